From an optimization exercise on the open Yosys and OpenROAD flow, aimed at small area and few clock cycles per item; shortcuts taken in it are not production practice. Where RTL was checked, it was by simulation tests only, not by an equivalence proof against the original. Runs are listed by start time; runs that overlapped did not see each other's results, and the first one shown may already differ from the original design. Not every run is shown, and edits may drop behaviour that the tests do not exercise. No functional check of the RTL was part of runs 2 and 3. No activity file was given, so power comes from the tool's default toggle rates.

### flow/run.sh
#!/bin/bash
# synth_recipe.tcl (not shown) runs the flow's synth.tcl, then flattens the netlist and writes it again
# the make line also repeats each setting of config.mk as NAME=value (left out here)
make -C /OpenROAD-flow-scripts/flow DESIGN_CONFIG=/design/flow/config.mk WORK_HOME=/design/flow/orfs CLKGATE_MAP_FILE= SYNTH_SCRIPT=/design/flow/synth_recipe.tcl finish
### flow/config.mk
export PLATFORM = sky130hd
export DESIGN_NAME = axi_ram
export DESIGN_NICKNAME = axi_ram
export VERILOG_FILES = /design/flow/design.v
export SDC_FILE = /design/flow/constraint.sdc
export NUM_CORES = 4
export LEC_CHECK = 0
export CAP_MARGIN = 20
export CORE_MARGIN = 2
export CORE_UTILIZATION = 40
export SLEW_MARGIN = 20
### flow/constraint.sdc
create_clock -name core_clock -period 5.0 [get_ports {clk}]
set_input_delay 1.0000 -clock core_clock [delete_from_list [all_inputs] [get_ports {clk}]]
set_output_delay 1.0000 -clock core_clock [all_outputs]
set_load 0.01 [all_outputs]
### flow/design.v
module axi_ram
(
    input  wire                   clk,
    input  wire                   rst,
    input  wire [8-1:0]    s_axi_awid,
    input  wire [8-1:0]  s_axi_awaddr,
    input  wire [7:0]             s_axi_awlen,
    input  wire [2:0]             s_axi_awsize,
    input  wire [1:0]             s_axi_awburst,
    input  wire                   s_axi_awlock,
    input  wire [3:0]             s_axi_awcache,
    input  wire [2:0]             s_axi_awprot,
    input  wire                   s_axi_awvalid,
    output wire                   s_axi_awready,
    input  wire [32-1:0]  s_axi_wdata,
    input  wire [4-1:0]  s_axi_wstrb,
    input  wire                   s_axi_wlast,
    input  wire                   s_axi_wvalid,
    output wire                   s_axi_wready,
    output wire [8-1:0]    s_axi_bid,
    output wire [1:0]             s_axi_bresp,
    output wire                   s_axi_bvalid,
    input  wire                   s_axi_bready,
    input  wire [8-1:0]    s_axi_arid,
    input  wire [8-1:0]  s_axi_araddr,
    input  wire [7:0]             s_axi_arlen,
    input  wire [2:0]             s_axi_arsize,
    input  wire [1:0]             s_axi_arburst,
    input  wire                   s_axi_arlock,
    input  wire [3:0]             s_axi_arcache,
    input  wire [2:0]             s_axi_arprot,
    input  wire                   s_axi_arvalid,
    output wire                   s_axi_arready,
    output wire [8-1:0]    s_axi_rid,
    output wire [32-1:0]  s_axi_rdata,
    output wire [1:0]             s_axi_rresp,
    output wire                   s_axi_rlast,
    output wire                   s_axi_rvalid,
    input  wire                   s_axi_rready
);
parameter VALID_ADDR_WIDTH = 8 - $clog2(4);
parameter WORD_WIDTH = 4;
parameter WORD_SIZE = 32/WORD_WIDTH;
localparam [0:0]
    READ_STATE_IDLE = 1'd0,
    READ_STATE_BURST = 1'd1;
reg [0:0] read_state_reg, read_state_next;
localparam [1:0]
    WRITE_STATE_IDLE = 2'd0,
    WRITE_STATE_BURST = 2'd1,
    WRITE_STATE_RESP = 2'd2;
reg [1:0] write_state_reg, write_state_next;
reg mem_wr_en;
reg mem_rd_en;
reg [8-1:0] read_id_reg, read_id_next;
reg [8-1:0] read_addr_reg, read_addr_next;
reg [7:0] read_count_reg, read_count_next;
reg [2:0] read_size_reg, read_size_next;
reg [1:0] read_burst_reg, read_burst_next;
reg [8-1:0] write_id_reg, write_id_next;
reg [8-1:0] write_addr_reg, write_addr_next;
reg [7:0] write_count_reg, write_count_next;
reg [2:0] write_size_reg, write_size_next;
reg [1:0] write_burst_reg, write_burst_next;
reg s_axi_awready_reg, s_axi_awready_next;
reg s_axi_wready_reg, s_axi_wready_next;
reg [8-1:0] s_axi_bid_reg, s_axi_bid_next;
reg s_axi_bvalid_reg, s_axi_bvalid_next;
reg s_axi_arready_reg, s_axi_arready_next;
reg [8-1:0] s_axi_rid_reg, s_axi_rid_next;
reg [32-1:0] s_axi_rdata_reg, s_axi_rdata_next;
reg s_axi_rlast_reg, s_axi_rlast_next;
reg s_axi_rvalid_reg, s_axi_rvalid_next;
reg [8-1:0] s_axi_rid_pipe_reg;
reg [32-1:0] s_axi_rdata_pipe_reg;
reg s_axi_rlast_pipe_reg;
reg s_axi_rvalid_pipe_reg;
reg [32-1:0] mem[(2**VALID_ADDR_WIDTH)-1:0];
wire [VALID_ADDR_WIDTH-1:0] s_axi_awaddr_valid = s_axi_awaddr >> (8 - VALID_ADDR_WIDTH);
wire [VALID_ADDR_WIDTH-1:0] s_axi_araddr_valid = s_axi_araddr >> (8 - VALID_ADDR_WIDTH);
wire [VALID_ADDR_WIDTH-1:0] read_addr_valid = read_addr_reg >> (8 - VALID_ADDR_WIDTH);
wire [VALID_ADDR_WIDTH-1:0] write_addr_valid = write_addr_reg >> (8 - VALID_ADDR_WIDTH);
assign s_axi_awready = s_axi_awready_reg;
assign s_axi_wready = s_axi_wready_reg;
assign s_axi_bid = s_axi_bid_reg;
assign s_axi_bresp = 2'b00;
assign s_axi_bvalid = s_axi_bvalid_reg;
assign s_axi_arready = s_axi_arready_reg;
assign s_axi_rid = 0 ? s_axi_rid_pipe_reg : s_axi_rid_reg;
assign s_axi_rdata = 0 ? s_axi_rdata_pipe_reg : s_axi_rdata_reg;
assign s_axi_rresp = 2'b00;
assign s_axi_rlast = 0 ? s_axi_rlast_pipe_reg : s_axi_rlast_reg;
assign s_axi_rvalid = 0 ? s_axi_rvalid_pipe_reg : s_axi_rvalid_reg;
integer i, j;
always @* begin
    write_state_next = WRITE_STATE_IDLE;
    mem_wr_en = 1'b0;
    write_id_next = write_id_reg;
    write_addr_next = write_addr_reg;
    write_count_next = write_count_reg;
    write_size_next = write_size_reg;
    write_burst_next = write_burst_reg;
    s_axi_awready_next = 1'b0;
    s_axi_wready_next = 1'b0;
    s_axi_bid_next = s_axi_bid_reg;
    s_axi_bvalid_next = s_axi_bvalid_reg && !s_axi_bready;
    case (write_state_reg)
        WRITE_STATE_IDLE: begin
            s_axi_awready_next = 1'b1;
            if (s_axi_awready && s_axi_awvalid) begin
                write_id_next = s_axi_awid;
                write_addr_next = s_axi_awaddr;
                write_count_next = s_axi_awlen;
                write_size_next = s_axi_awsize < $clog2(4) ? s_axi_awsize : $clog2(4);
                write_burst_next = s_axi_awburst;
                s_axi_awready_next = 1'b0;
                s_axi_wready_next = 1'b1;
                write_state_next = WRITE_STATE_BURST;
            end else begin
                write_state_next = WRITE_STATE_IDLE;
            end
        end
        WRITE_STATE_BURST: begin
            s_axi_wready_next = 1'b1;
            if (s_axi_wready && s_axi_wvalid) begin
                mem_wr_en = 1'b1;
                if (write_burst_reg != 2'b00) begin
                    write_addr_next = write_addr_reg + (1 << write_size_reg);
                end
                write_count_next = write_count_reg - 1;
                if (write_count_reg > 0) begin
                    write_state_next = WRITE_STATE_BURST;
                end else begin
                    s_axi_wready_next = 1'b0;
                    if (s_axi_bready || !s_axi_bvalid) begin
                        s_axi_bid_next = write_id_reg;
                        s_axi_bvalid_next = 1'b1;
                        s_axi_awready_next = 1'b1;
                        write_state_next = WRITE_STATE_IDLE;
                    end else begin
                        write_state_next = WRITE_STATE_RESP;
                    end
                end
            end else begin
                write_state_next = WRITE_STATE_BURST;
            end
        end
        WRITE_STATE_RESP: begin
            if (s_axi_bready || !s_axi_bvalid) begin
                s_axi_bid_next = write_id_reg;
                s_axi_bvalid_next = 1'b1;
                s_axi_awready_next = 1'b1;
                write_state_next = WRITE_STATE_IDLE;
            end else begin
                write_state_next = WRITE_STATE_RESP;
            end
        end
    endcase
end
always @(posedge clk) begin
    write_state_reg <= write_state_next;
    write_id_reg <= write_id_next;
    write_addr_reg <= write_addr_next;
    write_count_reg <= write_count_next;
    write_size_reg <= write_size_next;
    write_burst_reg <= write_burst_next;
    s_axi_awready_reg <= s_axi_awready_next;
    s_axi_wready_reg <= s_axi_wready_next;
    s_axi_bid_reg <= s_axi_bid_next;
    s_axi_bvalid_reg <= s_axi_bvalid_next;
    for (i = 0; i < WORD_WIDTH; i = i + 1) begin
        if (mem_wr_en & s_axi_wstrb[i]) begin
            mem[write_addr_valid][WORD_SIZE*i +: WORD_SIZE] <= s_axi_wdata[WORD_SIZE*i +: WORD_SIZE];
        end
    end
    if (rst) begin
        write_state_reg <= WRITE_STATE_IDLE;
        s_axi_awready_reg <= 1'b0;
        s_axi_wready_reg <= 1'b0;
        s_axi_bvalid_reg <= 1'b0;
    end
end
always @* begin
    read_state_next = READ_STATE_IDLE;
    mem_rd_en = 1'b0;
    s_axi_rid_next = s_axi_rid_reg;
    s_axi_rlast_next = s_axi_rlast_reg;
    s_axi_rvalid_next = s_axi_rvalid_reg && !(s_axi_rready || (0 && !s_axi_rvalid_pipe_reg));
    read_id_next = read_id_reg;
    read_addr_next = read_addr_reg;
    read_count_next = read_count_reg;
    read_size_next = read_size_reg;
    read_burst_next = read_burst_reg;
    s_axi_arready_next = 1'b0;
    case (read_state_reg)
        READ_STATE_IDLE: begin
            s_axi_arready_next = 1'b1;
            if (s_axi_arready && s_axi_arvalid) begin
                read_id_next = s_axi_arid;
                read_addr_next = s_axi_araddr;
                read_count_next = s_axi_arlen;
                read_size_next = s_axi_arsize < $clog2(4) ? s_axi_arsize : $clog2(4);
                read_burst_next = s_axi_arburst;
                s_axi_arready_next = 1'b0;
                read_state_next = READ_STATE_BURST;
            end else begin
                read_state_next = READ_STATE_IDLE;
            end
        end
        READ_STATE_BURST: begin
            if (s_axi_rready || (0 && !s_axi_rvalid_pipe_reg) || !s_axi_rvalid_reg) begin
                mem_rd_en = 1'b1;
                s_axi_rvalid_next = 1'b1;
                s_axi_rid_next = read_id_reg;
                s_axi_rlast_next = read_count_reg == 0;
                if (read_burst_reg != 2'b00) begin
                    read_addr_next = read_addr_reg + (1 << read_size_reg);
                end
                read_count_next = read_count_reg - 1;
                if (read_count_reg > 0) begin
                    read_state_next = READ_STATE_BURST;
                end else begin
                    s_axi_arready_next = 1'b1;
                    read_state_next = READ_STATE_IDLE;
                end
            end else begin
                read_state_next = READ_STATE_BURST;
            end
        end
    endcase
end
always @(posedge clk) begin
    read_state_reg <= read_state_next;
    read_id_reg <= read_id_next;
    read_addr_reg <= read_addr_next;
    read_count_reg <= read_count_next;
    read_size_reg <= read_size_next;
    read_burst_reg <= read_burst_next;
    s_axi_arready_reg <= s_axi_arready_next;
    s_axi_rid_reg <= s_axi_rid_next;
    s_axi_rlast_reg <= s_axi_rlast_next;
    s_axi_rvalid_reg <= s_axi_rvalid_next;
    if (mem_rd_en) begin
        s_axi_rdata_reg <= mem[read_addr_valid];
    end
    if (!s_axi_rvalid_pipe_reg || s_axi_rready) begin
        s_axi_rid_pipe_reg <= s_axi_rid_reg;
        s_axi_rdata_pipe_reg <= s_axi_rdata_reg;
        s_axi_rlast_pipe_reg <= s_axi_rlast_reg;
        s_axi_rvalid_pipe_reg <= s_axi_rvalid_reg;
    end
    if (rst) begin
        read_state_reg <= READ_STATE_IDLE;
        s_axi_arready_reg <= 1'b0;
        s_axi_rvalid_reg <= 1'b0;
        s_axi_rvalid_pipe_reg <= 1'b0;
    end
end
endmodule
==> results.ini, run 1 <==
[global_route]
grt_pass1_wl_mm = 303
antenna_found_initial = 17
grt_usage = 0.202
grt_max_degree = 111
overflow = 0
grt_pass1_vias = 40900

[pwr]
pwr-share-comb = 0.074
power_per_cell_area_nw_per_um2 = 403
pwr-share-clk = 0.403
vdd_drop_max_uv = 364
power_frac_seq = 0.523
swShare = 0.225
p_sw_uw = 8630
intPower_uw = 29800
p_leak_uw = 0.0293

[synth]
synthAdderAreaFrac = 0.00377
synth_top_area_frac = 0.774
synth-xor-area-share = 0.00220
synth_mux_area_frac = 0.147
yosys.area_share.simple = 0.0276
ys.flop_type = edfxtp_1
synth_compound_area_frac = 0.0288
synthCells = 3921
synth-edff-count = 2155
yosysWarnings = 1
synth_top_family_by_area = multiplexers
synth_area_um2 = 83600
async_flop_share = 0
synth_seq_area_share = 0.776
synth_area_per_cell_um2 = 21.3
synth-seq-cells = 2163
synth_area_leaders = edfxtp_1 77%, mux4_2 14%, nor2_1 1.5%
ys_types = 51
yosysTopAreaCell = edfxtp_1

[cts]
clk_pin_slew_ns = 0.06
cts_resized = 0
clockBufferDepth = 3
cts_buffers = 212
cts.htree.levels = 4
root_buffer = clkbuf_16
clk-insertion-delay-late_ns = 0.86
ctsHoldBuffers = 0
cts_sinks = 2163
postCtsSetupBuffers = 0
cts_tree = done

[final_layout]
syn2layout_area_growth_pct = 14.0
final_common_cell = edfxtp_1
register_area_um2 = 64900
largest_reg_flops = 2048
multiInputGateArea_um2 = 17600
layout_common_cells = 2155 x edfxtp_1, 514 x mux4_2, 326 x nor2_1
fillCellCount = 17200
fin_nets = 4332
drive_gt1_frac = 0.227

[setup_path]
end_kind = flop
startpoint_type = flop
cp_max_fo = 9
arrival_ns = 4.12
worstPathRequired_ns = 5.44
crit_type = reg -> reg
r2r_slack_ns = 1.32

[sta]
hold_slack_ns = 0.417
setup_viol = 0
tightest_slew_ns = 1.21
tns_ns = 0
fmax_mhz = 271
slew_headroom = 0.195
clock_skew_ns = 0.0378
period_share = 0.737
rsz0062_at_grt = false
finalHoldViolCount = 0
period_needed_ns = 3.68
maxSlewViolCount = 0

[floorplanning]
fp.dieW_um = 461
io-pin-count = 176
die_area_um2 = 213000
die_y_um = 461
rows = 167
fp.coreArea_um2 = 207000
start_util = 0.403

[routing]
via_per_inst = 5.70
finalWirelength_mm = 216
wl_met3_mm = 19.2
dr_wl_met2_mm = 102
wire_per_inst_um = 30.1
top_layer = met5
ant_nets = 0
drt_iter0_drc = 5091
dr.pass1.iters = 8
wl_met1_mm = 86.1
drc_errors = 0
vias = 40800

[run]
maxCapViolCount = 0

[placed_design]
port_buffers = 154
place_congestion = 0.833
dp_hpwl_mm = 135

[hold_path]
hold_path.class = reg -> reg

[status]
status = timing/DRC/antenna clean

==> final timing paths <==
kind	start	endpoint	depth (start not counted)
hold reg to reg	write_id_reg[0]	s_axi_bid_reg[0]	0
setup / recovery	write_addr_reg[2]	mem[44][26]	3
hold / removal	write_id_reg[0]	s_axi_bid_reg[0]	0
setup reg to reg	write_addr_reg[2]	mem[44][26]	3
==> metrics by stage <==
| step | instances | setup WS [ns] | total power, uW | cell area, um^2 | util |
|---|---|---|---|---|---|
| after CTS | 7149 | 1.31 | 38700 | 95300 | 0.459 |
| after global routing | 7151 | 0.979 | 39500 | 95300 | 0.459 |
| final | 7160 | 1.32 | 38400 | 95300 | 0.459 |
| after global placement | 6764 | 1.29 | 23300 | 88600 | 0.427 |
| after detailed placement | 6764 | 1.29 | 23400 | 88600 | 0.427 |
| after floorplan | 3926 | 2.55 | 22100 | 83700 | - |
==> logic make-up after synthesis <==
logic type      Yosys count
xor+xnor                 21
buf+inv                 255
fa+ha+maj                24
compound gates          322
mux                     586
simple gates            549
other cells               1
flops                  2163
==> layout make-up <==
type	instances	area share
clock inverter	125	0.0119
timing repair buffer	275	0.0265
inverter	30	0.00118
antenna	11	0.000289
clock buffer	260	0.0582
tap	2788	0.0366
multi-input combinational	1508	0.185
sequential	2163	0.681
==> power groups by stage <==
stage,sequential (uW),clock [uW],combinational [uW]
2_1_floorplan,20500,0,1610
3_3_place_gp,20500,0,2840
3_5_place_dp,20500,0,2870
4_1_cts,20100,15700,2880
5_1_grt,20100,16400,3000
6_report,20100,15500,2850
==> worst max-delay path: stages, from the launching register on <==
cell	delay, ns
edfxtp_1	0.54
nor3b_1	0.79
nand2_1	0.92
nor2_1	1.02
==> routing by layer <==
layer  GRT usage  vias up
met5           0        -
met4      0.0752       34
met3      0.0470      382
met2       0.314     1731
met1       0.278    21800
li1            -    16900
==> cell usage after synthesis, drive strengths merged (10+ instances only) <==
cell / number
a21oi: 47
a221oi: 90
a22o: 60
a32oi: 26
buf: 110
clkbuf: 115
edfxtp: 2155
ha: 22
inv: 30
mux2: 10
mux2i: 62
mux4: 514
nand2: 144
nand2b: 10
nor2: 329
nor2b: 10
nor3: 12
nor3b: 10
o21ai: 18
o22ai: 64
xnor2: 17
Testbench counts, summed over its fixed seeds: cycles 5,852, beats 6,951.
==> inputs of run 2 (changes only) <==
==> flow/design.v (replaced) <==
module axi_ram
(
    input  wire                   clk,
    input  wire                   rst,
    input  wire [8-1:0]    s_axi_awid,
    input  wire [8-1:0]  s_axi_awaddr,
    input  wire [7:0]             s_axi_awlen,
    input  wire [2:0]             s_axi_awsize,
    input  wire [1:0]             s_axi_awburst,
    input  wire                   s_axi_awlock,
    input  wire [3:0]             s_axi_awcache,
    input  wire [2:0]             s_axi_awprot,
    input  wire                   s_axi_awvalid,
    output wire                   s_axi_awready,
    input  wire [32-1:0]  s_axi_wdata,
    input  wire [4-1:0]  s_axi_wstrb,
    input  wire                   s_axi_wlast,
    input  wire                   s_axi_wvalid,
    output wire                   s_axi_wready,
    output wire [8-1:0]    s_axi_bid,
    output wire [1:0]             s_axi_bresp,
    output wire                   s_axi_bvalid,
    input  wire                   s_axi_bready,
    input  wire [8-1:0]    s_axi_arid,
    input  wire [8-1:0]  s_axi_araddr,
    input  wire [7:0]             s_axi_arlen,
    input  wire [2:0]             s_axi_arsize,
    input  wire [1:0]             s_axi_arburst,
    input  wire                   s_axi_arlock,
    input  wire [3:0]             s_axi_arcache,
    input  wire [2:0]             s_axi_arprot,
    input  wire                   s_axi_arvalid,
    output wire                   s_axi_arready,
    output wire [8-1:0]    s_axi_rid,
    output wire [32-1:0]  s_axi_rdata,
    output wire [1:0]             s_axi_rresp,
    output wire                   s_axi_rlast,
    output wire                   s_axi_rvalid,
    input  wire                   s_axi_rready
);
reg [31:0] mem [0:63];
reg       w_act;
reg [7:0] w_addr;
reg [7:0] w_cnt;
reg       w_last;
reg       b_valid;
reg [7:0] b_id;
reg       r_act;
reg [7:0] r_addr;
reg [7:0] r_cnt;
reg       r_lastq;
reg [7:0] r_id;
reg [2:0] r_inc;
function [2:0] inc_of;
    input [2:0] size;
    input [1:0] burst;
    begin
        if (burst == 2'b00)
            inc_of = 3'd0;
        else if (size == 3'd0)
            inc_of = 3'd1;
        else if (size == 3'd1)
            inc_of = 3'd2;
        else
            inc_of = 3'd4;
    end
endfunction
wire [7:0] ws_addr = w_act ? w_addr : s_axi_awaddr;
wire [7:0] ws_cnt  = w_act ? w_cnt  : s_axi_awlen;
wire [2:0] ws_inc  = inc_of(s_axi_awsize, s_axi_awburst);
wire       ws_last = w_act ? w_last : (s_axi_awlen == 8'd0);
wire       b_free  = !b_valid || s_axi_bready;
assign s_axi_wready  = s_axi_awvalid && (!ws_last || b_free);
assign s_axi_awready = s_axi_wvalid && ws_last && b_free;
assign s_axi_bvalid  = b_valid;
assign s_axi_bid     = b_id;
assign s_axi_bresp   = 2'b00;
wire w_hs = s_axi_wvalid && s_axi_wready;
always @(posedge clk) begin
    if (w_hs) begin
        w_addr <= ws_addr + {5'd0, ws_inc};
        w_cnt  <= ws_cnt - 8'd1;
        w_last <= (ws_cnt == 8'd1);
        w_act  <= !ws_last;
    end
    if (w_hs && ws_last) begin
        b_valid <= 1'b1;
        b_id    <= s_axi_awid;
    end else if (s_axi_bready) begin
        b_valid <= 1'b0;
    end
    if (rst) begin
        w_act   <= 1'b0;
        b_valid <= 1'b0;
    end
end
integer i;
always @(posedge clk) begin
    for (i = 0; i < 4; i = i + 1) begin
        if (w_hs && s_axi_wstrb[i])
            mem[ws_addr[7:2]][8*i +: 8] <= s_axi_wdata[8*i +: 8];
    end
end
wire r_last = r_lastq;
wire r_hs   = r_act && s_axi_rready;
assign s_axi_arready = !r_act || (s_axi_rready && r_last);
assign s_axi_rvalid  = r_act;
assign s_axi_rid     = r_id;
assign s_axi_rlast   = r_last;
assign s_axi_rresp   = 2'b00;
wire ar_hs = s_axi_arvalid && s_axi_arready;
reg [7:0] r_addr_n;
always @* begin
    if (r_hs && !r_last)
        r_addr_n = r_addr + {5'd0, r_inc};
    else if (ar_hs)
        r_addr_n = s_axi_araddr;
    else
        r_addr_n = r_addr;
end
wire [63:0] r_sel = 64'd1 << r_addr_n[7:2];
reg  [31:0] r_word;
reg  [31:0] r_data;
integer j;
always @* begin
    r_word = 32'd0;
    for (j = 0; j < 64; j = j + 1)
        r_word = r_word | (mem[j] & {32{r_sel[j]}});
end
assign s_axi_rdata = r_data;
always @(posedge clk) begin
    r_data <= r_word;
    r_addr <= r_addr_n;
    if (r_hs && !r_last) begin
        r_cnt   <= r_cnt - 8'd1;
        r_lastq <= (r_cnt == 8'd1);
    end else if (ar_hs) begin
        r_cnt   <= s_axi_arlen;
        r_lastq <= (s_axi_arlen == 8'd0);
        r_id   <= s_axi_arid;
        r_inc  <= inc_of(s_axi_arsize, s_axi_arburst);
    end
    if (r_hs && r_last)
        r_act <= ar_hs;
    else
        r_act <= r_act || ar_hs;
    if (rst)
        r_act <= 1'b0;
end
endmodule
--- a/flow/config.mk
+++ b/flow/config.mk
@@ -8,4 +8,6 @@
 export CAP_MARGIN = 20
 export CORE_MARGIN = 2
 export CORE_UTILIZATION = 40
+export CTS_BUF_LIST = sky130_fd_sc_hd__clkbuf_8
+export GPL_TIMING_DRIVEN = 0
 export SLEW_MARGIN = 20
==> results.ini, run 2 <==
[setup_path]
startpoint_type = flop
crit_type = reg -> reg
slowest_delay_ns = 0.84
slowest_stage = or4_4
cp_max_fo = 10
worstPathRequired_ns = 5.92
arrival_ns = 6.20
ff2ff_path_depth = 16
crit_family = simple AND/OR/NAND/NOR gates
path_cells = ha_4 > a211oi_4 > nor4_1 > a21oi_1 > and2_1 > buf_6 > inv_4 > buf_8 > nand3_4 > buf_12 > nor2_4 > buf_8 > a22oi_2 > and4_1 > nand4_1 > or4_4
critPathBufInv = 5
worst-path-stages = 16
end_kind = flop
r2r_slack_ns = -0.28
crit_path_frequent_cell = buf_8
rr_startpoint = r_addr[1]
worstReg2RegEnd = r_data[5]

[final_layout]
final_cells = 8626
syn2layout_area_growth_pct = 22.7
largest_reg_flops = 2048
multiInputGateArea_um2 = 17100
layout_common_cells = 2095 x edfxtp_1, 454 x a22oi_1, 386 x clkbuf_8
register_area_um2 = 63700
fin_nets = 5798
fillCellCount = 16700
final_common_cell = edfxtp_1
drive_gt1_frac = 0.238

[cts]
cts_tree = done
cts_buffers = 363
clockBufferDepth = 4
root_buffer = clkbuf_8
cts_sinks = 2136
cts.htree.levels = 5
clk_pin_slew_ns = 0.06
ctsHoldBuffers = 0
clk-insertion-delay-late_ns = 1.16

[routing]
drc_errors = 0
wire_per_inst_um = 50.8
ant_nets = 0
finalWirelength_mm = 438
dr.pass1.iters = 8
vias = 60500
drt_iter0_drc = 13700
via_per_inst = 7.01

[global_route]
antenna_found_initial = 57
overflow = 0
grt_pass1_wl_mm = 548
grt_usage = 0.420
grt_pass1_vias = 53100
grt_max_degree = 65

[hold_path]
worstHoldStart = s_axi_wdata[21]
min_path_cells = 1
whs_endpoint = mem[11][21]
hold_path.class = in -> reg

[synth]
synthTopCellsByCount = 2095 x edfxtp_1, 462 x a22oi_1, 373 x nand2_1
async_flop_share = 0
yosysTopAreaCell = edfxtp_1
synth_area_per_cell_um2 = 16.6
synth_top_area_frac = 0.784
ys_types = 86
synth-edff-count = 2095
synth_area_um2 = 80200
synth_seq_area_share = 0.795
synth.most_common_cell = edfxtp_1
synthCells = 4846
ys.flop_type = edfxtp_1
yosysWarnings = 1
synth-seq-cells = 2136
synth_area_leaders = edfxtp_1 78%, a22oi_1 4.3%, nand2_1 1.7%

[placed_design]
place_congestion = 1.07
dp_hpwl_mm = 313
port_buffers = 154
dp_cells = 7900

[pwr]
vdd_drop_max_uv = 304
intPower_uw = 28700
p_leak_uw = 0.0315
pwr-share-comb = 0.155
power_frac_seq = 0.487
pwr-share-clk = 0.358
total_power_uw = 40900
power_per_cell_area_nw_per_um2 = 416
p_sw_uw = 12200
swShare = 0.298

[sta]
period_needed_ns = 5.28
slew_headroom = 0.0770
fmax_mhz = 190
setup_viol = 18
clock_skew_ns = 0.122
maxSlewViolCount = 0
tightest_slew_ns = 1.37
rsz0062_at_grt = true
period_share = 1.06
finalHoldViolCount = 0
hold_slack_ns = 0.0627
setup_ws_ns = -0.276

[floorplanning]
die_area_um2 = 204000
fp.dieW_um = 452
rows = 164
fp.coreArea_um2 = 199000
start_util = 0.402
io-pin-count = 176
die_y_um = 452

[status]
status = failed layout checks
failed_checks = negative setup slack

[run]
maxCapViolCount = 0

[run 2: changes by cell type in the layout (fill, tap and decap cells not counted), moves of 101 or more]
cell,before,now
a22oi_1,0,454
clkbuf_16,215,4
clkbuf_8,0,386
mux4_2,514,0
nand2_1,139,363
nand3_1,5,115
nand4_1,0,101
nor2_1,326,124
nor2_2,1,201
[run 2: area by class of cell]
| cell class | count | area share |
|---|---|---|
| diodes | 49 | 0.00125 |
| plain buffers | 251 | 0.0192 |
| clock buffers | 375 | 0.0525 |
| clock inverters | 243 | 0.0116 |
| inverters | 20 | 0.000941 |
| multi-input cells | 2427 | 0.174 |
| flip-flops and latches | 2136 | 0.648 |
| well taps | 2656 | 0.0338 |
| repair buffers | 469 | 0.0592 |
[run 2: worst max-delay path by stage]
| stage | slack, ns | startpoint | end |
|---|---|---|---|
| floorplan | 1.09 | s_axi_arvalid | r_data[31] |
| global placement | -5.34 | s_axi_rready | r_data[3] |
| detailed placement | -2.64 | s_axi_arvalid | r_data[4] |
| CTS | -0.009 | r_inc[0] | r_data[2] |
| global route | -0.03 | r_inc[0] | r_data[1] |
| finish | -0.28 | r_addr[1] | r_data[5] |
[run 2: logic make-up after synthesis]
| logic type | count (synthesis) | synth area share |
|---|---|---|
| AND/OR/NAND/NOR | 1190 | 0.0694 |
| adder cells (fa/ha/maj) | 12 | 0.00206 |
| other | 1 | 0.0000468 |
| buffers and inverters | 286 | 0.0156 |
| multiplexers | 75 | 0.00952 |
| XOR/XNOR | 20 | 0.00218 |
| AO/OA/AOI/OAI | 1126 | 0.107 |
| flip-flops | 2136 | 0.795 |
[run 2: stage by stage]
step | setup TNS (ns) | area (um^2) | util | setup WS, ns
global placement | -2842.06 | 85100 | 0.427 | -5.34
floorplan | 0 | 80200 | - | 1.09
detailed placement | -85.20 | 89900 | 0.451 | -2.64
CTS | -0.00911 | 97600 | 0.490 | -0.00911
finish | -2.40 | 98400 | 0.493 | -0.276
global route | -0.0527 | 98300 | 0.493 | -0.0254
[run 2: power by group through the flow]
stage / registers, uW / clock network [uW] / logic, uW
4_1_cts: 19900 / 14400 / 5700
5_1_grt: 19900 / 15200 / 6070
2_1_floorplan: 20400 / 0 / 1610
3_3_place_gp: 20400 / 0 / 4930
3_5_place_dp: 20300 / 0 / 5380
6_report: 19900 / 14600 / 6350
[run 2: worst register-to-register path, cell delays in order (launching register included)]
cell      delay [ns]
edfxtp_1        0.44
ha_4            0.27
a211oi_4        0.33
nor4_1          0.09
a21oi_1         0.19
and2_1          0.18
buf_6           0.14
inv_4           0.08
buf_8           0.17
nand3_4         0.16
buf_12          0.14
nor2_4          0.07
buf_8           0.16
a22oi_2         0.74
and4_1          0.33
nand4_1         0.73
or4_4           0.85
[run 2: routing by layer]
layer / share of wire / global-route usage / vias to the layer above
met5: 0.0011 / 0.00420 / -
met4: 0.085 / 0.287 / 32
met3: 0.18 / 0.231 / 1538
met2: 0.39 / 0.559 / 6929
met1: 0.34 / 0.515 / 30500
li1: - / - / 21500
[run 2: repair_timing]
action                                  in CTS  in global routing
gates cloned                                 0                  0
pin swaps                                   44                 49
endpoints found under the setup margin      33                 25
buffers inserted                            30                 36
gates resized for setup                    309                 80
==> inputs of run 3 (changes only) <==
--- a/flow/design.v
+++ b/flow/design.v
@@ -118,15 +118,8 @@
     else
         r_addr_n = r_addr;
 end
-wire [63:0] r_sel = 64'd1 << r_addr_n[7:2];
-reg  [31:0] r_word;
 reg  [31:0] r_data;
-integer j;
-always @* begin
-    r_word = 32'd0;
-    for (j = 0; j < 64; j = j + 1)
-        r_word = r_word | (mem[j] & {32{r_sel[j]}});
-end
+wire [31:0] r_word = mem[r_addr_n[7:2]];
 assign s_axi_rdata = r_data;
 always @(posedge clk) begin
     r_data <= r_word;
--- a/flow/config.mk
+++ b/flow/config.mk
@@ -8,6 +8,6 @@
 export CAP_MARGIN = 20
 export CORE_MARGIN = 2
 export CORE_UTILIZATION = 40
-export CTS_BUF_LIST = sky130_fd_sc_hd__clkbuf_8
+export CTS_CLUSTER_SIZE = 24
 export GPL_TIMING_DRIVEN = 0
 export SLEW_MARGIN = 20
==> results.ini, run 3 <==
[synth]
synthTopCellsByCount = 2095 x edfxtp_1, 791 x nand2_1, 366 x nand3_1
synthAdderAreaFrac = 0.00197
yosys.area_share.simple = 0.0862
synth_area_um2 = 83600
synth-edff-count = 2095
yosysWarnings = 1
synth_top_family_by_area = simple AND/OR/NAND/NOR gates
ys_types = 69
synth_area_leaders = edfxtp_1 75%, mux4_2 5.2%, nand2_1 3.5%
synth_top_area_frac = 0.752
synthCells = 5166
synth_seq_area_share = 0.762
synth-xor-area-share = 0.00188
synth.most_common_cell = edfxtp_1
yosysTopAreaCell = edfxtp_1
synth_mux_area_frac = 0.0808
synth_compound_area_frac = 0.0475
ys.flop_type = edfxtp_1
synth_area_per_cell_um2 = 16.2
synth-seq-cells = 2136
async_flop_share = 0

[final_layout]
drive_gt1_frac = 0.145
fin_nets = 5711
final_core_util = 0.467
fillCellCount = 17800
syn2layout_area_growth_pct = 15.9
final_common_cell = edfxtp_1
largest_reg_flops = 2048
fin_area_um2 = 96900
layout_common_cells = 2095 x edfxtp_1, 790 x nand2_1, 366 x nand3_1
final_cells = 8625

[routing]
ant_nets = 0
finalWirelength_mm = 292
dr.pass1.iters = 8
vias = 51800
drc_errors = 0
drt_iter0_drc = 8254
via_per_inst = 6.00
wire_per_inst_um = 33.8

[setup_path]
critPathLaunch = s_axi_rready
ff2ff_path_depth = 12
critPathBufInv = 5
worstPathRequired_ns = 5.70
slowest_delay_ns = 0.67
startpoint_type = input port
arrival_ns = 5.97
crit_type = in -> reg
worstReg2RegEnd = r_data[5]
end_kind = flop
rr_startpoint = r_addr[0]
slowest_stage = buf_1
cp_max_fo = 10
r2r_slack_ns = -0.07
crit_path_end = r_data[5]
crit_path_frequent_cell = buf_4
worst-path-stages = 13
crit_family = buffers and inverters
path_cells = clkdlybuf4s50_1 > nand2b_1 > a21boi_4 > buf_4 > o21ai_4 > inv_2 > nor2_1 > buf_4 > buf_1 > a22oi_1 > nand3_1 > nand2_1 > or4_1

[run]
maxCapViolCount = 0

[sta]
finalHoldViolCount = 0
rsz0062_at_grt = true
period_needed_ns = 5.26
setup_viol = 15
fmax_mhz = 190
tns_ns = -1.33
clock_skew_ns = 0.0413
tightest_slew_ns = 1.26
period_share = 1.05
maxSlewViolCount = 0
slew_headroom = 0.157
setup_ws_ns = -0.262

[pwr]
vdd_drop_max_uv = 372
p_leak_uw = 0.0313
power_per_cell_area_nw_per_um2 = 446

[placed_design]
place_congestion = 1.02
port_buffers = 154
dp_slack_ns = -1.49
placed_cell_area_um2 = 89500
dp_cells = 8147
dp_hpwl_mm = 209

[floorplanning]
io-pin-count = 176
fp.coreArea_um2 = 207000
fp.dieW_um = 461
die_y_um = 461
die_area_um2 = 213000
rows = 167
start_util = 0.403

[global_route]
overflow = 0
grt_pass1_vias = 48900
antenna_found_initial = 61
grt_pass1_wl_mm = 393
grt_max_degree = 65
grt_usage = 0.271

[status]
failed_checks = negative setup slack
status = failed layout checks

[cts]
clk_pin_slew_ns = 0.06
cts_tree = done
root_buffer = clkbuf_16
cts_sinks = 2136
cts.htree.levels = 4
clockBufferDepth = 3
clk-insertion-delay-late_ns = 0.89
cts_buffers = 218

[hold_path]
min_path_cells = 1
hold_path.class = in -> reg
worstHoldStart = s_axi_wdata[25]

## run 3: where the power goes
| group | internal, uW | total [uW] | switching [uW] | leakage (uW) |
|---|---|---|---|---|
| combinational | 1990 | 7020 | 5020 | 0.00867 |
| clock | 9240 | 16200 | 7010 | 0.00346 |
| sequential | 19900 | 19900 | 70.4 | 0.0192 |
## run 3: layout make-up
class                   instances  area, um^2  area share
repair buffers                193        2200      0.0227
clock inverters               124        1140      0.0117
well taps                    2788        3490      0.0360
multi-input cells            2692       18600       0.192
inverters                      16        63.8    0.000658
plain buffers                 324        1620      0.0167
diodes                         71         178     0.00183
clock buffers                 281        5940      0.0613
flip-flops and latches       2136       63700       0.658
## run 3: metal layers
metal / wire length (um) / track usage / part of all wire / up-vias
li1: - / - / - / 21100
met2: 128000 / 0.402 / 0.44 / 3624
met4: 18500 / 0.155 / 0.063 / 38
met5: 255 / 0.00207 / 0.00087 / -
met3: 37800 / 0.0871 / 0.13 / 728
met1: 107000 / 0.351 / 0.37 / 26300
## run 3: kinds of logic (layout without fill, tap and decap cells)
family,count (synthesis),in the layout
fa+ha+maj,12,12
other cells,1,75
flops,2136,2136
xor+xnor,18,18
mux,432,432
compound gates,561,561
buf+inv,341,938
simple gates,1665,1665
## run 3: what timing repair did
action | CTS | global route
endpoints found under the hold margin | 0 | 0
setup endpoints to repair | 295 | 101
pin swaps | 0 | 3
setup buffers | 2 | 1
hold buffers | 0 | 0
gates resized for setup | 31 | 34
## run 3: how the worst min path moves through the flow
stage | end | slack [ns]
after CTS | mem[37][25] | 0.41
after detailed placement | b_valid | 0.56
after global routing | mem[37][25] | 0.44
final | mem[37][25] | 0.47
after global placement | b_valid | 0.53
after floorplan | b_valid | 0.55
## run 3: worst register-to-register path, cell delays in order, from the launching register on
cell       delay (ns)
edfxtp_1         0.37
ha_1             0.24
fa_1             0.41
a21o_1           0.24
nand4_1          0.11
o2111ai_2        0.36
nor2_1           0.49
buf_4            0.43
buf_1            0.69
a22oi_1          0.24
nand3_1          0.31
nand2_1          0.42
or4_1            0.61
## run 3: through the flow
stage | hold WS (ns) | power (uW)
CTS | 0.411 | 43000
finish | 0.472 | 43200
detailed placement | 0.563 | 27000
floorplan | 0.549 | 23400
global route | 0.443 | 44100
global placement | 0.527 | 26900
==> inputs of run 4 (changes only) <==
--- a/flow/design.v
+++ b/flow/design.v
@@ -45,12 +45,16 @@
 reg       w_last;
 reg       b_valid;
 reg [7:0] b_id;
-reg       r_act;
-reg [7:0] r_addr;
-reg [7:0] r_cnt;
-reg       r_lastq;
-reg [7:0] r_id;
-reg [2:0] r_inc;
+reg        a_act;
+reg  [7:0] a_addr;
+reg  [7:0] a_cnt;
+reg        a_last;
+reg  [7:0] a_id;
+reg  [2:0] a_inc;
+reg        r_act;
+reg [31:0] r_data;
+reg  [7:0] r_id;
+reg        r_last;
 function [2:0] inc_of;
     input [2:0] size;
     input [1:0] burst;
@@ -101,43 +105,41 @@
             mem[ws_addr[7:2]][8*i +: 8] <= s_axi_wdata[8*i +: 8];
     end
 end
-wire r_last = r_lastq;
-wire r_hs   = r_act && s_axi_rready;
-assign s_axi_arready = !r_act || (s_axi_rready && r_last);
+wire r_take = !r_act || s_axi_rready;
+wire a_move = a_act && r_take;
+assign s_axi_arready = !a_act || (a_last && r_take);
 assign s_axi_rvalid  = r_act;
 assign s_axi_rid     = r_id;
 assign s_axi_rlast   = r_last;
 assign s_axi_rresp   = 2'b00;
 wire ar_hs = s_axi_arvalid && s_axi_arready;
-reg [7:0] r_addr_n;
-always @* begin
-    if (r_hs && !r_last)
-        r_addr_n = r_addr + {5'd0, r_inc};
-    else if (ar_hs)
-        r_addr_n = s_axi_araddr;
-    else
-        r_addr_n = r_addr;
-end
-reg  [31:0] r_data;
-wire [31:0] r_word = mem[r_addr_n[7:2]];
+wire [31:0] a_word = mem[a_addr[7:2]];
 assign s_axi_rdata = r_data;
 always @(posedge clk) begin
-    r_data <= r_word;
-    r_addr <= r_addr_n;
-    if (r_hs && !r_last) begin
-        r_cnt   <= r_cnt - 8'd1;
-        r_lastq <= (r_cnt == 8'd1);
+    if (r_take) begin
+        r_act  <= a_act;
+        r_data <= a_word;
+        r_id   <= a_id;
+        r_last <= a_last;
+    end
+    if (a_move && !a_last) begin
+        a_addr <= a_addr + {5'd0, a_inc};
+        a_cnt  <= a_cnt - 8'd1;
+        a_last <= (a_cnt == 8'd1);
     end else if (ar_hs) begin
-        r_cnt   <= s_axi_arlen;
-        r_lastq <= (s_axi_arlen == 8'd0);
-        r_id   <= s_axi_arid;
-        r_inc  <= inc_of(s_axi_arsize, s_axi_arburst);
+        a_addr <= s_axi_araddr;
+        a_cnt  <= s_axi_arlen;
+        a_last <= (s_axi_arlen == 8'd0);
+        a_id   <= s_axi_arid;
+        a_inc  <= inc_of(s_axi_arsize, s_axi_arburst);
     end
-    if (r_hs && r_last)
-        r_act <= ar_hs;
+    if (a_move && a_last)
+        a_act <= ar_hs;
     else
-        r_act <= r_act || ar_hs;
-    if (rst)
+        a_act <= a_act || ar_hs;
+    if (rst) begin
+        a_act <= 1'b0;
         r_act <= 1'b0;
+    end
 end
 endmodule
--- a/flow/config.mk
+++ b/flow/config.mk
@@ -8,6 +8,7 @@
 export CAP_MARGIN = 20
 export CORE_MARGIN = 2
 export CORE_UTILIZATION = 40
-export CTS_CLUSTER_SIZE = 24
+export CTS_CLUSTER_DIAMETER = 120
+export CTS_CLUSTER_SIZE = 20
 export GPL_TIMING_DRIVEN = 0
 export SLEW_MARGIN = 20
==> results.ini, run 4 <==
[status]
status = failed layout checks
failed_checks = negative setup slack

[synth]
yosysWarnings = 1
yosysTopAreaCell = edfxtp_1
synth_seq_area_share = 0.770
synth-seq-cells = 2146
synth-edff-count = 2142
async_flop_share = 0
synth.most_common_cell = edfxtp_1
synth_top_area_frac = 0.769
synth_area_um2 = 83600
synthCells = 4099
synthTopCellsByCount = 2142 x edfxtp_1, 394 x mux4_2, 310 x nor2_1
synth_area_leaders = edfxtp_1 77%, mux4_2 11%, mux2i_1 3.6%
synth_area_per_cell_um2 = 20.4
ys_types = 60
ys.flop_type = edfxtp_1

[routing]
drt_iter0_drc = 7853
wire_per_inst_um = 38.0
ant_nets = 0
drc_errors = 0
vias = 44400
via_per_inst = 6.14
finalWirelength_mm = 275
dr.pass1.iters = 7

[sta]
maxSlewViolCount = 0
tightest_slew_ns = 1.29
clock_skew_ns = 0.0445
slew_headroom = 0.140
period_share = 1.06
period_needed_ns = 5.32
setup_viol = 32
rsz0062_at_grt = false
hold_slack_ns = 0.423
tns_ns = -5.23
finalHoldViolCount = 0
fmax_mhz = 188
setup_ws_ns = -0.325

[pwr]
total_power_uw = 34800
vdd_drop_max_uv = 309
power_per_cell_area_nw_per_um2 = 375
p_leak_uw = 0.0286

[placed_design]
dp_hpwl_mm = 191
place_congestion = 0.953
dp_slack_ns = -0.399
port_buffers = 154

[global_route]
grt_max_degree = 65
grt_pass1_vias = 42300
antenna_found_initial = 13
overflow = 0
grt_pass1_wl_mm = 366
grt_usage = 0.256

[final_layout]
drive_gt1_frac = 0.193
largest_reg_flops = 2048
syn2layout_area_growth_pct = 10.8
fin_nets = 4546
final_core_util = 0.447
layout_common_cells = 2142 x edfxtp_1, 394 x mux4_2, 298 x mux2i_1
final_common_cell = edfxtp_1

[cts]
root_buffer = clkbuf_16
ctsHoldBuffers = 0
cts_buffers = 117
clk-insertion-delay-late_ns = 0.83
cts.htree.levels = 3
clk_pin_slew_ns = 0.09
cts_sinks = 2146
clockBufferDepth = 3
cts_tree = done

[setup_path]
cp_max_fo = 10
crit_path_end = mem[34][25]
worstReg2RegEnd = mem[34][25]
rr_startpoint = w_act
r2r_slack_ns = -0.32
end_kind = flop
startpoint_type = flop
ff2ff_path_depth = 7
crit_type = reg -> reg
critPathLaunch = w_act
arrival_ns = 5.74
worstPathRequired_ns = 5.41

[floorplanning]
fp.coreArea_um2 = 207000
io-pin-count = 176
rows = 167
fp.dieW_um = 461
die_area_um2 = 213000
die_y_um = 461
start_util = 0.403

[hold_path]
min_path_cells = 0
hold_path.class = reg -> reg

[run]
maxCapViolCount = 0

==> run 4: cell count changes after synthesis, sizes merged, moves of 64 or more <==
cell / change
clkbuf: -64
nand4: -89
mux4: +205
a21oi: -121
nand2: -677
nand3: -361
==> run 4: per-stage QoR <==
step	cells	cell area (um^2)
6_report	7233	92700
5_1_grt	7224	92700
4_1_cts	7220	92600
3_5_place_dp	7084	89500
3_3_place_gp	7044	88700
2_1_floorplan	4102	83600
==> run 4: routing by layer <==
layer,GRT usage,vias to the layer above,part of all wire
met5,0,-,0.00023
met4,0.113,10,0.050
met3,0.0673,523,0.11
met2,0.392,2846,0.46
met1,0.343,23600,0.38
li1,-,17400,-
==> run 4: worst min-delay path by stage <==
stage	slack [ns]	end	start
after CTS	0.43	r_id[0]	a_id[0]
after detailed placement	0.40	r_id[0]	a_id[0]
after floorplan	0.40	r_id[0]	a_id[0]
after global placement	0.40	r_id[1]	a_id[1]
after global routing	0.43	r_id[7]	a_id[7]
final	0.42	r_id[0]	a_id[0]
==> run 4: critical path: stages, from the launching register on <==
cell	delay, ns
dfxtp_1	0.31
buf_2	0.19
buf_2	0.31
mux2i_1	0.82
inv_1	0.42
nor3_2	1.04
nand2_1	0.80
nor2_1	1.05
==> run 4: cell families after synthesis <==
| kind of cell | after synthesis | synth area share |
|---|---|---|
| flip-flops | 2146 | 0.770 |
| adder cells (fa/ha/maj) | 12 | 0.00197 |
| AND/OR/NAND/NOR | 541 | 0.0276 |
| XOR/XNOR | 25 | 0.00262 |
| buffers and inverters | 244 | 0.0176 |
| other | 1 | 0.0000448 |
| AO/OA/AOI/OAI | 409 | 0.0336 |
| multiplexers | 721 | 0.147 |
==> run 4: timing repair <==
action / in CTS / in global routing
endpoints found under the setup margin: 0 / 39
setup buffers: 0 / 0
gates resized for setup: 0 / 4
==> run 4: final cells by class <==
| class | count | area (um^2) |
|---|---|---|
| timing repair buffer | 195 | 2190 |
| fill | 17400 | 115000 |
| sequential | 2146 | 64400 |
| buffer | 231 | 1470 |
| inverter | 13 | 48.8 |
| clock inverter | 6 | 87.6 |
| clock buffer | 130 | 3040 |
| multi-input combinational | 1712 | 17900 |
| tap | 2788 | 3490 |
| antenna | 12 | 30.0 |
==> run 4: where the power goes <==
group          leakage [uW]  total, uW  switching (uW)  internal (uW)
Clock               0.00153      10100            5710           4340
Sequential           0.0194      20000            64.2          19900
Combinational       0.00774       4700            3140           1570
Total                0.0286      34800            8910          25800
Testbench counts for the RTL of run 4, summed over its fixed seeds: cycles 4,889, beats 6,951.
==> inputs of run 5 (changes only) <==
--- a/flow/design.v
+++ b/flow/design.v
@@ -45,16 +45,12 @@
 reg       w_last;
 reg       b_valid;
 reg [7:0] b_id;
-reg        a_act;
-reg  [7:0] a_addr;
-reg  [7:0] a_cnt;
-reg        a_last;
-reg  [7:0] a_id;
-reg  [2:0] a_inc;
-reg        r_act;
-reg [31:0] r_data;
-reg  [7:0] r_id;
-reg        r_last;
+reg       r_act;
+reg [7:0] r_nxt;
+reg [7:0] r_cnt;
+reg       r_lastq;
+reg [7:0] r_id;
+reg [2:0] r_inc;
 function [2:0] inc_of;
     input [2:0] size;
     input [1:0] burst;
@@ -98,48 +94,62 @@
         b_valid <= 1'b0;
     end
 end
+reg        wb_v;
+reg  [5:0] wb_addr;
+reg  [3:0] wb_strb;
+reg [31:0] wb_data;
+always @(posedge clk) begin
+    wb_v    <= w_hs && !rst;
+    wb_addr <= ws_addr[7:2];
+    wb_strb <= s_axi_wstrb;
+    wb_data <= s_axi_wdata;
+end
 integer i;
 always @(posedge clk) begin
     for (i = 0; i < 4; i = i + 1) begin
-        if (w_hs && s_axi_wstrb[i])
-            mem[ws_addr[7:2]][8*i +: 8] <= s_axi_wdata[8*i +: 8];
+        if (wb_v && wb_strb[i])
+            mem[wb_addr][8*i +: 8] <= wb_data[8*i +: 8];
     end
 end
-wire r_take = !r_act || s_axi_rready;
-wire a_move = a_act && r_take;
-assign s_axi_arready = !a_act || (a_last && r_take);
+wire r_last = r_lastq;
+wire r_hs   = r_act && s_axi_rready;
+assign s_axi_arready = !r_act || (s_axi_rready && r_last);
 assign s_axi_rvalid  = r_act;
 assign s_axi_rid     = r_id;
 assign s_axi_rlast   = r_last;
 assign s_axi_rresp   = 2'b00;
 wire ar_hs = s_axi_arvalid && s_axi_arready;
-wire [31:0] a_word = mem[a_addr[7:2]];
+wire [7:0] r_addr_n = (r_act && !r_last) ? r_nxt : s_axi_araddr;
+wire       r_fetch  = !r_act || s_axi_rready;
+reg  [31:0] r_data;
+wire [63:0] r_sel = 64'd1 << r_addr_n[7:2];
+reg  [31:0] r_word;
+integer j;
+always @* begin
+    r_word = 32'd0;
+    for (j = 0; j < 64; j = j + 1)
+        r_word = r_word | (mem[j] & {32{r_sel[j]}});
+end
 assign s_axi_rdata = r_data;
 always @(posedge clk) begin
-    if (r_take) begin
-        r_act  <= a_act;
-        r_data <= a_word;
-        r_id   <= a_id;
-        r_last <= a_last;
+    if (r_fetch)
+        r_data <= r_word;
+    if (r_hs && !r_last) begin
+        r_nxt   <= r_nxt + {5'd0, r_inc};
+        r_cnt   <= r_cnt - 8'd1;
+        r_lastq <= (r_cnt == 8'd1);
+    end else if (ar_hs) begin
+        r_nxt   <= s_axi_araddr + {5'd0, inc_of(s_axi_arsize, s_axi_arburst)};
+        r_cnt   <= s_axi_arlen;
+        r_lastq <= (s_axi_arlen == 8'd0);
+        r_id    <= s_axi_arid;
+        r_inc   <= inc_of(s_axi_arsize, s_axi_arburst);
     end
-    if (a_move && !a_last) begin
-        a_addr <= a_addr + {5'd0, a_inc};
-        a_cnt  <= a_cnt - 8'd1;
-        a_last <= (a_cnt == 8'd1);
-    end else if (ar_hs) begin
-        a_addr <= s_axi_araddr;
-        a_cnt  <= s_axi_arlen;
-        a_last <= (s_axi_arlen == 8'd0);
-        a_id   <= s_axi_arid;
-        a_inc  <= inc_of(s_axi_arsize, s_axi_arburst);
-    end
-    if (a_move && a_last)
-        a_act <= ar_hs;
+    if (r_hs && r_last)
+        r_act <= ar_hs;
     else
-        a_act <= a_act || ar_hs;
-    if (rst) begin
-        a_act <= 1'b0;
+        r_act <= r_act || ar_hs;
+    if (rst)
         r_act <= 1'b0;
-    end
 end
 endmodule
--- a/flow/config.mk
+++ b/flow/config.mk
@@ -11,4 +11,5 @@
 export CTS_CLUSTER_DIAMETER = 120
 export CTS_CLUSTER_SIZE = 20
 export GPL_TIMING_DRIVEN = 0
+export SETUP_SLACK_MARGIN = 0.4
 export SLEW_MARGIN = 20
==> results.ini, run 5 <==
[status]
status = timing/DRC/antenna clean

[routing]
drt_iter0_drc = 6375
finalWirelength_mm = 227
wire_per_inst_um = 30.2
via_per_inst = 5.90
ant_nets = 0
vias = 44400
drc_errors = 0
dr.pass1.iters = 9

[setup_path]
end_kind = flop
cp_max_fo = 8
arrival_ns = 5.23
startpoint_type = input port
rr_startpoint = r_lastq
worstPathRequired_ns = 5.47
crit_type = in -> reg
worstReg2RegEnd = r_data[31]
r2r_slack_ns = 0.34
ff2ff_path_depth = 11

[sta]
period_needed_ns = 4.76
tns_ns = 0
rsz0062_at_grt = true
clock_skew_ns = 0.0577
fmax_mhz = 210
maxSlewViolCount = 0
hold_slack_ns = 0.483
tightest_slew_ns = 1.16
slew_headroom = 0.223
period_share = 0.952
setup_viol = 0
finalHoldViolCount = 0

[cts]
cts_sinks = 2179
clockBufferDepth = 3
ctsHoldBuffers = 0
postCtsSetupBuffers = 0
clk-insertion-delay-late_ns = 0.81
cts_tree = done
clk_pin_slew_ns = 0.08
cts_buffers = 119
cts.htree.levels = 3
root_buffer = clkbuf_16

[final_layout]
fin_nets = 4932
final_common_cell = edfxtp_1
final_cells = 7527
syn2layout_area_growth_pct = 11.5
largest_reg_flops = 2048
multiInputGateArea_um2 = 13400
drive_gt1_frac = 0.0594
final_core_util = 0.448
layout_common_cells = 2133 x edfxtp_1, 843 x a22oi_1, 338 x nor2_1
fin_area_um2 = 88300
fillCellCount = 17100
register_area_um2 = 65100

[synth]
synth-seq-cells = 2179
synth-edff-count = 2133
ys_types = 55
synthCells = 4488
synth_area_per_cell_um2 = 17.7
ys.flop_type = edfxtp_1
yosysWarnings = 1
synth_area_leaders = edfxtp_1 81%, a22oi_1 8.0%, nor2_1 1.7%
yosysTopAreaCell = edfxtp_1
synth_seq_area_share = 0.820
synth.most_common_cell = edfxtp_1
synthTopCellsByCount = 2133 x edfxtp_1, 844 x a22oi_1, 358 x nor2_1
async_flop_share = 0
synth_top_area_frac = 0.808
synth_area_um2 = 79200

[placed_design]
dp_cells = 7315
dp_hpwl_mm = 162
placed_cell_area_um2 = 84700
place_congestion = 0.948
port_buffers = 153

[hold_path]
hold_path.class = reg -> reg
worstHoldStart = wb_data[15]
min_path_cells = 0
whs_endpoint = mem[3][15]

[pwr]
vdd_drop_max_uv = 293
p_leak_uw = 0.0260
power_per_cell_area_nw_per_um2 = 365

[global_route]
overflow = 0
grt_pass1_wl_mm = 317
grt_pass1_vias = 43300
grt_max_degree = 65
grt_usage = 0.219
antenna_found_initial = 6

[floorplanning]
fp.coreArea_um2 = 197000
io-pin-count = 176
die_area_um2 = 202000
die_y_um = 449
start_util = 0.402
rows = 163
fp.dieW_um = 449

[run]
maxCapViolCount = 0

==> run 5: cell count changes after synthesis, sizes merged, moves of 62 or more <==
cell,before,now
nand4,0,190
mux4,399,0
mux2i,298,17
a222oi,0,86
nand3,5,70
buf,153,16
clkbuf,77,241
o22ai,62,0
a22oi,100,844
==> run 5: metal layers <==
metal  track usage  part of all wire  wire [um]
met2         0.368              0.49     111000
met1         0.283              0.38      87400
met3        0.0422             0.087      19700
met4        0.0805             0.038       8670
met5       0.00308           0.00047        107
==> run 5: repair_timing <==
item                                    in CTS  in global routing
gates cloned                                 0                  0
hold endpoints to repair                     0                  0
gates resized for setup                      8                 15
endpoints found under the setup margin      29                 13
pin swaps                                    0                  0
==> run 5: cells by family after synthesis <==
family          synth area share
flops                      0.820
mux                      0.00352
xor+xnor                 0.00332
other cells            0.0000473
fa+ha+maj                0.00281
compound gates             0.101
buf+inv                   0.0139
simple gates              0.0558
==> run 5: power by group <==
| group | switching [uW] | internal [uW] |
|---|---|---|
| logic | 1000 | 514 |
| clock network | 5760 | 4530 |
| registers | 283 | 20200 |
| total | 7050 | 25200 |
==> run 5: worst max-delay path, stage by stage <==
cell and delay (ns):
clkdlybuf4s50_1 0.45, clkdlybuf4s25_2 0.38, a31oi_1 0.74, nor3_1 0.39, a222oi_1 0.96, nand3_1 0.50, or4_1 0.79
==> run 5: metrics by stage <==
| stage | setup WS (ns) | total power [uW] |
|---|---|---|
| global placement | -0.868 | 22300 |
| finish | 0.241 | 32300 |
| floorplan | 1.63 | 21400 |
| global route | 0.353 | 33100 |
| detailed placement | -0.715 | 22400 |
| CTS | 0.420 | 32300 |
==> run 5: final cells by class <==
type,instances,area share
Sequential cell,2179,0.737
Multi-Input combinational cell,2031,0.152
Tap cell,2640,0.0374
Clock buffer,199,0.0374
Timing Repair Buffer,186,0.0225
Buffer,258,0.0115
Clock inverter,7,0.00129
Inverter,23,0.000977
Antenna cell,4,0.000113
==> run 5: worst max path at each step <==
stage | to | start | cells past startpoint | slack, ns
2_1_floorplan | r_data[23] | s_axi_araddr[2] | 10 | 1.63
4_1_cts | r_data[19] | r_lastq | 11 | 0.42
5_1_grt | r_data[23] | s_axi_araddr[2] | 7 | 0.35
3_3_place_gp | r_data[31] | s_axi_araddr[6] | 11 | -0.87
3_5_place_dp | r_data[15] | s_axi_araddr[2] | 10 | -0.72
6_report | r_data[23] | s_axi_araddr[2] | 7 | 0.24
Testbench counts for the RTL of run 5, summed over its fixed seeds: cycles 4,720, beats 6,951.
==> inputs of run 6 (changes only) <==
==> flow/flow/run.sh (new file) <==
#!/bin/bash
# The standard layout, with a plain buffer (not a delay cell) on every port.
set -euo pipefail
export BUFFER_PORTS_ARGS="-buffer_cell sky130_fd_sc_hd__buf_2"
bash standard.sh > standard.log 2>&1
==> flow/standard.sh (new file) <==
#!/bin/bash
# synth_recipe.tcl (not shown) runs the flow's synth.tcl, then flattens the netlist and writes it again
# the make line also repeats each setting of config.mk as NAME=value (left out here)
make -C /OpenROAD-flow-scripts/flow DESIGN_CONFIG=/design/flow/config.mk WORK_HOME=/design/flow/orfs CLKGATE_MAP_FILE= SYNTH_SCRIPT=/design/flow/synth_recipe.tcl "${@:-finish}"
--- a/flow/config.mk
+++ b/flow/config.mk
@@ -8,8 +8,8 @@
 export CAP_MARGIN = 20
 export CORE_MARGIN = 2
 export CORE_UTILIZATION = 40
-export CTS_CLUSTER_DIAMETER = 120
-export CTS_CLUSTER_SIZE = 20
+export CTS_CLUSTER_DIAMETER = 150
+export CTS_CLUSTER_SIZE = 24
 export GPL_TIMING_DRIVEN = 0
 export SETUP_SLACK_MARGIN = 0.4
 export SLEW_MARGIN = 20
removed: flow/run.sh
==> results.ini, run 6 <==
[hold_path]
hold_path.class = in -> reg

[sta]
finalHoldViolCount = 0
setup_viol = 0
setup_ws_ns = 0.435
period_share = 0.913
period_needed_ns = 4.57
maxSlewViolCount = 0
hold_slack_ns = 0.313
fmax_mhz = 219
rsz0062_at_grt = true
tightest_slew_ns = 1.16
clock_skew_ns = 0.0494
slew_headroom = 0.221
tns_ns = 0

[synth]
yosysTopAreaCell = edfxtp_1
synth_compound_area_frac = 0.101
yosysWarnings = 1
synth_top_area_frac = 0.808
synth_area_leaders = edfxtp_1 81%, a22oi_1 8.0%, nor2_1 1.7%
synth-seq-cells = 2179
synth_top_family_by_area = compound AO/OA/AOI/OAI gates
synth_area_um2 = 79200
synth.most_common_cell = edfxtp_1
yosys.area_share.simple = 0.0558
synth-edff-count = 2133
async_flop_share = 0
synthAdderAreaFrac = 0.00281
synth_area_per_cell_um2 = 17.7
synth-xor-area-share = 0.00332
synthCells = 4488
synth_mux_area_frac = 0.00352
synth_seq_area_share = 0.820
ys.flop_type = edfxtp_1
ys_types = 55
synthTopCellsByCount = 2133 x edfxtp_1, 844 x a22oi_1, 358 x nor2_1

[cts]
cts_resized = 5
clockBufferDepth = 3
ctsHoldBuffers = 0
postCtsSetupBuffers = 0
cts.htree.levels = 3
cts_buffers = 100
root_buffer = clkbuf_16
cts_sinks = 2179
clk_pin_slew_ns = 0.10
cts_tree = done
clk-insertion-delay-late_ns = 0.80

[setup_path]
ff2ff_path_depth = 11
worstPathRequired_ns = 5.55
arrival_ns = 5.11
end_kind = flop
critPathLaunch = r_lastq
crit_path_end = r_data[31]
worstReg2RegEnd = r_data[31]
r2r_slack_ns = 0.43
cp_max_fo = 10
startpoint_type = flop
crit_type = reg -> reg
rr_startpoint = r_lastq

[routing]
vias = 44000
wire_per_inst_um = 30.0
finalWirelength_mm = 225
dr.pass1.iters = 8
ant_nets = 0
drt_iter0_drc = 6354
via_per_inst = 5.88
drc_errors = 0

[final_layout]
largest_reg_flops = 2048
fin_nets = 4907
drive_gt1_frac = 0.0837
syn2layout_area_growth_pct = 9.69
num_antenna_cells = 0
final_common_cell = edfxtp_1
layout_common_cells = 2133 x edfxtp_1, 844 x a22oi_1, 342 x nor2_1
final_cells = 7491

[pwr]
power_per_cell_area_nw_per_um2 = 360
p_leak_uw = 0.0258
pwr-share-comb = 0.044
total_power_uw = 31300
intPower_uw = 24400
power_frac_seq = 0.654
swShare = 0.219
pwr-share-clk = 0.302
vdd_drop_max_uv = 279
p_sw_uw = 6850

[floorplanning]
start_util = 0.402
fp.dieW_um = 449
io-pin-count = 176
fp.coreArea_um2 = 197000
die_area_um2 = 202000
rows = 163
die_y_um = 449

[placed_design]
dp_cells = 7309
place_congestion = 0.972
dp_hpwl_mm = 161
dp_slack_ns = -0.406
port_buffers = 153

[global_route]
grt_max_degree = 65
antenna_found_initial = 5
grt_usage = 0.217
grt_pass1_vias = 42900
grt_pass1_wl_mm = 314
overflow = 0

[status]
status = timing/DRC/antenna clean

[run]
maxCapViolCount = 0

==> run 6: cell counts after synthesis <==
No cell type changed its count.
==> run 6: cell families after synthesis <==
group | count (synthesis)
compound gates | 1042
other cells | 1
buf+inv | 281
fa+ha+maj | 16
xor+xnor | 30
mux | 26
flops | 2179
simple gates | 913
==> run 6: power by group through the flow <==
stage	registers, uW	logic, uW	clock network [uW]
global route	20500	1430	10100
CTS	20500	1340	9540
finish	20500	1380	9440
floorplan	20800	547	0
detailed placement	20900	1340	0
global placement	21000	1230	0
==> run 6: layout make-up <==
class / instances / area [um^2]
Buffer: 258 / 1020
Clock buffer: 173 / 2800
Clock inverter: 7 / 115
Fill cell: 17400 / 110000
Inverter: 23 / 86.3
Multi-Input combinational cell: 2031 / 13400
Sequential cell: 2179 / 65100
Tap cell: 2640 / 3300
Timing Repair Buffer: 180 / 1140
==> run 6: how the worst min path moves through the flow <==
stage,start,end,cells after the start
after global routing,s_axi_wdata[11],wb_data[11],1
after global placement,w_addr[2],wb_addr[0],1
after floorplan,w_addr[2],wb_addr[0],1
final,s_axi_wdata[11],wb_data[11],1
after detailed placement,wb_data[13],mem[3][13],0
after CTS,s_axi_wdata[11],wb_data[11],1
==> run 6: worst max-delay path, cell delays in order (launching register included) <==
cell and delay [ns]:
edfxtp_1 0.51, buf_2 0.24, nor4bb_1 0.48, a31o_1 0.16
clkbuf_2 0.44, nand2_1 0.20, nor2_1 0.80, clkbuf_1 0.62
a22oi_1 0.19, nand4_1 0.27, nor4_1 0.16, nand2_1 0.27
==> run 6: metal layers <==
metal / track usage / part of all wire / vias up
li1: - / - / 19000
met5: 0 / 0.000036 / -
met1: 0.282 / 0.39 / 22700
met2: 0.369 / 0.50 / 2059
met4: 0.0655 / 0.030 / 2
met3: 0.0396 / 0.083 / 290
==> run 6: through the flow <==
| stage | utilization | instance area, um^2 |
|---|---|---|
| 2_1_floorplan | - | 79200 |
| 3_3_place_gp | 0.423 | 83300 |
| 3_5_place_dp | 0.426 | 83900 |
| 4_1_cts | 0.441 | 86800 |
| 5_1_grt | 0.441 | 86900 |
| 6_report | 0.441 | 86900 |
==> inputs of run 7 (changes only) <==
==> flow/run.sh (new file) <==
#!/bin/bash
# synth_recipe.tcl (not shown) runs the flow's synth.tcl, then flattens the netlist and writes it again
# the make line also repeats each setting of config.mk as NAME=value (left out here)
make -C /OpenROAD-flow-scripts/flow DESIGN_CONFIG=/design/flow/config.mk WORK_HOME=/design/flow/orfs CLKGATE_MAP_FILE= SYNTH_SCRIPT=/design/flow/synth_recipe.tcl finish
removed: flow/flow/run.sh
removed: flow/standard.sh
==> results.ini, run 7 <==
[final_layout]
fin_nets = 4913
fin_area_um2 = 87800
final_common_cell = edfxtp_1
largest_reg_flops = 2048
layout_common_cells = 2133 x edfxtp_1, 843 x a22oi_1, 339 x nor2_1
syn2layout_area_growth_pct = 10.9
drive_gt1_frac = 0.0560

[global_route]
grt_max_degree = 65
grt_util_met2 = 0.368
antenna_found_initial = 5
grt_use_met1 = 0.281
top_usage_layer = met2
grt_pass1_wl_mm = 316
grt_usage = 0.219
globalRouteMet3Util = 0.0431
overflow = 0
grt_pass1_vias = 43200

[run]
maxCapViolCount = 0

[routing]
via_per_inst = 5.88
finalWirelength_mm = 227
ant_nets = 0
vias = 44100
dr.pass1.iters = 9
drc_errors = 0
wire_per_inst_um = 30.2
drt_iter0_drc = 6446

[cts]
cts_buffers = 100
postCtsSetupBuffers = 0
cts_tree = done
clockBufferDepth = 3
clk_pin_slew_ns = 0.10
root_buffer = clkbuf_16
clk-insertion-delay-late_ns = 0.82
cts_sinks = 2179
cts.htree.levels = 3

[setup_path]
cp_max_fo = 9
startpoint_type = input port
ff2ff_path_depth = 11
crit_type = in -> reg
slowest_stage = a222oi_1
crit_family = simple AND/OR/NAND/NOR gates
rr_startpoint = r_lastq
arrival_ns = 5.11
critPathBufInv = 2
end_kind = flop
slowest_delay_ns = 1.01
path_cells = clkdlybuf4s50_1 > inv_1 > a31oi_4 > or2_2 > nor2_1 > a222oi_1 > nand3_1 > or4_1
r2r_slack_ns = 0.36
worstReg2RegEnd = r_data[31]
worstPathRequired_ns = 5.47

[sta]
clock_skew_ns = 0.0713
fmax_mhz = 216
finalHoldViolCount = 0
setup_viol = 0
tightest_slew_ns = 1.25
rsz0062_at_grt = true
maxSlewViolCount = 0
period_needed_ns = 4.64
period_share = 0.927
hold_slack_ns = 0.487
slew_headroom = 0.159

[synth]
synth_top_family_by_area = compound AO/OA/AOI/OAI gates
yosys.area_share.simple = 0.0558
synth_area_per_cell_um2 = 17.7
yosysTopAreaCell = edfxtp_1
ys_types = 55
yosysWarnings = 1
synthAdderAreaFrac = 0.00281
synth_mux_area_frac = 0.00352
synth_area_um2 = 79200
synth_area_leaders = edfxtp_1 81%, a22oi_1 8.0%, nor2_1 1.7%
synth.most_common_cell = edfxtp_1
synthTopCellsByCount = 2133 x edfxtp_1, 844 x a22oi_1, 358 x nor2_1
synth_top_area_frac = 0.808
synth_compound_area_frac = 0.101
ys.flop_type = edfxtp_1
synth-xor-area-share = 0.00332
async_flop_share = 0
synth-seq-cells = 2179
synth-edff-count = 2133
synthCells = 4488
synth_seq_area_share = 0.820

[placed_design]
dp_hpwl_mm = 162
placed_cell_area_um2 = 84700
port_buffers = 153
place_congestion = 0.948

[floorplanning]
fp.coreArea_um2 = 197000
io-pin-count = 176
die_y_um = 449
rows = 163
start_util = 0.402
die_area_um2 = 202000
fp.dieW_um = 449

[hold_path]
worstHoldStart = wb_data[15]
whs_endpoint = mem[3][15]
min_path_cells = 0
hold_path.class = reg -> reg

[status]
status = timing/DRC/antenna clean

[pwr]
p_leak_uw = 0.0258
power_per_cell_area_nw_per_um2 = 358
vdd_drop_max_uv = 285

==> run 7: area by class of cell <==
type / count / area [um^2]
inverters: 23 / 86.3
clock inverters: 7 / 119
fillers: 17100 / 109000
diodes: 3 / 7.51
multi-input cells: 2031 / 13500
well taps: 2640 / 3300
plain buffers: 258 / 1020
clock buffers: 172 / 2770
flip-flops and latches: 2179 / 65100
repair buffers: 186 / 1980
==> run 7: worst reg2reg max path, delay by kind of cell (launching register included) <==
family                 cells  cell delay (ns)
buffers and inverters      3             1.31
DFF                        1             0.50
AOI/OAI and AO/OA          2             0.32
and+or+nand+nor            6             2.31
==> run 7: metrics by stage <==
step / TNS, ns / total power, uW / cells / util / setup WS (ns)
5_1_grt: 0 / 32200 / 7497 / 0.446 / 0.399
4_1_cts: 0 / 31500 / 7494 / 0.445 / 0.422
6_report: 0 / 31400 / 7499 / 0.446 / 0.363
2_1_floorplan: 0 / 21400 / 4491 / - / 1.63
3_3_place_gp: -20.40 / 22300 / 7284 / 0.427 / -0.868
3_5_place_dp: -17.07 / 22400 / 7315 / 0.430 / -0.715
==> run 7: timing repair <==
item	in CTS	in global routing
resized for setup	8	18
hold buffers	0	0
setup endpoints to repair	31	14
pin swaps	0	1
==> run 7: where the power goes <==
| part | internal, uW | total (uW) | switching (uW) | leakage (uW) |
|---|---|---|---|---|
| clock network | 3840 | 9460 | 5610 | 0.00137 |
| registers | 20200 | 20500 | 282 | 0.0196 |
| logic | 515 | 1520 | 1010 | 0.00478 |
| total | 24500 | 31400 | 6900 | 0.0258 |
==> run 7: cell families (layout without fill, tap and decap cells) <==
group           Yosys count  after routing
mux                      26             26
compound gates         1042           1042
simple gates            913            913
fa+ha+maj                16             16
buf+inv                 281            646
xor+xnor                 30             30
flops                  2179           2179
other cells               1              7
==> run 7: how the worst max path moves through the flow <==
| stage | slack [ns] | to | start | cells past startpoint |
|---|---|---|---|---|
| 2_1_floorplan | 1.63 | r_data[23] | s_axi_araddr[2] | 10 |
| 6_report | 0.36 | r_data[23] | s_axi_araddr[3] | 8 |
| 4_1_cts | 0.42 | r_data[19] | r_lastq | 11 |
| 3_5_place_dp | -0.72 | r_data[15] | s_axi_araddr[2] | 10 |
| 5_1_grt | 0.40 | r_data[23] | r_act | 9 |
| 3_3_place_gp | -0.87 | r_data[31] | s_axi_araddr[6] | 11 |
==> run 7: metal layers <==
metal  part of all wire  wire length, um
met2               0.49           111000
met3              0.086            19500
met5           0.000035                8
met4              0.038             8620
met1               0.38            87100
==> inputs of run 8 (changes only) <==
==> flow/flow/run.sh (new file) <==
#!/bin/bash
# The standard layout, with a plain buffer (not a delay cell) on every port.
set -euo pipefail
export BUFFER_PORTS_ARGS="-buffer_cell sky130_fd_sc_hd__buf_1"
bash standard.sh > standard.log 2>&1
==> flow/standard.sh (new file) <==
#!/bin/bash
# synth_recipe.tcl (not shown) runs the flow's synth.tcl, then flattens the netlist and writes it again
# the make line also repeats each setting of config.mk as NAME=value (left out here)
make -C /OpenROAD-flow-scripts/flow DESIGN_CONFIG=/design/flow/config.mk WORK_HOME=/design/flow/orfs CLKGATE_MAP_FILE= SYNTH_SCRIPT=/design/flow/synth_recipe.tcl "${@:-finish}"
--- a/flow/config.mk
+++ b/flow/config.mk
@@ -9,7 +9,7 @@
 export CORE_MARGIN = 2
 export CORE_UTILIZATION = 40
 export CTS_CLUSTER_DIAMETER = 150
-export CTS_CLUSTER_SIZE = 24
+export CTS_CLUSTER_SIZE = 28
 export GPL_TIMING_DRIVEN = 0
 export SETUP_SLACK_MARGIN = 0.4
 export SLEW_MARGIN = 20
removed: flow/run.sh
==> results.ini, run 8 <==
[status]
status = timing/DRC/antenna clean

[cts]
root_buffer = clkbuf_16
clockBufferDepth = 3
cts.htree.levels = 3
clk-insertion-delay-late_ns = 0.79
cts_tree = done
cts_sinks = 2179
clk_pin_slew_ns = 0.12
cts_buffers = 87

[synth]
synth_area_leaders = edfxtp_1 81%, a22oi_1 8.0%, nor2_1 1.7%
yosysTopAreaCell = edfxtp_1
synthCells = 4488
ys.flop_type = edfxtp_1
synth_area_um2 = 79200
synth.most_common_cell = edfxtp_1
ys_types = 55
synth_top_area_frac = 0.808
async_flop_share = 0
synth_area_per_cell_um2 = 17.7
synth_seq_area_share = 0.820
synth-seq-cells = 2179
yosysWarnings = 1
synthTopCellsByCount = 2133 x edfxtp_1, 844 x a22oi_1, 358 x nor2_1
synth-edff-count = 2133

[sta]
period_needed_ns = 4.75
rsz0062_at_grt = true
setup_viol = 0
finalHoldViolCount = 0
tightest_slew_ns = 1.21
clock_skew_ns = 0.0461
slew_headroom = 0.187
period_share = 0.949
tns_ns = 0
fmax_mhz = 211
maxSlewViolCount = 0
setup_ws_ns = 0.254

[pwr]
power_per_cell_area_nw_per_um2 = 355
vdd_drop_max_uv = 305
total_power_uw = 30600
p_leak_uw = 0.0251

[setup_path]
arrival_ns = 5.16
slowest_stage = nor4_1
worstPathRequired_ns = 5.41
slowest_delay_ns = 0.99
end_kind = flop
startpoint_type = flop
cp_max_fo = 10
path_cells = nand2b_1 > buf_6 > a31oi_4 > or2_1 > clkbuf_2 > nor2_1 > clkbuf_1 > a22oi_1 > nand4_1 > nor4_1 > nand2_1
crit_type = reg -> reg
ff2ff_path_depth = 11

[global_route]
grt_util_met2 = 0.366
grt_pass1_wl_mm = 314
antenna_found_initial = 7
globalRouteMet3Util = 0.0373
grt_usage = 0.217
grt_max_degree = 65
grt_pass1_vias = 42700
overflow = 0
top_usage_layer = met2
grt_use_met1 = 0.283

[final_layout]
fin_nets = 4891
fillCellCount = 17300
fin_area_um2 = 86400
layout_common_cells = 2133 x edfxtp_1, 844 x a22oi_1, 327 x nor2_1
final_core_util = 0.438
final_common_cell = edfxtp_1
syn2layout_area_growth_pct = 9.01
drive_gt1_frac = 0.0529
largest_reg_flops = 2048

[placed_design]
port_buffers = 153
dp_hpwl_mm = 162
placed_cell_area_um2 = 83700
place_congestion = 0.945
dp_slack_ns = -0.517

[routing]
drt_iter0_drc = 6378
dr.pass1.iters = 9
vias = 44100
finalWirelength_mm = 226
drc_errors = 0
ant_nets = 0
wire_per_inst_um = 30.2
via_per_inst = 5.91

[run]
maxCapViolCount = 0

[floorplanning]
rows = 163
die_y_um = 449
die_area_um2 = 202000
io-pin-count = 176
fp.dieW_um = 449
fp.coreArea_um2 = 197000
start_util = 0.402

[hold_path]
hold_path.class = in -> reg
min_path_cells = 1

[run 8: critical path, delay by kind of cell (launching register included)]
family	cells	cell delay (ns)
compound gates	2	0.70
buf+inv	3	0.93
flops	1	0.53
simple gates	6	2.21
[run 8: cell type report]
cell class | instances | area, um^2 | area share
Antenna cell | 3 | 7.51 | 0.0000869
Buffer | 258 | 1020 | 0.0118
Clock buffer | 145 | 2420 | 0.0280
Clock inverter | 6 | 92.6 | 0.00107
Inverter | 23 | 86.3 | 0.00100
Multi-Input combinational cell | 2031 | 13400 | 0.156
Sequential cell | 2179 | 65100 | 0.753
Tap cell | 2640 | 3300 | 0.0382
Timing Repair Buffer | 177 | 916 | 0.0106
[run 8: layer usage]
metal  up-vias  part of all wire
met5         -           0.00016
li1      19000                 -
met1     22700              0.39
met3       335             0.083
met2      2134              0.49
met4         6             0.036
[run 8: stage by stage]
stage | cells | hold slack (ns)
finish | 7462 | 0.315
CTS | 7456 | 0.258
floorplan | 4491 | 0.469
detailed placement | 7305 | 0.480
global route | 7460 | 0.289
global placement | 7284 | 0.500
[run 8: logic make-up after synthesis]
group / synth area share
muxes: 0.00352
and+or+nand+nor: 0.0558
other: 0.0000473
AOI/OAI and AO/OA: 0.101
buffers and inverters: 0.0139
adders and majority gates: 0.00281
DFF: 0.820
xor gates and xnor gates: 0.00332
[run 8: path summary, 6_finish.rpt]
check	slack (ns)	to	from
max	0.25	r_data[21]	r_lastq
min	0.31	wb_data[14]	s_axi_wdata[14]
max reg2reg	0.25	r_data[21]	r_lastq
min reg2reg	0.50	mem[3][10]	wb_data[10]
[run 8: what timing repair did]
| action | in CTS | in global routing |
|---|---|---|
| endpoints found under the setup margin | 30 | 7 |
| setup buffers | 0 | 0 |
| pin swaps | 0 | 1 |
| hold buffers | 0 | 0 |
| gates resized for setup | 12 | 9 |
| gates cloned | 0 | 0 |
| endpoints found under the hold margin | 0 | 0 |
[run 8: report_power, final]
| part | internal (uW) | switching [uW] |
|---|---|---|
| registers | 20200 | 291 |
| logic | 356 | 1000 |
| clock network | 3390 | 5410 |
| total | 23900 | 6710 |
==> inputs of run 9 (changes only) <==
==> flow/flow/run.sh (replaced) <==
#!/bin/bash
# The standard layout, with a plain buffer (not a delay cell) on every port.
set -euo pipefail
export BUFFER_PORTS_ARGS="-buffer_cell sky130_fd_sc_hd__buf_2"
bash standard.sh > standard.log 2>&1
--- a/flow/config.mk
+++ b/flow/config.mk
@@ -7,9 +7,9 @@
 export LEC_CHECK = 0
 export CAP_MARGIN = 20
 export CORE_MARGIN = 2
-export CORE_UTILIZATION = 40
+export CORE_UTILIZATION = 50
 export CTS_CLUSTER_DIAMETER = 150
-export CTS_CLUSTER_SIZE = 28
+export CTS_CLUSTER_SIZE = 24
 export GPL_TIMING_DRIVEN = 0
 export SETUP_SLACK_MARGIN = 0.4
 export SLEW_MARGIN = 20
==> results.ini, run 9 <==
[sta]
period_needed_ns = 4.72
rsz0062_at_grt = true
slew_headroom = 0.133
clock_skew_ns = 0.0404
setup_ws_ns = 0.280
fmax_mhz = 212
finalHoldViolCount = 0
period_share = 0.944
hold_slack_ns = 0.326
maxSlewViolCount = 0
setup_viol = 0
tightest_slew_ns = 1.30

[routing]
finalWirelength_mm = 252
drc_errors = 0
vias = 46300
dr.pass1.iters = 9
ant_nets = 0
wire_per_inst_um = 36.2
via_per_inst = 6.65
drt_iter0_drc = 8194

[cts]
cts_buffers = 100
clk_pin_slew_ns = 0.10
cts_tree = done
root_buffer = clkbuf_16
clockBufferDepth = 3
ctsHoldBuffers = 0
clk-insertion-delay-late_ns = 0.78
cts.htree.levels = 3
postCtsSetupBuffers = 0
cts_sinks = 2179

[global_route]
globalRouteMet3Util = 0.0767
grt_pass1_vias = 43100
antenna_found_initial = 6
top_usage_layer = met2
grt_pass1_wl_mm = 341
grt_usage = 0.306
overflow = 0
grt_max_degree = 65
grt_use_met1 = 0.443
grt_util_met2 = 0.450

[synth]
synth_area_um2 = 79200
synthTopCellsByCount = 2133 x edfxtp_1, 844 x a22oi_1, 358 x nor2_1
synth_seq_area_share = 0.820
synth-seq-cells = 2179
synth_area_leaders = edfxtp_1 81%, a22oi_1 8.0%, nor2_1 1.7%
async_flop_share = 0
synthCells = 4488
synth.most_common_cell = edfxtp_1
synth_top_area_frac = 0.808
yosysWarnings = 1
ys.flop_type = edfxtp_1
yosysTopAreaCell = edfxtp_1
synth-edff-count = 2133
synth_area_per_cell_um2 = 17.7
ys_types = 55

[floorplanning]
fp.coreArea_um2 = 158000
fp.dieW_um = 402
die_y_um = 402
start_util = 0.502
io-pin-count = 176
rows = 146
die_area_um2 = 162000

[placed_design]
dp_slack_ns = -1.12
place_congestion = 1.02
port_buffers = 153
dp_hpwl_mm = 178

[pwr]
p_sw_uw = 6920
swShare = 0.220
pwr-share-clk = 0.301
intPower_uw = 24500
p_leak_uw = 0.0260
power_frac_seq = 0.651
vdd_drop_max_uv = 280
power_per_cell_area_nw_per_um2 = 361
pwr-share-comb = 0.047

[setup_path]
end_kind = flop
crit_type = reg -> reg
arrival_ns = 5.29
startpoint_type = flop
worstPathRequired_ns = 5.57
cp_max_fo = 10

[hold_path]
hold_path.class = in -> reg

[final_layout]
fin_nets = 4934
largest_reg_flops = 2048
final_common_cell = edfxtp_1
syn2layout_area_growth_pct = 9.77
layout_common_cells = 2133 x edfxtp_1, 844 x a22oi_1, 301 x clkbuf_1
fillCellCount = 12500
drive_gt1_frac = 0.111

[run]
maxCapViolCount = 0

[status]
status = timing/DRC/antenna clean

## run 9: cell counts after synthesis
No cell type changed its count.
## run 9: final cells by class
class	instances	area, um^2	area share
repair buffers	207	1540	0.0178
diodes	9	22.5	0.000259
plain buffers	258	1030	0.0119
clock buffers	174	2820	0.0325
flip-flops and latches	2179	65100	0.748
clock inverters	6	58.8	0.000676
multi-input cells	2031	13700	0.158
inverters	23	86.3	0.000993
well taps	2072	2590	0.0298
## run 9: per-layer routing
layer,up-vias,wire length (um)
met1,23900,101000
met2,2898,111000
met3,429,28900
met4,4,11400
met5,-,25
li1,19100,-
## run 9: path summary, 6_finish.rpt
path | endpoint | slack [ns] | cells after the start | start
worst min-delay path | wb_data[9] | 0.33 | 1 | s_axi_wdata[9]
worst min register to register | wb_addr[0] | 0.50 | 1 | w_addr[2]
worst max register to register | r_data[8] | 0.28 | 12 | r_lastq
worst max-delay path | r_data[8] | 0.28 | 12 | r_lastq
## run 9: power groups by stage
stage,Combinational [uW],Clock [uW],Sequential [uW]
floorplan,547,0,20800
global placement,1230,0,21000
detailed placement,1410,0,20900
CTS,1440,9500,20500
global route,1530,10100,20500
finish,1480,9470,20500
## run 9: repair_timing
action                                  CTS  global route
endpoints found under the setup margin   30            23
endpoints found under the hold margin     0             0
resized for setup                        31            26
pin swaps                                 1             0
## run 9: cells by family after synthesis
logic type | share of synthesized area
AND/OR/NAND/NOR | 0.0558
other | 0.0000473
buffers and inverters | 0.0139
multiplexers | 0.00352
AO/OA/AOI/OAI | 0.101
XOR/XNOR | 0.00332
flip-flops | 0.820
adder cells (fa/ha/maj) | 0.00281
## run 9: critical path: stages (launching register included)
cell and delay [ns]:
edfxtp_1 0.50, buf_2 0.23, nor4bb_1 0.42, a31o_1 0.16, clkbuf_2 0.45, nand2_1 0.17, nor2_1 0.74, clkbuf_1 0.86
a22oi_1 0.25, nand3_1 0.19, nor4_2 0.05, buf_2 0.19, nand2_1 0.28
## run 9: stage by stage
step                utilization  std cells  cell area (um^2)  power, uW  TNS [ns]
global route              0.551       6950             86900      32100         0
CTS                       0.549       6943             86700      31400         0
floorplan                     -       4491             79200      21400         0
global placement          0.523       6716             82600      22200    -23.89
finish                    0.551       6959             87000      31400         0
detailed placement        0.530       6763             83700      22300    -19.52

==> separate check: timing with driven ports <==
No port has a modelled driver above. Below, the same layouts with a new extraction and two added sets of constraints.
Step 1 sets driving cells, clkbuf_16 on the clock port and buf_2 on the other inputs (assumed; they add their load-dependent delay and slew).
Step 2 moves the port delays by t, midway between the first and last clock arrival at a register: inputs arrive t later, outputs are due t later. That takes back most of the time a late clock gives input paths.
a / b / c = ideal ports / drivers / drivers and shift; a / b = the first two.
run	t, ns	setup slack, ns	hold slack, ns	clock arrival spread, ns	worst data-port slew with drivers (ns)
run 1	0.911	1.316 / 1.316 / 1.237	0.417 / 0.417 / 0.417	0.048 / 0.048	0.07
run 2	1.200	-0.276 / -0.276 / -1.267	0.063 / -0.004 / 0.523	0.130 / 0.129	0.06
run 3	0.952	-0.262 / -0.206 / -1.158	0.472 / 0.407 / 0.575	0.058 / 0.058	0.14
run 4	0.893	-0.325 / -0.325 / -0.839	0.423 / 0.423 / 0.423	0.050 / 0.051	0.09
run 5	0.875	0.241 / 0.291 / -0.584	0.483 / 0.483 / 0.483	0.068 / 0.068	0.06
run 6	0.851	0.435 / 0.435 / -0.312	0.313 / 0.253 / 0.481	0.055 / 0.055	0.08
run 7	0.868	0.363 / 0.363 / -0.451	0.487 / 0.487 / 0.487	0.079 / 0.078	0.06
run 8	0.846	0.254 / 0.254 / -0.374	0.315 / 0.250 / 0.498	0.054 / 0.054	0.09
run 9	0.847	0.280 / 0.280 / -0.372	0.326 / 0.260 / 0.500	0.052 / 0.051	0.07
With both steps, setup timing fails in 5 of these runs, where it was met with ideal ports. For run 2, which loses most, drivers alone change the setup slack by 0.000 ns; drivers and shift together by -0.991 ns.
